This is an optimization exercise on Yosys and OpenROAD, whose aim is small area and few clock cycles, not a production implementation.
Only simulation tests tie the RTL to the original design; equivalence was not proved.
The runs stand in the order in which they began. Some may have run side by side, so a run need not build on the results above it, and the first need not be the original design.
Not every run is shown, and edits may drop behaviour that the tests do not exercise.
In runs 15 to 17 the design's own scripts or RTL, not TritonCTS, make the clock network.
The clock input has no modelled driver; a real chip could not lean on it and would need a root buffer or a full tree.

## constraint.sdc

```tcl
create_clock -name core_clock -period 5.0 [get_ports {clk}]
set_input_delay 1.0000 -clock core_clock [delete_from_list [all_inputs] [get_ports {clk}]]
set_output_delay 1.0000 -clock core_clock [all_outputs]
set_load 0.01 [all_outputs]
```

## design.v

```verilog
`timescale 1ns / 1ps
module fifo
   #(
      parameter DATA_WIDTH = 8,
      parameter LOG2_DEPTH = 3 
   )   
   (
      input clk,
      input rst_n,
      input [DATA_WIDTH-1:0]  din,
      input wr_en,
      input rd_en,
      output reg [DATA_WIDTH-1:0] dout,
      output full,
      output empty,
      output reg valid
   );
    parameter MAX_COUNT = 2**LOG2_DEPTH;
    reg   [LOG2_DEPTH-1 : 0]   rd_ptr;
    reg   [LOG2_DEPTH-1 : 0]   wr_ptr;
    reg   [DATA_WIDTH-1 : 0]   mem[MAX_COUNT-1 : 0];    
    reg   [LOG2_DEPTH : 0]     depth_cnt;
    always @(posedge clk) begin
        if(~rst_n) begin
            wr_ptr <= 'h0;
            rd_ptr <= 'h0;
        end  
        else begin
            if(wr_en)
                wr_ptr <= wr_ptr+1;            
            if(rd_en)
                rd_ptr <= rd_ptr+1;
        end  
    end 
    assign empty= (depth_cnt=='h0);
    assign full = (depth_cnt==MAX_COUNT);
    always @(posedge clk) begin
        if (wr_en)
            mem[wr_ptr] <= din;
    end  
    always @(posedge clk) begin
        if (~rst_n) begin
            dout <= 'h0;
            valid <= 1'b0;
        end else begin
            if (rd_en)
                valid <= 1'b1;
            else
                valid <= 1'b0;
            dout <= mem[rd_ptr];            
        end
    end
    always @(posedge clk) begin
        if (~rst_n)
            depth_cnt <= 'h0;
        else begin
            case({rd_en,wr_en})
                2'b10    :  depth_cnt <= depth_cnt-1;
                2'b01    :  depth_cnt <= depth_cnt+1;
            endcase
        end  
    end  
endmodule
`timescale 1ns / 1ps
module bus_bridge
    #(
         parameter DATA_WIDTH = 32,
         parameter ADDR_WIDTH = 32
    )
    (
        input clk,
        input rst_n,
        output rsp_empty_n,    
        output rsp_full_n,
        input req_write,
        input req_din,
        input rsp_read,
        input [ADDR_WIDTH-1:0] address,
        input [31:0] size,
        input [DATA_WIDTH-1:0] dataout,
        output reg [DATA_WIDTH-1:0] datain,
        output writeReq,
        output [DATA_WIDTH-1:0] writeReq_data,
        output [ADDR_WIDTH-1:0] writeReq_addr,
        input writeAck,
        output readReq,
        output [ADDR_WIDTH-1:0] readReq_addr,
        input readAck,
        input [DATA_WIDTH-1:0] readReq_data
    );
    reg [1:0] state;
    parameter free=0, mem_request=1, bus_write=2, bus_read=3;    
    parameter FIFO_WIDTH = DATA_WIDTH + ADDR_WIDTH + 1;
    wire [FIFO_WIDTH-1:0] request_fifo_din;
    wire [FIFO_WIDTH-1:0] request_fifo_dout;
    wire request_fifo_rd_en;
    wire request_fifo_full;
    wire request_fifo_emp;    
    wire request_fifo_valid;
    wire write_request;
    wire read_request;
    wire [ADDR_WIDTH-1:0] req_address;
    wire [DATA_WIDTH-1:0] req_data; 
    wire bus_write_done;
    wire bus_read_done;       
    always @(posedge clk) begin
         if ( ~rst_n ) begin
             state <= free;
         end else begin
             case (state)
                 free: 
                     if ( req_write )                    
                         state <= mem_request;
                 mem_request: 
                     if ( write_request )
                         state <= bus_write;
                     else if ( read_request )
                         state <= bus_read;
                 bus_write: 
                     if ( bus_write_done ) begin
                         if ( ~request_fifo_emp )
                             state <= mem_request;
                         else
                             state <= free;
                     end
                 bus_read: 
                     if ( bus_read_done ) begin
                         if ( ~request_fifo_emp )
                             state <= mem_request;
                         else
                             state <= free;
                     end                
                 default : state <= free;  
             endcase        
         end
     end  
    assign request_fifo_rd_en = ( state == mem_request && request_fifo_valid == 1'b0 ) ? 1'b1 : 1'b0;
    assign request_fifo_din = {req_din, dataout, address};    
    fifo #(
        .DATA_WIDTH( FIFO_WIDTH ),
        .LOG2_DEPTH( 3 )
    )
    fifo_U(
        .clk( clk ),
        .rst_n( rst_n ),        
        .din ( request_fifo_din ),
        .wr_en ( req_write ),
        .rd_en ( request_fifo_rd_en ),
        .dout ( request_fifo_dout ),
        .full ( request_fifo_full ),
        .empty ( request_fifo_emp ),
        .valid ( request_fifo_valid )               
    );    
    assign write_request = request_fifo_dout[DATA_WIDTH+ADDR_WIDTH] & request_fifo_valid;
    assign read_request = ~request_fifo_dout[DATA_WIDTH+ADDR_WIDTH] & request_fifo_valid;    
    assign req_address = request_fifo_dout[ADDR_WIDTH-1:0];
    assign req_data = request_fifo_dout[DATA_WIDTH+ADDR_WIDTH-1:ADDR_WIDTH];
    assign bus_write_done = ( state == bus_write && writeAck == 1'b1 ) ? 1'b1 : 1'b0;
    assign bus_read_done = ( state == bus_read && readAck == 1'b1 ) ? 1'b1 : 1'b0;
    always @(posedge clk) begin
        if ( bus_read_done )
            datain <= readReq_data;
    end  
    assign rsp_empty_n = (state == free ) ? 1'b1 : 1'b0;
    assign rsp_full_n = (state == free) ? 1'b1 : 1'b0;
    assign writeReq =  write_request;
    assign writeReq_addr = req_address;
    assign writeReq_data = req_data;
    assign readReq = read_request;
    assign readReq_addr = req_address;
endmodule
`timescale 1ns / 1ps
module bus_bridge_512 (
    input clk,
    input rst_n,
    output rsp_empty_n,
    output rsp_full_n,
    input req_write,
    input req_din,
    input rsp_read,
    input [31:0] address,
    input [31:0] size,
    input [511:0] dataout,
    output [511:0] datain,
    output writeReq,
    output [511:0] writeReq_data,
    output [31:0] writeReq_addr,
    input writeAck,
    output readReq,
    output [31:0] readReq_addr,
    input readAck,
    input [511:0] readReq_data
);
    bus_bridge #(
         .DATA_WIDTH ( 512 ),
         .ADDR_WIDTH ( 32 )
    )
    bus_bridge_U (
        .clk (clk),
        .rst_n (rst_n),
        .rsp_empty_n (rsp_empty_n),
        .rsp_full_n (rsp_full_n),
        .req_write (req_write),
        .req_din (req_din),
        .rsp_read (rsp_read),
        .address (address),
        .size (size),
        .dataout (dataout),
        .datain (datain),
        .writeReq (writeReq),
        .writeReq_data (writeReq_data),
        .writeReq_addr (writeReq_addr),
        .writeAck (writeAck),
        .readReq (readReq),
        .readReq_addr (readReq_addr),
        .readAck (readAck),
        .readReq_data (readReq_data)
    );
endmodule
```

## config.mk

```make
export PLATFORM = sky130hd
export DESIGN_NAME = bus_bridge_512
export DESIGN_NICKNAME = bus_bridge_512
export VERILOG_FILES = /design/flow/design.v
export SDC_FILE = /design/flow/constraint.sdc
export NUM_CORES = 4
export LEC_CHECK = 0
export CAP_MARGIN = 20
export CORE_AREA = 10 10 790 790
export DIE_AREA = 0 0 800 800
export SLEW_MARGIN = 20
export SYNTH_MEMORY_MAX_BITS = 8192
```

## run.sh

```bash
#!/bin/bash
# synth_recipe.tcl (not shown) runs the flow's synth.tcl, then flattens the netlist and writes it again
# the make line also repeats each setting of config.mk as NAME=value (left out here)
make -C /OpenROAD-flow-scripts/flow DESIGN_CONFIG=/design/flow/config.mk WORK_HOME=/design/flow/orfs CLKGATE_MAP_FILE= SYNTH_SCRIPT=/design/flow/synth_recipe.tcl finish
```

==> results of run 1 <==
-- cell usage in the layout, fill, tap and decap left out, types with 34 or more instances in the layout --
cell	count
sky130_fd_sc_hd__mux4_2	1090
sky130_fd_sc_hd__buf_4	125
sky130_fd_sc_hd__clkinv_1	72
sky130_fd_sc_hd__clkdlybuf4s50_1	2148
sky130_fd_sc_hd__nor2b_1	554
sky130_fd_sc_hd__edfxtp_1	4872
sky130_fd_sc_hd__clkinv_16	34
sky130_fd_sc_hd__clkbuf_16	583
sky130_fd_sc_hd__mux2i_1	549
sky130_fd_sc_hd__diode_2	262
sky130_fd_sc_hd__clkinv_2	72
sky130_fd_sc_hd__clkbuf_8	57
sky130_fd_sc_hd__clkbuf_1	178
sky130_fd_sc_hd__dfxtp_1	555
sky130_fd_sc_hd__buf_12	121
-- logic make-up after synthesis --
family | synth area share
xor gates and xnor gates | 0.000266
muxes | 0.152
and+or+nand+nor | 0.0184
AOI/OAI and AO/OA | 0.000196
buffers and inverters | 0.0316
DFF | 0.797
adders and majority gates | 0.000671
-- metal layers --
metal  global-route usage  part of all wire
met5                    0            0.0011
met2                0.356              0.52
met4                0.120             0.062
met3               0.0467             0.068
met1                0.228              0.35
-- metrics by stage --
step	util	hold WS [ns]	std cells
floorplan	-	0.441	8629
global placement	0.373	0.478	18145
detailed placement	0.373	0.470	18145
CTS	0.405	0.307	19213
global route	0.406	0.337	19418
finish	0.406	0.433	19475
-- cell type report --
type / count / area, um^2
flip-flops and latches: 5430 / 157000
fillers: 53238 / 360000
diodes: 262 / 656
clock buffers: 818 / 16000
clock inverters: 250 / 3110
repair buffers: 2396 / 24900
well taps: 8064 / 10100
inverters: 5 / 18.8
multi-input cells: 2250 / 34000
-- worst reg2reg max path: stages, from the launching register on --
cell and delay (ns):
sky130_fd_sc_hd__dfxtp_4 0.98, sky130_fd_sc_hd__buf_4 0.64, sky130_fd_sc_hd__mux4_2 0.60, sky130_fd_sc_hd__mux2i_1 0.70, sky130_fd_sc_hd__nor2b_1 0.14
-- synth_stat cells --
master,n,share of area
sky130_fd_sc_hd__nor3_1,2,0.000051
sky130_fd_sc_hd__fa_1,1,0.00010
sky130_fd_sc_hd__nor4_1,1,0.000032
sky130_fd_sc_hd__xnor2_1,4,0.00018
sky130_fd_sc_hd__clkbuf_1,98,0.0019
sky130_fd_sc_hd__nor2b_1,554,0.018
sky130_fd_sc_hd__nand2b_1,4,0.00013
sky130_fd_sc_hd__mux4_2,1090,0.12
sky130_fd_sc_hd__nor2_1,8,0.00015
sky130_fd_sc_hd__o21ai_0,3,0.000076
sky130_fd_sc_hd__dfxtp_1,558,0.057
sky130_fd_sc_hd__buf_1,49,0.00093
sky130_fd_sc_hd__inv_1,5,0.000095
sky130_fd_sc_hd__buf_2,120,0.0030
sky130_fd_sc_hd__edfxtp_1,4872,0.74
sky130_fd_sc_hd__a21oi_1,2,0.000051
sky130_fd_sc_hd__nand3_1,1,0.000025
sky130_fd_sc_hd__a211oi_1,1,0.000038
sky130_fd_sc_hd__buf_4,677,0.026
sky130_fd_sc_hd__nand2_1,7,0.00013
sky130_fd_sc_hd__a31oi_1,1,0.000032
sky130_fd_sc_hd__and3_1,1,0.000032
sky130_fd_sc_hd__ha_1,9,0.00057
sky130_fd_sc_hd__xor2_1,2,0.000089
sky130_fd_sc_hd__and2_1,8,0.00025
sky130_fd_sc_hd__or4_1,1,0.000038
sky130_fd_sc_hd__mux2i_1,550,0.028
-- worst min path at each step --
stage                                                       start                                             to  depth (start not counted)
global route                                                rst_n       bus_bridge_U.fifo_U.dout[523]$_SDFF_PN0_                          2
CTS                                             readReq_data[325]             bus_bridge_U.datain[325]$_DFFE_PP_                          1
global placement    bus_bridge_U.fifo_U.depth_cnt[3]$_SDFFE_PN0P_  bus_bridge_U.fifo_U.depth_cnt[3]$_SDFFE_PN0P_                          2
floorplan           bus_bridge_U.fifo_U.depth_cnt[3]$_SDFFE_PN0P_  bus_bridge_U.fifo_U.depth_cnt[3]$_SDFFE_PN0P_                          2
detailed placement  bus_bridge_U.fifo_U.depth_cnt[3]$_SDFFE_PN0P_  bus_bridge_U.fifo_U.depth_cnt[3]$_SDFFE_PN0P_                          2
finish                                            readReq_data[3]               bus_bridge_U.datain[3]$_DFFE_PP_                          1
-- registers in the layout (all words and copies together) (netlist names) --
name,count
bus_bridge_U.fifo_U.dout,545
bus_bridge_U.fifo_U.depth_cnt,4
bus_bridge_U.fifo_U.wr_ptr,3
bus_bridge_U.datain,512
bus_bridge_U.fifo_U.valid,1
bus_bridge_U.fifo_U.rd_ptr,3
bus_bridge_U.state,2
bus_bridge_U.fifo_U.mem,4360
==> metrics.cfg, run 1 <==
[global_route]
first_global_vias=94710
globalRouteTotalUtil=0.204
globalRouteOverflowTotal=0
grt_first_pass_wirelength_um=887000
grt_start_max_net_pins=115
grt_antenna_before_repair=531

[logic_synthesis]
synth-seq-cells=5430
yosysWarnings=2
synthesis.nets=9734
seq_area_frac_synth=0.797
synth_cells=8629
syn_area_per_cell_um2=22.9
synthesis.area_um2=198000
synth.lib_cells_used.distinct=27

[route]
drc=0
antenna_nets_post_route=0
routed_wire_length_per_instance_um=34.9
num_vias=94950
detail_route.iter0.violations=9774
detail_route.wirelength_um=680000
vias_per_cell=4.88
router_iterations_before_antenna_repair=6

[worst_setup_path]
max_stage_delay_ns=0.88
r2r_start=bus_bridge_U.fifo_U.rd_ptr[0]$_SDFFE_PN0P_
critPathRequiredTime_ns=4.00
worst_ep_arrival_time_ns=2.66
r2r_cells=4
critical_path.top_delay_family=flip-flops
timing.reg2reg.setup_slack_ns=1.79
critical_path_buf_inv_count=1
crit_path_end_kind=primary output
timing.critical_path.depth=1
crit_end=writeReq_data[85]
critPathLaunchType=flop
cpMaxStageDelayCell=sky130_fd_sc_hd__dfxtp_1
timing.critical_path.from=bus_bridge_U.fifo_U.dout[117]$_SDFF_PN0_
timing.critical_path.cells=clkdlybuf4s50_1
r2r_end=bus_bridge_U.fifo_U.dout[130]$_SDFF_PN0_
max_fo_critical_path=1
type_of_the_worst_setup_path=flop to primary output

[finish]
finalInstanceArea_um2=246000
areaGrowthSynthToFinish_pct=24.6
drive_above_1_share=0.195
nNetsFinal=11767

[clocking]
cts-htree-levels=6
ctsResizeCount=0
hold_buffers=0
buffer_depth_of_the_longest_clock_path=4
clk_latency_ns=1.10
post-cts-setup-buffer-count=0
ctsRootBufferMaster=sky130_fd_sc_hd__clkbuf_16
clock-sinks=5430
tritoncts.num_buffers=579
tritoncts=built
clkSlewWorstSetupHoldPaths_ns=0.06

[timing]
final_worst_slack_ns=1.34
timing.max_slew.rel_slack=0.119
fmax_mhz=273
clock_skew_after_layout_ns=0.0782
hold_viol=0
timing_max_transition_violations_final=0
tightest_slew_ns=1.32
fin_setup_tns_ns=0
timing.final.crit_share=0.732
unrepaired_setup_endpoints_after_global_routing=no
setup-violations-final=0
min_period_ns=3.66

[job]
cap_violations=0

[die]
die_width_um=800
rows=286
die-area_um2=640000
initial_utilization=0.326
floorplan_die_height_um=800
core-area_um2=607000
io-pin-count=2187

[place]
place_congestion=0.987
setup_slack_at_placement_ns=0.930
dp_hpwl_um=488000
dpl-instance-area_um2=226000
port_buffers=2153

[run_status]
run_status=timing/DRC/antenna clean

[min_path]
min-delay-path-class=input port to flop

Testbench counts, summed over its fixed seeds: cycles 24,469.
Power of run 1 is not shown: the default activity estimate is doubtful for this run.
==> run 2: changes to the inputs <==
==> design.v (replaced) <==
`timescale 1ns / 1ps
`timescale 1ns / 1ps
module bus_bridge
    #(
         parameter DATA_WIDTH = 32,
         parameter ADDR_WIDTH = 32
    )
    (
        input clk,
        input rst_n,
        output rsp_empty_n,
        output rsp_full_n,
        input req_write,
        input req_din,
        input rsp_read,
        input [ADDR_WIDTH-1:0] address,
        input [31:0] size,
        input [DATA_WIDTH-1:0] dataout,
        output reg [DATA_WIDTH-1:0] datain,
        output writeReq,
        output [DATA_WIDTH-1:0] writeReq_data,
        output [ADDR_WIDTH-1:0] writeReq_addr,
        input writeAck,
        output readReq,
        output [ADDR_WIDTH-1:0] readReq_addr,
        input readAck,
        input [DATA_WIDTH-1:0] readReq_data
    );
    reg busy;
    always @(posedge clk) begin
        if ( ~rst_n )
            busy <= 1'b0;
        else if ( req_write )
            busy <= 1'b1;
        else if ( writeAck | readAck )
            busy <= 1'b0;
    end
    always @(posedge clk) begin
        if ( readAck )
            datain <= readReq_data;
    end
    assign rsp_full_n  = ~busy;
    assign rsp_empty_n = ~busy;
    assign writeReq      = req_write & req_din;
    assign readReq       = req_write & ~req_din;
    assign writeReq_addr = address;
    assign readReq_addr  = address;
    assign writeReq_data = dataout;
endmodule
`timescale 1ns / 1ps
module bus_bridge_512 (
    input clk,
    input rst_n,
    output rsp_empty_n,
    output rsp_full_n,
    input req_write,
    input req_din,
    input rsp_read,
    input [31:0] address,
    input [31:0] size,
    input [511:0] dataout,
    output [511:0] datain,
    output writeReq,
    output [511:0] writeReq_data,
    output [31:0] writeReq_addr,
    input writeAck,
    output readReq,
    output [31:0] readReq_addr,
    input readAck,
    input [511:0] readReq_data
);
    bus_bridge #(
         .DATA_WIDTH ( 512 ),
         .ADDR_WIDTH ( 32 )
    )
    bus_bridge_U (
        .clk (clk),
        .rst_n (rst_n),
        .rsp_empty_n (rsp_empty_n),
        .rsp_full_n (rsp_full_n),
        .req_write (req_write),
        .req_din (req_din),
        .rsp_read (rsp_read),
        .address (address),
        .size (size),
        .dataout (dataout),
        .datain (datain),
        .writeReq (writeReq),
        .writeReq_data (writeReq_data),
        .writeReq_addr (writeReq_addr),
        .writeAck (writeAck),
        .readReq (readReq),
        .readReq_addr (readReq_addr),
        .readAck (readAck),
        .readReq_data (readReq_data)
    );
endmodule
==> run 2 against run 1 <==
Compared with the run above:
- die area unchanged
- critical path depth increased by 3
- first-iteration DRC count shrank 84%
- area after synthesis is 90% lower
- worst hold slack better by 0.049 ns
- setup slack worse by 0.25 ns
- count of clock-buffer cells in the layout down 731
- via count fell by 84%
- critical path type is now input port to primary output
- critical endpoint is now readReq
- largest cell class unchanged
==> metrics.cfg, run 2 <==
[logic_synthesis]
yosysWarnings=1
synth.lib_cells_used.distinct=8
syn_area_per_cell_um2=18.0
post_synth_most_frequent_cells=sky130_fd_sc_hd__buf_4, sky130_fd_sc_hd__edfxtp_1, sky130_fd_sc_hd__nand2_1
synthesis.area_um2=19800
synth_top_cell_by_area=sky130_fd_sc_hd__edfxtp_1
synth_top_area_frac=0.778
synth_cells=1096
seq_area_frac_synth=0.779
synth-seq-cells=513
synth_top_flop_cell=sky130_fd_sc_hd__edfxtp_1
synth-edff-count=512
netlist_top_cells_area=sky130_fd_sc_hd__edfxtp_1, sky130_fd_sc_hd__buf_4, sky130_fd_sc_hd__dfxtp_1
synthMostInstantiatedCell=sky130_fd_sc_hd__buf_4
synthesis.nets=2191
postSynth.asyncResetShare=0

[finish]
number_of_flip_flops_in_the_largest_register=512
layout.filler_cells=70524
regMostFlops=bus_bridge_U.datain
areaGrowthSynthToFinish_pct=96.3
drive_above_1_share=0.0778
biggest_regs=bus_bridge_U.datain (512), bus_bridge_U.busy (1)
nNetsFinal=2739
layout.cells.most_common=sky130_fd_sc_hd__clkdlybuf4s50_1
layout_common_cells=sky130_fd_sc_hd__clkdlybuf4s50_1, sky130_fd_sc_hd__edfxtp_1, sky130_fd_sc_hd__clkbuf_16

[route]
drc=0
router_iterations_before_antenna_repair=5
num_vias=14847
detail_route.iter0.violations=1545
routed_wire_length_per_instance_um=46.8
antenna_nets_post_route=0
detail_route.wirelength_um=460000
vias_per_cell=1.51

[global_route]
globalRouteOverflowTotal=0
grt_first_pass_wirelength_um=489000
grt_antenna_before_repair=352
first_global_vias=13377
globalRouteTotalUtil=0.137
grt_start_max_net_pins=98

[timing]
hold_viol=0
fin_setup_tns_ns=0
fmax_mhz=255
min_period_ns=3.91
timing.max_slew.rel_slack=0.345
timing.final.crit_share=0.783
unrepaired_setup_endpoints_after_global_routing=no
setup-violations-final=0
tightest_slew_ns=0.982
clock_skew_after_layout_ns=0
timing_max_transition_violations_final=0

[run_status]
run_status=timing/DRC/antenna clean

[worst_setup_path]
r2r_cells=2
critPathRequiredTime_ns=4.00
max_stage_delay_ns=0.59
type_of_the_worst_setup_path=input port to primary output
critical_path_buf_inv_count=3
critical_path.top_delay_family=buffers and inverters
worst_ep_arrival_time_ns=2.91
critPathLaunchType=input port
timing.critical_path.cells=clkdlybuf4s50_1, nor2b_1, buf_4, clkdlybuf4s50_1
r2r_start=bus_bridge_U.busy$_SDFFE_PN0P_
timing.critical_path.mode_cell=sky130_fd_sc_hd__clkdlybuf4s50_1
max_fo_critical_path=3
cpMaxStageDelayCell=sky130_fd_sc_hd__clkdlybuf4s50_1
r2r_end=bus_bridge_U.busy$_SDFFE_PN0P_
timing.reg2reg.setup_slack_ns=4.35
crit_path_end_kind=primary output

[place]
port_buffers=1033
dp_hpwl_um=437000
place_congestion=0.936

[clocking]
tritoncts=built
clock-sinks=513
post-cts-setup-buffer-count=0
buffer_depth_of_the_longest_clock_path=4
clk_latency_ns=0.76
hold_buffers=0
cts-htree-levels=3
ctsResizeCount=0
tritoncts.num_buffers=78
clkSlewWorstSetupHoldPaths_ns=0.06
ctsRootBufferMaster=sky130_fd_sc_hd__clkbuf_16

[die]
io-pin-count=2187
core-area_um2=607000
die-area_um2=640000
initial_utilization=0.0326
die_width_um=800
rows=286
floorplan_die_height_um=800

[job]
cap_violations=0

[min_path]
hold_path_startpoint=bus_bridge_U.busy$_SDFFE_PN0P_
holdPathEnd=bus_bridge_U.busy$_SDFFE_PN0P_
min-delay-path-class=flop to flop
whs_path_depth=2

## run 2: cell type report
class	instances	area (um^2)	area share
repair buffers	1045	10500	0.270
clock buffers	87	2030	0.0523
inverters	1	3.75	0.0000968
flip-flops and latches	513	15400	0.397
diodes	76	190	0.00490
multi-input cells	5	32.5	0.000839
clock inverters	45	563	0.0145
well taps	8064	10100	0.260
## run 2: worst max-delay path by stage
stage               cells past startpoint       from       to
global route                            4  req_write  readReq
finish                                  4  req_write  readReq
CTS                                     4  req_write  readReq
detailed placement                      4  req_write  readReq
global placement                        4  req_write  readReq
floorplan                               1  req_write  readReq
## run 2: stage by stage
stage	setup slack, ns	std cells	util	hold slack [ns]	instance area (um^2)
2_1_floorplan	2.80	1096	-	0.446	19800
3_3_place_gp	0.941	9628	0.0594	0.473	36000
3_5_place_dp	0.972	9628	0.0594	0.470	36000
4_1_cts	0.971	9760	0.0636	0.482	38600
5_1_grt	0.992	9814	0.0639	0.520	38700
6_report	1.09	9836	0.0639	0.482	38800
## run 2: cells by family after synthesis
logic type	after synthesis	share of synthesized area
buffers and inverters	578	0.219
flip-flops	513	0.779
AND/OR/NAND/NOR	4	0.00101
AO/OA/AOI/OAI	1	0.000633
## run 2: per-layer routing
layer  wire (um)  track usage
met1       85000       0.0733
met2      203000        0.215
met3      154000        0.216
met4       17400       0.0374
met5        1270       0.0133
## run 2: worst reg2reg max path: cells and delay by family, from the launching register on
family	cells	cell delay (ns)
AO/OA/AOI/OAI	1	0.17
AND/OR/NAND/NOR	1	0.07
flip-flops	1	0.34
Testbench counts for the RTL of run 2, summed over its fixed seeds: cycles 17,662.
Power of run 2 is not shown: the default activity estimate is doubtful for this run.
==> run 3: changes to the inputs <==
==> flow/run.sh (new file) <==
#!/bin/bash
# Standard layout, unchanged (baseline for a custom flow).
bash standard.sh > standard.log 2>&1
==> standard.sh (new file) <==
#!/bin/bash
# synth_recipe.tcl (not shown) runs the flow's synth.tcl, then flattens the netlist and writes it again
# the make line also repeats each setting of config.mk as NAME=value (left out here)
make -C /OpenROAD-flow-scripts/flow DESIGN_CONFIG=/design/flow/config.mk WORK_HOME=/design/flow/orfs CLKGATE_MAP_FILE= SYNTH_SCRIPT=/design/flow/synth_recipe.tcl "${@:-finish}"
--- a/config.mk
+++ b/config.mk
@@ -8,4 +8,4 @@
 export CAP_MARGIN = 20
-export CORE_AREA = 10 10 790 790
-export DIE_AREA = 0 0 800 800
+export CORE_AREA = 5 5 395 395
+export DIE_AREA = 0 0 400 400
 export SLEW_MARGIN = 20
removed: run.sh
==> run 3 against run 2 <==
Compared with the run above:
- the run now fails in I/O pin placement (3_2_place_iop)
- area after synthesis did not move
- synthesized cell count unchanged
==> metrics.cfg, run 3 <==
[logic_synthesis]
synth-seq-cells=513
synthesis.area_um2=19800
synth_cells=1096
seq_area_frac_synth=0.779
synth-edff-count=512
synthesis.nets=2191
postSynth.asyncResetShare=0
synth.lib_cells_used.distinct=8
synth_top_area_frac=0.778
synth_top_cell_by_area=sky130_fd_sc_hd__edfxtp_1
synthMostInstantiatedCell=sky130_fd_sc_hd__buf_4
netlist_top_cells_area=sky130_fd_sc_hd__edfxtp_1, sky130_fd_sc_hd__buf_4, sky130_fd_sc_hd__dfxtp_1
yosysWarnings=1
syn_area_per_cell_um2=18.0
synth_top_flop_cell=sky130_fd_sc_hd__edfxtp_1
post_synth_most_frequent_cells=sky130_fd_sc_hd__buf_4, sky130_fd_sc_hd__edfxtp_1, sky130_fd_sc_hd__nand2_1

[die]
die_width_um=400
initial_utilization=0.130
rows=143
floorplan_die_height_um=400

[run_status]
run_status=aborted with a tool error
tool.error=[ERROR PPL-0024] Number of IO pins (2187) exceeds maximum number of available positions (1446). Increase the die perimeter from 1600.00um to 2974.32um.
failed_stage=I/O pin placement (3_2_place_iop)

-- run 3: cell counts after synthesis --
No cell type changed its count.
-- run 3: logic make-up after synthesis --
group | after synthesis | synth area share
buffers and inverters | 578 | 0.219
DFF | 513 | 0.779
and+or+nand+nor | 4 | 0.00101
AOI/OAI and AO/OA | 1 | 0.000633
==> run 4: changes to the inputs <==
==> run.sh (new file) <==
#!/bin/bash
# synth_recipe.tcl (not shown) runs the flow's synth.tcl, then flattens the netlist and writes it again
# the make line also repeats each setting of config.mk as NAME=value (left out here)
make -C /OpenROAD-flow-scripts/flow DESIGN_CONFIG=/design/flow/config.mk WORK_HOME=/design/flow/orfs CLKGATE_MAP_FILE= SYNTH_SCRIPT=/design/flow/synth_recipe.tcl finish
removed: flow/run.sh
removed: standard.sh
==> run 4 against run 3 <==
Compared with the run above:
- the flow again stops in I/O pin placement (3_2_place_iop)
- area after synthesis did not move
- synthesized cell count did not move
==> metrics.cfg, run 4 <==
[logic_synthesis]
synth.lib_cells_used.distinct=8
post_synth_most_frequent_cells=sky130_fd_sc_hd__buf_4, sky130_fd_sc_hd__edfxtp_1, sky130_fd_sc_hd__nand2_1
synth-edff-count=512
postSynth.asyncResetShare=0
netlist_top_cells_area=sky130_fd_sc_hd__edfxtp_1, sky130_fd_sc_hd__buf_4, sky130_fd_sc_hd__dfxtp_1
synth_top_area_frac=0.778
synth_cells=1096
syn_area_per_cell_um2=18.0
yosysWarnings=1
synth_top_cell_by_area=sky130_fd_sc_hd__edfxtp_1
synth_top_flop_cell=sky130_fd_sc_hd__edfxtp_1
synthMostInstantiatedCell=sky130_fd_sc_hd__buf_4
synthesis.nets=2191
synthesis.area_um2=19800
synth-seq-cells=513
seq_area_frac_synth=0.779

[die]
floorplan_die_height_um=400
die_width_um=400
initial_utilization=0.130
rows=143

[run_status]
tool.error=[ERROR PPL-0024] Number of IO pins (2187) exceeds maximum number of available positions (1446). Increase the die perimeter from 1600.00um to 2974.32um.
run_status=aborted with a tool error
failed_stage=I/O pin placement (3_2_place_iop)

-- run 4: cell counts after synthesis --
Identical to the previous run, type by type.
-- run 4: logic make-up after synthesis --
family | share of synthesized area
buffers and inverters | 0.219
AO/OA/AOI/OAI | 0.000633
flip-flops | 0.779
AND/OR/NAND/NOR | 0.00101
==> run 5: changes to the inputs <==
--- a/config.mk
+++ b/config.mk
@@ -8,4 +8,5 @@
 export CAP_MARGIN = 20
-export CORE_AREA = 5 5 395 395
-export DIE_AREA = 0 0 400 400
+export CORE_AREA = 2 2 1498 60
+export CTS_BUF_LIST = sky130_fd_sc_hd__clkbuf_2 sky130_fd_sc_hd__clkbuf_4 sky130_fd_sc_hd__clkbuf_8
+export DIE_AREA = 0 0 1500 62
 export SLEW_MARGIN = 20
==> run 5 against run 4 <==
Compared with the run above:
- the flow stops in global routing (5_1_grt)
- synthesized cell count stayed put
- area after synthesis unchanged
==> metrics.cfg, run 5 <==
[global_route]
grt_start_max_net_pins=118
first_global_vias=13881
grt_first_pass_wirelength_um=196000
globalRouteOverflowTotal=2004
globalRouteTotalUtil=0.347

[logic_synthesis]
post_synth_xor_area_fraction=0
seq_area_frac_synth=0.779
synth.lib_cells_used.distinct=8
synth_fa_ha_area_frac=0
synthesis.nets=2191
synth-edff-count=512
synth_top_cell_by_area=sky130_fd_sc_hd__edfxtp_1
fraction_of_the_mapped_netlist_area_in_compound_gates=0.000633
synth_top_area_frac=0.778
yosysWarnings=1
synth-seq-cells=513
synth_simple_gate_area_frac=0.00101
netlist_top_cells_area=sky130_fd_sc_hd__edfxtp_1, sky130_fd_sc_hd__buf_4, sky130_fd_sc_hd__dfxtp_1
syn_area_per_cell_um2=18.0
synthMostInstantiatedCell=sky130_fd_sc_hd__buf_4
post_synthesis_mux_area_share=0
synthesis.area_um2=19800
synth_top_family_by_area=buffers and inverters
synth_top_flop_cell=sky130_fd_sc_hd__edfxtp_1
synth_cells=1096
post_synth_most_frequent_cells=sky130_fd_sc_hd__buf_4, sky130_fd_sc_hd__edfxtp_1, sky130_fd_sc_hd__nand2_1
postSynth.asyncResetShare=0

[die]
io-pin-count=2187
initial_utilization=0.231
die_width_um=1500
floorplan_die_height_um=62
rows=21

[clocking]
ctsResizeCount=0
tritoncts.num_buffers=48
hold_buffers=0
post-cts-setup-buffer-count=0
ctsRootBufferMaster=sky130_fd_sc_hd__clkbuf_8
cts-htree-levels=2
buffer_depth_of_the_longest_clock_path=3
clock-sinks=513

[run_status]
tool.error=[ERROR GRT-0116] Global routing finished with congestion. Check the congestion regions in the DRC Viewer.
run_status=aborted with a tool error
failed_stage=global routing (5_1_grt)

[place]
dpl-instance-area_um2=27500
place_congestion=1.71
port_buffers=1033
dp_hpwl_um=134000

run 5: cell counts after synthesis:
No cell type changed its count.
run 5: worst max-delay path by stage:
stage,startpoint,endpoint,cells after the start
global placement,req_din,writeReq,3
detailed placement,req_din,writeReq,3
floorplan,req_write,readReq,1
CTS,req_din,writeReq,3
run 5: kinds of logic after synthesis:
| kind of cell | count (synthesis) |
|---|---|
| buffers and inverters | 578 |
| AOI/OAI and AO/OA | 1 |
| and+or+nand+nor | 4 |
| DFF | 513 |
run 5: layer usage:
layer	GRT overflow	track usage
met5	135	0.427
met4	0	0.0490
met3	1865	0.578
met2	0	0.332
met1	4	0.292
run 5: metrics by stage:
step | setup slack, ns | util | hold WS (ns) | instances
2_1_floorplan | 2.80 | - | 0.446 | 1096
3_3_place_gp | 1.74 | 0.322 | 0.463 | 2806
3_5_place_dp | 1.74 | 0.322 | 0.474 | 2806
4_1_cts | 1.74 | 0.332 | 0.488 | 2887
==> run 6: changes to the inputs <==
==> flow/run.sh (new file) <==
#!/bin/bash
# Standard ORFS layout with two changes after the (unchanged) standard
# synthesis: ports are buffered with the smallest buffer, and CTS inserts no
# dummy loads and uses small clock buffers.
set -uo pipefail
bash standard.sh synth > synth.log 2>&1 || exit 1
export BUFFER_PORTS_ARGS="-buffer_cell sky130_fd_sc_hd__buf_1"
export CTS_ARGS="-sink_clustering_enable -repair_clock_nets -dont_use_dummy_load -buf_list {sky130_fd_sc_hd__clkbuf_2 sky130_fd_sc_hd__clkbuf_4 sky130_fd_sc_hd__clkbuf_8}"
bash standard.sh finish > layout.log 2>&1 || exit 1
==> standard.sh (new file) <==
#!/bin/bash
# synth_recipe.tcl (not shown) runs the flow's synth.tcl, then flattens the netlist and writes it again
# the make line also repeats each setting of config.mk as NAME=value (left out here)
make -C /OpenROAD-flow-scripts/flow DESIGN_CONFIG=/design/flow/config.mk WORK_HOME=/design/flow/orfs CLKGATE_MAP_FILE= SYNTH_SCRIPT=/design/flow/synth_recipe.tcl "${@:-finish}"
--- a/config.mk
+++ b/config.mk
@@ -8,5 +8,5 @@
 export CAP_MARGIN = 20
-export CORE_AREA = 2 2 1498 60
+export CORE_AREA = 10 10 790 790
 export CTS_BUF_LIST = sky130_fd_sc_hd__clkbuf_2 sky130_fd_sc_hd__clkbuf_4 sky130_fd_sc_hd__clkbuf_8
-export DIE_AREA = 0 0 1500 62
+export DIE_AREA = 0 0 800 800
 export SLEW_MARGIN = 20
removed: run.sh
==> run 6 against run 5 <==
Compared with the run above:
- the run now finishes clean
- area after synthesis did not move
- synthesized cell count did not move
==> metrics.cfg, run 6 <==
[timing]
fin_setup_tns_ns=0
timing_max_transition_violations_final=0
setup-violations-final=0
final_worst_slack_ns=1.80
tightest_slew_ns=1.13
timing.final.crit_share=0.641
min_period_ns=3.20
hold_viol=0
fmax_mhz=312
unrepaired_setup_endpoints_after_global_routing=no
timing.max_slew.rel_slack=0.248
clock_skew_after_layout_ns=0

[global_route]
grt_first_pass_wirelength_um=490000
first_global_vias=14046
globalRouteTotalUtil=0.137
grt_start_max_net_pins=120
globalRouteOverflowTotal=0
grt_antenna_before_repair=371

[place]
port_buffers=1033
place_congestion=0.983
dpl-instance-area_um2=29600
dp_hpwl_um=438000
setup_slack_at_placement_ns=1.59

[clocking]
ctsRootBufferMaster=sky130_fd_sc_hd__clkbuf_8
tritoncts=built
clk_latency_ns=0.90
ctsResizeCount=0
cts-htree-levels=3
clkSlewWorstSetupHoldPaths_ns=0.05
buffer_depth_of_the_longest_clock_path=4
tritoncts.num_buffers=111
clock-sinks=513

[finish]
finalInstanceArea_um2=32100
nNetsFinal=2859
areaGrowthSynthToFinish_pct=62.6
multi_input_area_um2=32.5
regMostFlops=bus_bridge_U.datain
final-seq-area_um2=15400
layout.filler_cells=71378
biggest_regs=bus_bridge_U.datain (512), bus_bridge_U.busy (1)
number_of_flip_flops_in_the_largest_register=512
layout.cells.most_common=sky130_fd_sc_hd__buf_1
drive_above_1_share=0.0749
layout_common_cells=sky130_fd_sc_hd__buf_1, sky130_fd_sc_hd__edfxtp_1, sky130_fd_sc_hd__clkbuf_8

[worst_setup_path]
critPathRequiredTime_ns=4.00
r2r_end=bus_bridge_U.busy$_SDFFE_PN0P_
timing.critical_path.mode_cell=sky130_fd_sc_hd__buf_1
crit_path_end_kind=primary output
r2r_start=bus_bridge_U.busy$_SDFFE_PN0P_
cpMaxStageDelayCell=sky130_fd_sc_hd__nor2b_1
timing.critical_path.cells=buf_1, nor2b_1, buf_1
max_fo_critical_path=3
critPathLaunchType=input port
type_of_the_worst_setup_path=input port to primary output
timing.reg2reg.setup_slack_ns=4.36
max_stage_delay_ns=0.55
worst_ep_arrival_time_ns=2.20
r2r_cells=2

[die]
die_width_um=800
die-area_um2=640000
io-pin-count=2187
floorplan_die_height_um=800
initial_utilization=0.0326
core-area_um2=607000
rows=286

[route]
routed_wire_length_per_instance_um=46.6
detail_route.iter0.violations=1535
antenna_nets_post_route=0
router_iterations_before_antenna_repair=6
num_vias=15363
drc=0
vias_per_cell=1.55
detail_route.wirelength_um=461000

[logic_synthesis]
synth_cells=1096
post_synth_most_frequent_cells=sky130_fd_sc_hd__buf_4, sky130_fd_sc_hd__edfxtp_1, sky130_fd_sc_hd__nand2_1
synth-edff-count=512
netlist_top_cells_area=sky130_fd_sc_hd__edfxtp_1, sky130_fd_sc_hd__buf_4, sky130_fd_sc_hd__dfxtp_1
synthesis.area_um2=19800
synth_top_flop_cell=sky130_fd_sc_hd__edfxtp_1
seq_area_frac_synth=0.779
yosysWarnings=1
syn_area_per_cell_um2=18.0
synthMostInstantiatedCell=sky130_fd_sc_hd__buf_4
synth.lib_cells_used.distinct=8
synthesis.nets=2191
synth_top_area_frac=0.778
synth_top_cell_by_area=sky130_fd_sc_hd__edfxtp_1
postSynth.asyncResetShare=0
synth-seq-cells=513

[min_path]
whs_path_depth=1
hold_path_startpoint=readReq_data[362]
holdPathEnd=bus_bridge_U.datain[362]$_DFFE_PP_
min-delay-path-class=input port to flop

[run_status]
run_status=timing/DRC/antenna clean

[job]
cap_violations=0

run 6: through the flow:
step | util | hold slack [ns] | std cells
global placement | 0.0488 | 0.478 | 9633
global route | 0.0528 | 0.0402 | 9871
detailed placement | 0.0488 | 0.478 | 9633
finish | 0.0530 | 0.182 | 9899
floorplan | - | 0.446 | 1096
CTS | 0.0527 | 0.000260 | 9826
run 6: worst max path at each step:
stage	startpoint	to	slack, ns	cells past startpoint
5_1_grt	req_write	readReq	1.63	3
2_1_floorplan	req_write	readReq	2.80	1
6_report	req_write	readReq	1.80	3
4_1_cts	req_write	readReq	1.59	3
3_5_place_dp	req_write	readReq	1.59	3
3_3_place_gp	req_write	readReq	1.58	3
run 6: cell families (layout without fill, tap and decap cells):
logic type,after synthesis,after routing,synth area share
AND/OR/NAND/NOR,4,4,0.00101
other,0,73,0
AO/OA/AOI/OAI,1,1,0.000633
buffers and inverters,578,1244,0.219
flip-flops,513,513,0.779
run 6: final cells by class:
type,count,area share
clock buffer,111,0.0476
timing repair buffer,1132,0.152
antenna,73,0.00569
inverter,1,0.000117
tap,8064,0.314
multi-input combinational,5,0.00101
sequential,513,0.479
run 6: per-layer routing:
layer / vias up / share of wire / global-route usage
met4: 82 / 0.039 / 0.0420
li1: 4651 / - / -
met5: - / 0.0029 / 0.0106
met2: 3158 / 0.44 / 0.214
met1: 6566 / 0.17 / 0.0678
met3: 906 / 0.35 / 0.226
run 6: repair_timing:
action                                 CTS  global route
endpoints found under the hold margin   82             0
hold buffers                            82             0
buffers inserted                         0             0
run 6: critical path, delay by kind of cell:
family | cells | cell delay, ns
buffers and inverters | 2 | 0.64
and+or+nand+nor | 1 | 0.55
Power of run 6 is not shown: the default activity estimate is doubtful for this run.
==> run 7: changes to the inputs <==
==> flow/run.sh (replaced) <==
#!/bin/bash
# Standard ORFS layout with these changes after the (unchanged) standard
# synthesis: read-data pins go on the left edge and write-data pins on the
# right edge of a tall, narrow die; ports are buffered with the smallest
# buffer; CTS inserts no dummy loads and uses small clock buffers.
set -uo pipefail
bash standard.sh synth > synth.log 2>&1 || exit 1
export PRE_IO_PLACEMENT_TCL="$PWD/flow/pins.tcl"
export BUFFER_PORTS_ARGS="-buffer_cell sky130_fd_sc_hd__buf_1"
export CTS_ARGS="-sink_clustering_enable -repair_clock_nets -dont_use_dummy_load -buf_list {sky130_fd_sc_hd__clkbuf_2 sky130_fd_sc_hd__clkbuf_4 sky130_fd_sc_hd__clkbuf_8}"
bash standard.sh finish > layout.log 2>&1 || exit 1
==> flow/pins.tcl (new file) <==
# Read-data pins (in and out) on the left edge, write-data pass-through pins
# on the right edge; place_pins orders them within each edge.
set left_pins {}
set right_pins {}
for {set i 0} {$i < 512} {incr i} {
  lappend left_pins "readReq_data\[$i\]" "datain\[$i\]"
  lappend right_pins "dataout\[$i\]" "writeReq_data\[$i\]"
}
set_io_pin_constraint -pin_names $left_pins -region left:*
set_io_pin_constraint -pin_names $right_pins -region right:*
--- a/config.mk
+++ b/config.mk
@@ -8,5 +8,5 @@
 export CAP_MARGIN = 20
-export CORE_AREA = 10 10 790 790
+export CORE_AREA = 2 2 78 1458
 export CTS_BUF_LIST = sky130_fd_sc_hd__clkbuf_2 sky130_fd_sc_hd__clkbuf_4 sky130_fd_sc_hd__clkbuf_8
-export DIE_AREA = 0 0 800 800
+export DIE_AREA = 0 0 80 1460
 export SLEW_MARGIN = 20
==> run 7 against run 6 <==
Compared with the run above:
- the flow now stops in global routing (5_1_grt)
- synthesized cell count unchanged
- area after synthesis unchanged
==> metrics.cfg, run 7 <==
[logic_synthesis]
post_synth_most_frequent_cells=sky130_fd_sc_hd__buf_4, sky130_fd_sc_hd__edfxtp_1, sky130_fd_sc_hd__nand2_1
synth_top_flop_cell=sky130_fd_sc_hd__edfxtp_1
synthesis.nets=2191
synth_top_area_frac=0.778
seq_area_frac_synth=0.779
synthesis.area_um2=19800
synth-edff-count=512
postSynth.asyncResetShare=0
synth.lib_cells_used.distinct=8
synth-seq-cells=513
yosysWarnings=1
synthMostInstantiatedCell=sky130_fd_sc_hd__buf_4
netlist_top_cells_area=sky130_fd_sc_hd__edfxtp_1, sky130_fd_sc_hd__buf_4, sky130_fd_sc_hd__dfxtp_1
syn_area_per_cell_um2=18.0
synth_top_cell_by_area=sky130_fd_sc_hd__edfxtp_1
synth_cells=1096

[die]
rows=535
die_width_um=80
io-pin-count=2187
floorplan_die_height_um=1460
initial_utilization=0.180

[global_route]
globalRouteTotalUtil=1.24
grt_start_max_net_pins=100
globalRouteOverflowTotal=53661
grt_first_pass_wirelength_um=922000
first_global_vias=42356

[clocking]
buffer_depth_of_the_longest_clock_path=4
cts-htree-levels=2
post-cts-setup-buffer-count=0
clock-sinks=513
ctsResizeCount=0
ctsRootBufferMaster=sky130_fd_sc_hd__clkbuf_8
tritoncts.num_buffers=50
hold_buffers=0

[run_status]
failed_stage=global routing (5_1_grt)
run_status=aborted with a tool error
tool.error=[ERROR GRT-0116] Global routing finished with congestion. Check the congestion regions in the DRC Viewer.

[place]
port_buffers=1033
dp_hpwl_um=540000
setup_slack_at_placement_ns=2.25
place_congestion=1.70

[run 7: worst min path at each step]
stage	from	to	slack, ns	cells past startpoint
after floorplan	bus_bridge_U.busy$_SDFFE_PN0P_	bus_bridge_U.busy$_SDFFE_PN0P_	0.45	2
after global placement	bus_bridge_U.busy$_SDFFE_PN0P_	bus_bridge_U.busy$_SDFFE_PN0P_	0.46	2
after detailed placement	bus_bridge_U.busy$_SDFFE_PN0P_	bus_bridge_U.busy$_SDFFE_PN0P_	0.47	2
after CTS	readReq_data[459]	bus_bridge_U.datain[459]$_DFFE_PP_	0.009	1
[run 7: stage by stage]
| stage | hold slack, ns | cells | utilization | instance area, um^2 |
|---|---|---|---|---|
| 2_1_floorplan | 0.446 | 1096 | - | 19800 |
| 3_3_place_gp | 0.461 | 2915 | 0.193 | 21200 |
| 3_5_place_dp | 0.470 | 2915 | 0.193 | 21200 |
| 4_1_cts | 0.00923 | 2965 | 0.200 | 21900 |
[run 7: logic make-up after synthesis]
| group | share of synthesized area |
|---|---|
| buf+inv | 0.219 |
| simple gates | 0.00101 |
| compound gates | 0.000633 |
| flops | 0.779 |
[run 7: metal layers]
| layer | global-route usage | overflow |
|---|---|---|
| met5 | 0.421 | 98 |
| met4 | 4.06 | 39151 |
| met3 | 0.859 | 2792 |
| met2 | 0.977 | 11616 |
| met1 | 0.432 | 4 |
==> run 8: changes to the inputs <==
--- a/flow/pins.tcl
+++ b/flow/pins.tcl
@@ -10 +10,9 @@
 set_io_pin_constraint -pin_names $right_pins -region right:*
+# Pins joined only by a pass-through wire have no cell to pull them together,
+# so keep each such set next to each other.
+for {set i 0} {$i < 512} {incr i} {
+  set_io_pin_constraint -group -order -pin_names [list "dataout\[$i\]" "writeReq_data\[$i\]"]
+}
+for {set i 0} {$i < 32} {incr i} {
+  set_io_pin_constraint -group -order -pin_names [list "writeReq_addr\[$i\]" "address\[$i\]" "readReq_addr\[$i\]"]
+}
==> run 8 against run 7 <==
Compared with the run above:
- the flow again stops in global routing (5_1_grt)
- area after synthesis is the same
- synthesized cell count is the same
==> metrics.cfg, run 8 <==
[logic_synthesis]
synth_top_cell_by_area=sky130_fd_sc_hd__edfxtp_1
yosysWarnings=1
synth-seq-cells=513
synthesis.area_um2=19800
synth_top_area_frac=0.778
synth_top_flop_cell=sky130_fd_sc_hd__edfxtp_1
synthMostInstantiatedCell=sky130_fd_sc_hd__buf_4
synth.lib_cells_used.distinct=8
postSynth.asyncResetShare=0
syn_area_per_cell_um2=18.0
netlist_top_cells_area=sky130_fd_sc_hd__edfxtp_1, sky130_fd_sc_hd__buf_4, sky130_fd_sc_hd__dfxtp_1
seq_area_frac_synth=0.779
synthesis.nets=2191
post_synth_most_frequent_cells=sky130_fd_sc_hd__buf_4, sky130_fd_sc_hd__edfxtp_1, sky130_fd_sc_hd__nand2_1
synth-edff-count=512
synth_cells=1096

[place]
placedCellCount=2916
dpl-instance-area_um2=21200
dp_hpwl_um=234000
port_buffers=1033
place_congestion=1.61

[clocking]
clock-sinks=513
tritoncts.num_buffers=50
ctsResizeCount=0
buffer_depth_of_the_longest_clock_path=3
post-cts-setup-buffer-count=0
cts-htree-levels=2
hold_buffers=0
ctsRootBufferMaster=sky130_fd_sc_hd__clkbuf_8

[global_route]
grt_first_pass_wirelength_um=462000
first_global_vias=27945
globalRouteTotalUtil=0.597
globalRouteOverflowTotal=2018
grt_start_max_net_pins=106

[die]
rows=535
initial_utilization=0.180
floorplan_die_height_um=1460
io-pin-count=2187
die_width_um=80

[run_status]
run_status=aborted with a tool error
failed_stage=global routing (5_1_grt)
tool.error=[ERROR GRT-0116] Global routing finished with congestion. Check the congestion regions in the DRC Viewer.

==> run 8: cell counts after synthesis <==
No cell type changed its count.
==> run 8: through the flow <==
step                worst slack, ns  hold WS, ns
global placement               2.12        0.463
detailed placement             2.13        0.459
floorplan                      2.80        0.446
CTS                            1.55        0.114
==> run 8: kinds of logic after synthesis <==
logic type / Yosys count / synth area share
buffers and inverters: 578 / 0.219
DFF: 513 / 0.779
and+or+nand+nor: 4 / 0.00101
AOI/OAI and AO/OA: 1 / 0.000633
==> run 8: worst max path at each step <==
| stage | from | cells past startpoint | endpoint |
|---|---|---|---|
| floorplan | req_write | 1 | readReq |
| global placement | readAck | 2 | bus_bridge_U.datain[432]$_DFFE_PP_ |
| detailed placement | readAck | 2 | bus_bridge_U.datain[436]$_DFFE_PP_ |
| CTS | bus_bridge_U.datain[461]$_DFFE_PP_ | 1 | datain[461] |
==> run 8: layer usage <==
layer	track usage	overflow
met5	0.0758	0
met4	0.724	389
met3	0.429	0
met2	0.876	1629
met1	0.408	0
==> run 9: changes to the inputs <==
--- a/flow/pins.tcl
+++ b/flow/pins.tcl
@@ -1,3 +1,3 @@
-# Read-data pins (in and out) on the left edge, write-data pass-through pins
-# on the right edge; place_pins orders them within each edge.
+# Read-data pins (in and out) on the left edge of a tall, narrow die; the
+# write-data pass-through pins go wherever place_pins puts them.
 set left_pins {}
@@ -9,3 +9,3 @@
 set_io_pin_constraint -pin_names $left_pins -region left:*
-set_io_pin_constraint -pin_names $right_pins -region right:*
+
 # Pins joined only by a pass-through wire have no cell to pull them together,
--- a/config.mk
+++ b/config.mk
@@ -8,5 +8,5 @@
 export CAP_MARGIN = 20
-export CORE_AREA = 2 2 78 1458
+export CORE_AREA = 2 2 78 1698
 export CTS_BUF_LIST = sky130_fd_sc_hd__clkbuf_2 sky130_fd_sc_hd__clkbuf_4 sky130_fd_sc_hd__clkbuf_8
-export DIE_AREA = 0 0 80 1460
+export DIE_AREA = 0 0 80 1700
 export SLEW_MARGIN = 20
==> run 9 against run 8 <==
Compared with the run above:
- the run fails in I/O pin placement (3_2_place_iop)
- area after synthesis unchanged
- synthesized cell count unchanged
==> metrics.cfg, run 9 <==
[run_status]
run_status=aborted with a tool error
failed_stage=I/O pin placement (3_2_place_iop)
tool.error=[ERROR PPL-0086] Pin group of size 2 was not assigned.

[logic_synthesis]
postSynth.asyncResetShare=0
synth_cells=1096
synth.lib_cells_used.distinct=8
seq_area_frac_synth=0.779
synth-seq-cells=513
synthesis.area_um2=19800
synthMostInstantiatedCell=sky130_fd_sc_hd__buf_4
synth-edff-count=512
syn_area_per_cell_um2=18.0
synthesis.nets=2191
synth_top_flop_cell=sky130_fd_sc_hd__edfxtp_1
synth_top_cell_by_area=sky130_fd_sc_hd__edfxtp_1
yosysWarnings=1
synth_top_area_frac=0.778
post_synth_most_frequent_cells=sky130_fd_sc_hd__buf_4, sky130_fd_sc_hd__edfxtp_1, sky130_fd_sc_hd__nand2_1
netlist_top_cells_area=sky130_fd_sc_hd__edfxtp_1, sky130_fd_sc_hd__buf_4, sky130_fd_sc_hd__dfxtp_1

[die]
floorplan_die_height_um=1700
die_width_um=80
initial_utilization=0.155
rows=623

-- run 9: cell counts after synthesis --
Identical to the previous run, type by type.
-- run 9: cell families after synthesis --
family / share of synthesized area
compound gates: 0.000633
flops: 0.779
simple gates: 0.00101
buf+inv: 0.219
==> run 10: changes to the inputs <==
==> flow/run.sh (replaced) <==
#!/bin/bash
# Standard ORFS layout with two changes after the (unchanged) standard
# synthesis: ports are buffered with the smallest buffer, and CTS inserts no
# dummy loads and uses small clock buffers.
set -uo pipefail
bash standard.sh synth > synth.log 2>&1 || exit 1
export BUFFER_PORTS_ARGS="-buffer_cell sky130_fd_sc_hd__buf_1"
export CTS_ARGS="-sink_clustering_enable -repair_clock_nets -dont_use_dummy_load -buf_list {sky130_fd_sc_hd__clkbuf_2 sky130_fd_sc_hd__clkbuf_4 sky130_fd_sc_hd__clkbuf_8}"
bash standard.sh finish > layout.log 2>&1 || exit 1
--- a/config.mk
+++ b/config.mk
@@ -8,5 +8,5 @@
 export CAP_MARGIN = 20
-export CORE_AREA = 2 2 78 1698
+export CORE_AREA = 2 2 1148 398
 export CTS_BUF_LIST = sky130_fd_sc_hd__clkbuf_2 sky130_fd_sc_hd__clkbuf_4 sky130_fd_sc_hd__clkbuf_8
-export DIE_AREA = 0 0 80 1700
+export DIE_AREA = 0 0 1150 400
 export SLEW_MARGIN = 20
removed: flow/pins.tcl
==> run 10 against run 9 <==
Compared with the run above:
- the run now finishes clean
- synthesized cell count is the same
- area after synthesis is the same
==> metrics.cfg, run 10 <==
[run_status]
run_status=timing/DRC/antenna clean

[global_route]
globalRouteOverflowTotal=0
grt_antenna_before_repair=263
globalRouteTotalUtil=0.175
grt_first_pass_wirelength_um=449000
first_global_vias=12957
grt_start_max_net_pins=92

[place]
place_congestion=1.08
placedCellCount=7594
port_buffers=1033
dp_hpwl_um=362000

[timing]
setup-violations-final=0
fmax_mhz=336
hold_viol=0
tightest_slew_ns=1.20
clock_skew_after_layout_ns=0
fin_setup_tns_ns=0
timing.final.crit_share=0.596
unrepaired_setup_endpoints_after_global_routing=no
timing_max_transition_violations_final=0
timing.max_slew.rel_slack=0.198
min_period_ns=2.98

[clocking]
post-cts-setup-buffer-count=0
cts-htree-levels=3
clkSlewWorstSetupHoldPaths_ns=0.07
tritoncts=built
clk_latency_ns=0.86
clock-sinks=513
hold_buffers=0
buffer_depth_of_the_longest_clock_path=3
ctsRootBufferMaster=sky130_fd_sc_hd__clkbuf_8
tritoncts.num_buffers=96
ctsResizeCount=0

[die]
initial_utilization=0.0437
floorplan_die_height_um=400
die-area_um2=460000
die_width_um=1150
core-area_um2=452000
rows=145
io-pin-count=2187

[logic_synthesis]
synth.lib_cells_used.distinct=8
synth_fa_ha_area_frac=0
synth_top_family_by_area=buffers and inverters
synth_simple_gate_area_frac=0.00101
synth_top_area_frac=0.778
synth_top_flop_cell=sky130_fd_sc_hd__edfxtp_1
yosysWarnings=1
post_synth_most_frequent_cells=sky130_fd_sc_hd__buf_4, sky130_fd_sc_hd__edfxtp_1, sky130_fd_sc_hd__nand2_1
fraction_of_the_mapped_netlist_area_in_compound_gates=0.000633
synthMostInstantiatedCell=sky130_fd_sc_hd__buf_4
synthesis.nets=2191
post_synthesis_mux_area_share=0
netlist_top_cells_area=sky130_fd_sc_hd__edfxtp_1, sky130_fd_sc_hd__buf_4, sky130_fd_sc_hd__dfxtp_1
synth-edff-count=512
post_synth_xor_area_fraction=0
postSynth.asyncResetShare=0
syn_area_per_cell_um2=18.0
seq_area_frac_synth=0.779
synth_top_cell_by_area=sky130_fd_sc_hd__edfxtp_1
synthesis.area_um2=19800
synth-seq-cells=513
synth_cells=1096

[finish]
layout.cells.most_common=sky130_fd_sc_hd__buf_1
instances_no_fill=7732
regMostFlops=bus_bridge_U.datain
biggest_regs=bus_bridge_U.datain (512), bus_bridge_U.busy (1)
areaGrowthSynthToFinish_pct=44.0
layout_common_cells=sky130_fd_sc_hd__buf_1, sky130_fd_sc_hd__edfxtp_1, sky130_fd_sc_hd__clkbuf_8
layout.filler_cells=52917
number_of_flip_flops_in_the_largest_register=512
drive_above_1_share=0.0686
nNetsFinal=2760

[worst_setup_path]
critPathLaunchType=flop
critical_path_buf_inv_count=1
cpMaxStageDelayCell=sky130_fd_sc_hd__edfxtp_1
r2r_cells=2
timing.reg2reg.setup_slack_ns=4.37
worst_ep_arrival_time_ns=1.98
max_stage_delay_ns=0.91
critical_path.top_delay_family=flip-flops
critPathRequiredTime_ns=4.00
type_of_the_worst_setup_path=flop to primary output
r2r_start=bus_bridge_U.busy$_SDFFE_PN0P_
max_fo_critical_path=1
r2r_end=bus_bridge_U.busy$_SDFFE_PN0P_
timing.critical_path.cells=buf_1
crit_path_end_kind=primary output

[min_path]
hold_path_startpoint=readReq_data[173]
min-delay-path-class=input port to flop
holdPathEnd=bus_bridge_U.datain[173]$_DFFE_PP_
whs_path_depth=1

[route]
num_vias=18785
detail_route.iter0.violations=4335
routed_wire_length_per_instance_um=55.1
detail_route.wirelength_um=426000
drc=0
vias_per_cell=2.43
router_iterations_before_antenna_repair=7
antenna_nets_post_route=0

[job]
cap_violations=0

==> run 10: cell counts after synthesis <==
Identical to the previous run, type by type.
==> run 10: through the flow <==
step	setup slack, ns	hold WS [ns]	cell area [um^2]	utilization
after floorplan	2.80	0.446	19800	-
after global placement	2.11	0.458	27000	0.0598
after detailed placement	2.15	0.462	27000	0.0598
after CTS	1.74	0.158	28400	0.0628
after global routing	1.81	0.203	28400	0.0629
final	2.02	0.265	28500	0.0630
==> run 10: cells by family (layout without fill, tap and decap cells) <==
family,count (synthesis),count (layout)
flip-flops,513,513
AO/OA/AOI/OAI,1,1
buffers and inverters,578,1145
AND/OR/NAND/NOR,4,4
other,0,42
==> run 10: cell type report <==
type                    count  area [um^2]  share of cell area
flip-flops and latches    513        15400               0.541
well taps                6027         7540               0.265
repair buffers           1048         4060               0.143
clock buffers              96         1320              0.0464
diodes                     42          105             0.00369
multi-input cells           5         32.5             0.00114
inverters                   1         3.75            0.000132
==> run 10: how the worst max path moves through the flow <==
stage,from,cells past startpoint,end,slack [ns]
after floorplan,req_write,1,readReq,2.80
after global placement,readAck,2,bus_bridge_U.datain[384]$_DFFE_PP_,2.11
after detailed placement,readAck,2,bus_bridge_U.datain[384]$_DFFE_PP_,2.15
after CTS,bus_bridge_U.busy$_SDFFE_PN0P_,2,rsp_full_n,1.74
after global routing,bus_bridge_U.busy$_SDFFE_PN0P_,2,rsp_full_n,1.81
final,bus_bridge_U.datain[158]$_DFFE_PP_,1,datain[158],2.02
==> run 10: per-layer routing <==
metal	share of wire	routed length, um	global-route usage
met3	0.26	109000	0.217
met2	0.30	128000	0.173
met5	0.030	12800	0.204
met4	0.020	8730	0.0242
met1	0.39	168000	0.203
Power of run 10 is not shown: the default activity estimate is doubtful for this run.
==> run 11: changes to the inputs <==
==> flow/run.sh (replaced) <==
#!/bin/bash
# Standard ORFS layout with these changes after the (unchanged) standard
# synthesis: pins placed by flow/pins.tcl on a tall, narrow die; ports are
# buffered with the smallest buffer; CTS inserts no dummy loads and uses
# small clock buffers.
set -uo pipefail
bash standard.sh synth > synth.log 2>&1 || exit 1
export PRE_IO_PLACEMENT_TCL="$PWD/flow/pins.tcl"
export BUFFER_PORTS_ARGS="-buffer_cell sky130_fd_sc_hd__buf_1"
export CTS_ARGS="-sink_clustering_enable -repair_clock_nets -dont_use_dummy_load -root_buf sky130_fd_sc_hd__clkbuf_16 -buf_list {sky130_fd_sc_hd__clkbuf_8}"
bash standard.sh finish > layout.log 2>&1 || exit 1
==> flow/pins.tcl (new file) <==
# Pin placement for a tall, narrow die (sourced just before place_pins).
# Left edge: readReq_data[i] and datain[i] next to each other, so each
# datain register sits between its two pins. Right edge: the pass-through
# pins dataout[i]/writeReq_data[i] and address[i]/writeReq_addr[i]/
# readReq_addr[i] next to each other (place_pins has no cell to pull such
# pins together), with clk and readAck in the middle of the right edge so
# the clock tree and the readAck fan-out start at the centre of the
# registers. Pins are 0.8 x 0.3 um met3 shapes on every second met3 track,
# as place_pins makes them; place_pins places the remaining pins.
set block [ord::get_db_block]
set die [$block getDieArea]
set dbu [$block getDefUnits]
set W [expr {double([$die xMax]) / $dbu}]
set pitch 0.68
set off 0.34
set first 4
proc put_pin {name x y} {
  place_pin -pin_name $name -layer met3 -location [list $x $y] -pin_size {0.8 0.3}
}
set k $first
for {set i 0} {$i < 512} {incr i} {
  put_pin "readReq_data\[$i\]" 0.4 [expr {$off + $pitch * $k}]
  incr k 2
  put_pin "datain\[$i\]" 0.4 [expr {$off + $pitch * $k}]
  incr k 2
}
set right {}
for {set i 0} {$i < 512} {incr i} {
  lappend right "dataout\[$i\]" "writeReq_data\[$i\]"
}
for {set i 0} {$i < 32} {incr i} {
  lappend right "writeReq_addr\[$i\]" "address\[$i\]" "readReq_addr\[$i\]"
}
# the middle of the left-edge data pins
set mid [expr {$first + 1024}]
set k $first
set n 0
foreach p $right {
  if {$n == 512} {
    # skip the middle slots, leaving room for clk and readAck
    put_pin clk [expr {$W - 0.4}] [expr {$off + $pitch * ($mid - 4)}]
    put_pin readAck [expr {$W - 0.4}] [expr {$off + $pitch * ($mid + 4)}]
    set k [expr {$mid + 8}]
  }
  put_pin $p [expr {$W - 0.4}] [expr {$off + $pitch * $k}]
  incr k 2
  incr n
}
--- a/config.mk
+++ b/config.mk
@@ -8,5 +8,5 @@
 export CAP_MARGIN = 20
-export CORE_AREA = 2 2 1148 398
+export CORE_AREA = 2 2 78 1538
 export CTS_BUF_LIST = sky130_fd_sc_hd__clkbuf_2 sky130_fd_sc_hd__clkbuf_4 sky130_fd_sc_hd__clkbuf_8
-export DIE_AREA = 0 0 1150 400
+export DIE_AREA = 0 0 80 1540
 export SLEW_MARGIN = 20
==> run 11 against run 10 <==
Compared with the run above:
- the run now fails in global routing (5_1_grt)
- synthesized cell count unchanged
- area after synthesis unchanged
==> metrics.cfg, run 11 <==
[logic_synthesis]
post_synth_xor_area_fraction=0
postSynth.asyncResetShare=0
synth_cells=1096
syn_area_per_cell_um2=18.0
fraction_of_the_mapped_netlist_area_in_compound_gates=0.000633
synth_top_cell_by_area=sky130_fd_sc_hd__edfxtp_1
synth_top_area_frac=0.778
netlist_top_cells_area=sky130_fd_sc_hd__edfxtp_1, sky130_fd_sc_hd__buf_4, sky130_fd_sc_hd__dfxtp_1
synthMostInstantiatedCell=sky130_fd_sc_hd__buf_4
post_synth_most_frequent_cells=sky130_fd_sc_hd__buf_4, sky130_fd_sc_hd__edfxtp_1, sky130_fd_sc_hd__nand2_1
synth_top_flop_cell=sky130_fd_sc_hd__edfxtp_1
synthesis.nets=2191
post_synthesis_mux_area_share=0
seq_area_frac_synth=0.779
synth_top_family_by_area=buffers and inverters
synth_simple_gate_area_frac=0.00101
synth_fa_ha_area_frac=0
synth.lib_cells_used.distinct=8
yosysWarnings=1
synth-edff-count=512
synthesis.area_um2=19800
synth-seq-cells=513

[clocking]
ctsResizeCount=0
ctsRootBufferMaster=sky130_fd_sc_hd__clkbuf_16
cts-htree-levels=2
buffer_depth_of_the_longest_clock_path=4
clock-sinks=513
hold_buffers=0
tritoncts.num_buffers=40
post-cts-setup-buffer-count=0

[place]
placedCellCount=3002
dp_hpwl_um=23400
dpl-instance-area_um2=21400
place_congestion=0.592
port_buffers=1033

[run_status]
tool.error=[ERROR GRT-0080] Invalid pin placement.
failed_stage=global routing (5_1_grt)
run_status=aborted with a tool error

[die]
io-pin-count=41
initial_utilization=0.171
rows=564
floorplan_die_height_um=1540
die_width_um=80

-- run 11: cell counts after synthesis --
Identical to the previous run, type by type.
-- run 11: worst max path at each step --
stage          startpoint       end  slack, ns  depth (start not counted)
3_5_place_dp    req_write  writeReq       2.24                          4
2_1_floorplan   req_write   readReq       2.80                          1
3_3_place_gp    req_write  writeReq       2.24                          4
4_1_cts         req_write  writeReq       2.23                          4
-- run 11: stage by stage --
stage                     setup WS, ns  hold slack (ns)
after floorplan                   2.80            0.446
after global placement            2.24            0.456
after detailed placement          2.24            0.471
after CTS                         2.23            0.213
-- run 11: kinds of logic after synthesis --
family          count (synthesis)
simple gates                    4
buf+inv                       578
flops                         513
compound gates                  1
==> run 12: changes to the inputs <==
--- a/flow/run.sh
+++ b/flow/run.sh
@@ -9,3 +9,3 @@
 export BUFFER_PORTS_ARGS="-buffer_cell sky130_fd_sc_hd__buf_1"
-export CTS_ARGS="-sink_clustering_enable -repair_clock_nets -dont_use_dummy_load -root_buf sky130_fd_sc_hd__clkbuf_16 -buf_list {sky130_fd_sc_hd__clkbuf_8}"
+export CTS_ARGS="-sink_clustering_enable -repair_clock_nets -dont_use_dummy_load -buf_list {sky130_fd_sc_hd__clkbuf_4 sky130_fd_sc_hd__clkbuf_8 sky130_fd_sc_hd__clkbuf_16}"
 bash standard.sh finish > layout.log 2>&1 || exit 1
==> run 12 against run 11 <==
Compared with the run above:
- the run again fails in global routing (5_1_grt)
- synthesized cell count did not move
- area after synthesis did not move
==> metrics.cfg, run 12 <==
[logic_synthesis]
netlist_top_cells_area=sky130_fd_sc_hd__edfxtp_1, sky130_fd_sc_hd__buf_4, sky130_fd_sc_hd__dfxtp_1
seq_area_frac_synth=0.779
synthMostInstantiatedCell=sky130_fd_sc_hd__buf_4
synth_top_flop_cell=sky130_fd_sc_hd__edfxtp_1
synthesis.area_um2=19800
syn_area_per_cell_um2=18.0
synth-edff-count=512
synth_top_area_frac=0.778
synth-seq-cells=513
yosysWarnings=1
postSynth.asyncResetShare=0
synth.lib_cells_used.distinct=8
post_synth_most_frequent_cells=sky130_fd_sc_hd__buf_4, sky130_fd_sc_hd__edfxtp_1, sky130_fd_sc_hd__nand2_1
synth_cells=1096
synthesis.nets=2191
synth_top_cell_by_area=sky130_fd_sc_hd__edfxtp_1

[run_status]
failed_stage=global routing (5_1_grt)
run_status=aborted with a tool error
tool.error=[ERROR GRT-0080] Invalid pin placement.

[place]
place_congestion=0.592
placedCellCount=3002
dp_hpwl_um=23400
port_buffers=1033

[die]
initial_utilization=0.171
floorplan_die_height_um=1540
io-pin-count=41
die_width_um=80
rows=564

[clocking]
ctsRootBufferMaster=sky130_fd_sc_hd__clkbuf_16
hold_buffers=0
clock-sinks=513
ctsResizeCount=0
post-cts-setup-buffer-count=0
tritoncts.num_buffers=22
cts-htree-levels=1
buffer_depth_of_the_longest_clock_path=3

run 12: cell counts after synthesis:
No cell type changed its count.
run 12: worst max-delay path by stage:
stage / endpoint / start
3_3_place_gp: writeReq / req_write
4_1_cts: writeReq / req_write
3_5_place_dp: writeReq / req_write
2_1_floorplan: readReq / req_write
run 12: logic make-up after synthesis:
logic type | count (synthesis) | synth area share
flip-flops | 513 | 0.779
AND/OR/NAND/NOR | 4 | 0.00101
AO/OA/AOI/OAI | 1 | 0.000633
buffers and inverters | 578 | 0.219
run 12: metrics by stage:
stage / setup slack [ns] / area (um^2)
CTS: 2.23 / 21900
detailed placement: 2.24 / 21400
global placement: 2.24 / 21400
floorplan: 2.80 / 19800
==> run 13: changes to the inputs <==
--- a/flow/run.sh
+++ b/flow/run.sh
@@ -8,4 +8,5 @@
 export PRE_IO_PLACEMENT_TCL="$PWD/flow/pins.tcl"
+export PRE_CTS_TCL="$PWD/flow/cts_pre.tcl"
 export BUFFER_PORTS_ARGS="-buffer_cell sky130_fd_sc_hd__buf_1"
-export CTS_ARGS="-sink_clustering_enable -repair_clock_nets -dont_use_dummy_load -buf_list {sky130_fd_sc_hd__clkbuf_4 sky130_fd_sc_hd__clkbuf_8 sky130_fd_sc_hd__clkbuf_16}"
+export CTS_ARGS="-sink_clustering_enable -repair_clock_nets -dont_use_dummy_load -sink_clustering_size 12 -sink_clustering_max_diameter 40 -buf_list {sky130_fd_sc_hd__clkbuf_4 sky130_fd_sc_hd__clkbuf_8 sky130_fd_sc_hd__clkbuf_16}"
 bash standard.sh finish > layout.log 2>&1 || exit 1
==> flow/cts_pre.tcl (new file) <==
set_max_transition 0.100 -clock_path [all_clocks]
--- a/flow/pins.tcl
+++ b/flow/pins.tcl
@@ -33,4 +33,2 @@
 }
-# the middle of the left-edge data pins
-set mid [expr {$first + 1024}]
 set k $first
@@ -40,5 +38,5 @@
     # skip the middle slots, leaving room for clk and readAck
-    put_pin clk [expr {$W - 0.4}] [expr {$off + $pitch * ($mid - 4)}]
-    put_pin readAck [expr {$W - 0.4}] [expr {$off + $pitch * ($mid + 4)}]
-    set k [expr {$mid + 8}]
+    put_pin clk [expr {$W - 0.4}] [expr {$off + $pitch * ($k + 2)}]
+    put_pin readAck [expr {$W - 0.4}] [expr {$off + $pitch * ($k + 6)}]
+    incr k 10
   }
==> run 13 against run 12 <==
Compared with the run above:
- the run now finishes clean
- area after synthesis is the same
- synthesized cell count unchanged
==> metrics.cfg, run 13 <==
[clocking]
ctsResizeCount=0
tritoncts.num_buffers=48
clock-sinks=513
post-cts-setup-buffer-count=0
clk_latency_ns=0.69
tritoncts=built
clkSlewWorstSetupHoldPaths_ns=0.10
hold_buffers=0

[route]
drc=0
routed_wire_length_per_instance_um=12.4
router_iterations_before_antenna_repair=4
antenna_nets_post_route=0
vias_per_cell=3.02
num_vias=9201
detail_route.wirelength_um=37700
detail_route.iter0.violations=191

[logic_synthesis]
synth_top_cell_by_area=sky130_fd_sc_hd__edfxtp_1
synthMostInstantiatedCell=sky130_fd_sc_hd__buf_4
netlist_top_cells_area=sky130_fd_sc_hd__edfxtp_1, sky130_fd_sc_hd__buf_4, sky130_fd_sc_hd__dfxtp_1
synth_top_flop_cell=sky130_fd_sc_hd__edfxtp_1
post_synth_most_frequent_cells=sky130_fd_sc_hd__buf_4, sky130_fd_sc_hd__edfxtp_1, sky130_fd_sc_hd__nand2_1
synth-seq-cells=513
synth-edff-count=512
synth_top_area_frac=0.778
synth_cells=1096
yosysWarnings=1
postSynth.asyncResetShare=0
syn_area_per_cell_um2=18.0
synthesis.area_um2=19800
synthesis.nets=2191
synth.lib_cells_used.distinct=8
seq_area_frac_synth=0.779

[finish]
regMostFlops=bus_bridge_U.datain
multi_input_area_um2=32.5
number_of_flip_flops_in_the_largest_register=512
drive_above_1_share=0.0520
biggest_regs=bus_bridge_U.datain (512), bus_bridge_U.busy (1)
areaGrowthSynthToFinish_pct=14.3
layout.filler_cells=12712
instances_no_fill=3049
antenna_cells=0
nNetsFinal=2731
final-seq-area_um2=15400
layout.cells.most_common=sky130_fd_sc_hd__buf_1
layout_common_cells=sky130_fd_sc_hd__buf_1, sky130_fd_sc_hd__edfxtp_1, sky130_fd_sc_hd__clkbuf_16

[global_route]
first_global_vias=10774
grt_antenna_before_repair=0
grt_start_max_net_pins=119
grt_first_pass_wirelength_um=54300
globalRouteTotalUtil=0.0594
globalRouteOverflowTotal=0

[place]
dp_hpwl_um=23700
port_buffers=1033
place_congestion=0.596
placedCellCount=3001

[die]
rows=564
initial_utilization=0.171
floorplan_die_height_um=1540
core-area_um2=116000
io-pin-count=41
die-area_um2=123000
die_width_um=80

[timing]
setup-violations-final=0
timing_max_transition_violations_final=0
fin_setup_tns_ns=0
unrepaired_setup_endpoints_after_global_routing=no
timing.max_slew.rel_slack=0.568
timing.final.crit_share=0.530
hold_viol=0
tightest_slew_ns=0.649
finalHoldWorstSlack_ns=0.456
clock_skew_after_layout_ns=0
fmax_mhz=377
min_period_ns=2.65

[job]
cap_violations=0

[worst_setup_path]
r2r_start=bus_bridge_U.busy$_SDFFE_PN0P_
crit_path_end_kind=primary output
timing.critical_path.from=req_write
worst_ep_arrival_time_ns=1.65
critPathRequiredTime_ns=4.00
max_fo_critical_path=3
type_of_the_worst_setup_path=input port to primary output
critPathLaunchType=input port

[min_path]
min-delay-path-class=input port to flop
hold_path_startpoint=readReq_data[278]

[run_status]
run_status=timing/DRC/antenna clean

-- run 13: cell counts after synthesis --
Identical to the previous run, type by type.
-- run 13: final cells by class --
type	count	area share
clock buffers	48	0.0532
repair buffers	1067	0.185
inverters	1	0.000166
well taps	1415	0.0784
multi-input cells	5	0.00144
flip-flops and latches	513	0.682
-- run 13: logic make-up (layout without fill, tap and decap cells) --
family,count (synthesis),in the layout,synth area share
AOI/OAI and AO/OA,1,1,0.000633
and+or+nand+nor,4,4,0.00101
DFF,513,513,0.779
buffers and inverters,578,1116,0.219
-- run 13: path summary, 6_finish.rpt --
kind | endpoint | slack [ns] | depth (start not counted)
hold reg to reg | bus_bridge_U.busy$_SDFFE_PN0P_ | 0.48 | 2
hold / removal | bus_bridge_U.datain[278]$_DFFE_PP_ | 0.46 | 1
setup / recovery | writeReq | 2.35 | 4
setup reg to reg | bus_bridge_U.busy$_SDFFE_PN0P_ | 4.36 | 2
-- run 13: worst max-delay path: stages --
cell and delay, ns:
sky130_fd_sc_hd__buf_1 0.07, sky130_fd_sc_hd__buf_4 0.23, sky130_fd_sc_hd__and2_1 0.17, sky130_fd_sc_hd__buf_4 0.13
-- run 13: layer usage --
| layer | track usage | up-vias | part of all wire | wire [um] |
|---|---|---|---|---|
| met4 | 0.0522 | 0 | 0.066 | 2470 |
| met2 | 0.0882 | 1091 | 0.41 | 15500 |
| met1 | 0.0514 | 3747 | 0.29 | 10800 |
| met5 | 0 | - | 0 | 0 |
| li1 | - | 4305 | - | - |
| met3 | 0.0404 | 58 | 0.24 | 8970 |
-- run 13: per-stage QoR --
step	utilization	instance area, um^2	setup WS [ns]
floorplan	-	19800	2.80
global placement	0.185	21400	2.22
detailed placement	0.185	21400	2.23
CTS	0.195	22600	2.22
global route	0.195	22600	2.25
finish	0.195	22600	2.35
Power of run 13 is not shown: the default activity estimate is doubtful for this run.
==> run 14: changes to the inputs <==
==> flow/run.sh (replaced) <==
#!/bin/bash
# Standard ORFS layout with these changes after the (unchanged) standard
# synthesis: pins placed by flow/pins.tcl on a tall, narrow die; ports are
# buffered with the smallest buffer; the clock tree is built by
# flow/my_cts.tcl (a balanced three-level buffer tree) instead of TritonCTS.
set -uo pipefail
bash standard.sh synth > synth.log 2>&1 || exit 1
export PRE_IO_PLACEMENT_TCL="$PWD/flow/pins.tcl"
export PRE_CTS_TCL="$PWD/flow/my_cts.tcl"
export BUFFER_PORTS_ARGS="-buffer_cell sky130_fd_sc_hd__buf_1"
bash standard.sh finish > layout.log 2>&1 || exit 1
==> flow/my_cts.tcl (new file) <==
# A simple clock tree: split the clock sinks in two along the longer side of
# their bounding box, recursively, down to groups of at most LEAF_SIZE sinks;
# each group gets a buffer at the centre of what it drives, so the tree is a
# balanced binary tree with every sink at the same depth.
proc mycts_centroid {pts} {
  set sx 0; set sy 0
  foreach p $pts { set sx [expr {$sx + [lindex $p 0]}]; set sy [expr {$sy + [lindex $p 1]}] }
  set n [llength $pts]
  return [list [expr {$sx / $n}] [expr {$sy / $n}]]
}
# sinks: list of {x y iterm}; fanouts: how many parts each level splits into,
# from the top; masters: the buffer cell of each level, from the top, one
# more than fanouts (the last is the leaf buffer). Returns {x y input-iterm}
# of the subtree's buffer.
proc mycts_build {sinks fanouts masters level} {
  global mycts
  set block [ord::get_db_block]
  set master [lindex $masters 0]
  if {[llength $fanouts] == 0} {
    set children $sinks
  } else {
    set k [lindex $fanouts 0]
    set xs [lmap s $sinks {lindex $s 0}]
    set ys [lmap s $sinks {lindex $s 1}]
    set dx [expr {[tcl::mathfunc::max {*}$xs] - [tcl::mathfunc::min {*}$xs]}]
    set dy [expr {[tcl::mathfunc::max {*}$ys] - [tcl::mathfunc::min {*}$ys]}]
    set idx [expr {$dx > $dy ? 0 : 1}]
    set sorted [lsort -real -index $idx $sinks]
    set n [llength $sorted]
    set children {}
    for {set j 0} {$j < $k} {incr j} {
      set lo [expr {($n * $j) / $k}]
      set hi [expr {($n * ($j + 1)) / $k - 1}]
      if {$hi < $lo} { continue }
      lappend children [mycts_build [lrange $sorted $lo $hi] [lrange $fanouts 1 end] [lrange $masters 1 end] [expr {$level + 1}]]
    }
  }
  set c [mycts_centroid $children]
  set i [incr mycts(count)]
  set inst [odb::dbInst_create $block [$mycts(db) findMaster $master] "clkbuf_my_${level}_$i"]
  set net [odb::dbNet_create $block "clknet_my_${level}_$i"]
  $net setSigType CLOCK
  foreach ch $children { [lindex $ch 2] connect $net }
  set dbu [$block getDefUnits]
  $inst setLocation [expr {int([lindex $c 0] * $dbu)}] [expr {int([lindex $c 1] * $dbu)}]
  $inst setPlacementStatus PLACED
  [$inst findITerm X] connect $net
  return [list [lindex $c 0] [lindex $c 1] [$inst findITerm A]]
}
proc my_clock_tree {args} {
  global mycts
  set mycts(db) [ord::get_db]
  set block [ord::get_db_block]
  set dbu [$block getDefUnits]
  set clk_net [$block findNet $mycts(clk_net)]
  set sinks {}
  foreach it [$clk_net getITerms] {
    if {[$it isInputSignal] || [[$it getMTerm] getSigType] eq "CLOCK" || [$it isClocked]} {
      set xy [$it getAvgXY]
      if {[lindex $xy 0] == 0} { set loc [[$it getInst] getLocation]; set xy [list 1 [lindex $loc 0] [lindex $loc 1]] }
      lappend sinks [list [expr {double([lindex $xy 1]) / $dbu}] [expr {double([lindex $xy 2]) / $dbu}] $it]
    }
  }
  puts "my_clock_tree: [llength $sinks] sinks on $mycts(clk_net)"
  foreach s $sinks { [lindex $s 2] disconnect }
  set mycts(count) 0
  set root [mycts_build $sinks $mycts(fanouts) $mycts(masters) 0]
  [lindex $root 2] connect $clk_net
  puts "my_clock_tree: $mycts(count) buffers"
  set_propagated_clock [all_clocks]
}

# Used in place of TritonCTS: flow/run.sh sources this file before CTS, and
# the CTS step's call to clock_tree_synthesis then builds this tree instead.
# Four branches from the root, each splitting into eight leaf buffers of 16
# registers each: every register sits three buffers below the clock port.
set mycts(clk_net) clk
set mycts(fanouts) {4 8}
set mycts(masters) {sky130_fd_sc_hd__clkbuf_16 sky130_fd_sc_hd__clkbuf_16 sky130_fd_sc_hd__clkbuf_8}
rename clock_tree_synthesis orfs_clock_tree_synthesis
proc clock_tree_synthesis {args} { my_clock_tree }
removed: flow/cts_pre.tcl
==> run 14 against run 13 <==
Compared with the run above:
- area after synthesis did not move
- synthesized cell count unchanged
- the run now fails in clock tree synthesis (4_1_cts)
==> metrics.cfg, run 14 <==
[logic_synthesis]
synth-seq-cells=513
postSynth.asyncResetShare=0
post_synthesis_mux_area_share=0
netlist_top_cells_area=sky130_fd_sc_hd__edfxtp_1, sky130_fd_sc_hd__buf_4, sky130_fd_sc_hd__dfxtp_1
synth_top_flop_cell=sky130_fd_sc_hd__edfxtp_1
synthMostInstantiatedCell=sky130_fd_sc_hd__buf_4
synth_cells=1096
post_synth_most_frequent_cells=sky130_fd_sc_hd__buf_4, sky130_fd_sc_hd__edfxtp_1, sky130_fd_sc_hd__nand2_1
synth_fa_ha_area_frac=0
syn_area_per_cell_um2=18.0
yosysWarnings=1
synthesis.area_um2=19800
synth_top_area_frac=0.778
post_synth_xor_area_fraction=0
seq_area_frac_synth=0.779
synth_top_family_by_area=buffers and inverters
synth_top_cell_by_area=sky130_fd_sc_hd__edfxtp_1
synth_simple_gate_area_frac=0.00101
synth-edff-count=512
synth.lib_cells_used.distinct=8
synthesis.nets=2191
fraction_of_the_mapped_netlist_area_in_compound_gates=0.000633

[die]
die_width_um=80
floorplan_die_height_um=1540
rows=564
initial_utilization=0.171
io-pin-count=41

[place]
placedCellCount=3001
dp_hpwl_um=23700
port_buffers=1033
place_congestion=0.596

[run_status]
failed_stage=clock tree synthesis (4_1_cts)
run_status=aborted with a tool error
tool.error=Error: cts.tcl, 36 can't read "mycts(clk_net)": no such element in array

run 14: cells by family after synthesis:
kind of cell           count (synthesis)
AO/OA/AOI/OAI                          1
buffers and inverters                578
AND/OR/NAND/NOR                        4
flip-flops                           513
run 14: worst max-delay path by stage:
stage | slack, ns | end | cells after the start
3_3_place_gp | 2.22 | writeReq | 4
2_1_floorplan | 2.80 | readReq | 1
3_5_place_dp | 2.23 | writeReq | 4
run 14: stage by stage:
step                      instance area [um^2]  setup slack, ns
after floorplan                          19800             2.80
after global placement                   21400             2.22
after detailed placement                 21400             2.23
==> run 15: changes to the inputs <==
--- a/flow/my_cts.tcl
+++ b/flow/my_cts.tcl
@@ -76,5 +76,5 @@
 # registers each: every register sits three buffers below the clock port.
-set mycts(clk_net) clk
-set mycts(fanouts) {4 8}
-set mycts(masters) {sky130_fd_sc_hd__clkbuf_16 sky130_fd_sc_hd__clkbuf_16 sky130_fd_sc_hd__clkbuf_8}
+set ::mycts(clk_net) clk
+set ::mycts(fanouts) {4 8}
+set ::mycts(masters) {sky130_fd_sc_hd__clkbuf_16 sky130_fd_sc_hd__clkbuf_16 sky130_fd_sc_hd__clkbuf_8}
 rename clock_tree_synthesis orfs_clock_tree_synthesis
==> run 15 against run 14 <==
Compared with the run above:
- now clean on timing, DRC and antenna
- synthesized cell count is the same
- area after synthesis is the same
==> metrics.cfg, run 15 <==
[worst_setup_path]
crit_path_end_kind=primary output
worst_ep_arrival_time_ns=1.65
critical_path_buf_inv_count=3
timing.critical_path.cells=buf_1, buf_4, and2_1, buf_4
cpMaxStageDelayCell=sky130_fd_sc_hd__buf_4
critical_path.top_delay_family=buffers and inverters
critPathLaunchType=input port
max_stage_delay_ns=0.23
max_fo_critical_path=3
critPathRequiredTime_ns=4.00
type_of_the_worst_setup_path=input port to primary output
timing.critical_path.mode_cell=sky130_fd_sc_hd__buf_4

[timing]
unrepaired_setup_endpoints_after_global_routing=no
hold_viol=0
fin_setup_tns_ns=0
timing.max_slew.rel_slack=0.564
timing_max_transition_violations_final=0
timing.final.crit_share=0.530
min_period_ns=2.65
final_worst_slack_ns=2.35
setup-violations-final=0
fmax_mhz=377
clock_skew_after_layout_ns=0
tightest_slew_ns=0.654

[finish]
multi_input_area_um2=32.5
antenna_cells=0
areaGrowthSynthToFinish_pct=11.0
final-seq-area_um2=15400
biggest_regs=bus_bridge_U.datain (512), bus_bridge_U.busy (1)
finalInstanceArea_um2=21900
number_of_flip_flops_in_the_largest_register=512
layout.filler_cells=12801
postLayoutCoreUtil=0.190
layout.cells.most_common=sky130_fd_sc_hd__buf_1
nNetsFinal=2720
layout_common_cells=sky130_fd_sc_hd__buf_1, sky130_fd_sc_hd__edfxtp_1, sky130_fd_sc_hd__clkbuf_8, sky130_fd_sc_hd__buf_4, sky130_fd_sc_hd__clkbuf_16
drive_above_1_share=0.0456
regMostFlops=bus_bridge_U.datain

[place]
place_congestion=0.596
dp_hpwl_um=23700
dpl-instance-area_um2=21400
port_buffers=1033
setup_slack_at_placement_ns=2.23

[die]
die_width_um=80
floorplan_die_height_um=1540
die-area_um2=123000
rows=564
io-pin-count=41
initial_utilization=0.171
core-area_um2=116000

[global_route]
met2_routing_resource_usage_after_global_routing=0.0557
grt_start_max_net_pins=119
grt_antenna_before_repair=0
busiest_layer=met2
globalRouteOverflowTotal=0
grt_util_met3=0.0406
first_global_vias=10152
use_met1=0.0508
grt_first_pass_wirelength_um=46400
globalRouteTotalUtil=0.0464

[clocking]
ctsResizeCount=0
hold_buffers=0
clkSlewWorstSetupHoldPaths_ns=0.10
clk_latency_ns=0.65
post-cts-setup-buffer-count=0

[logic_synthesis]
synthesis.nets=2191
postSynth.asyncResetShare=0
syn_area_per_cell_um2=18.0
synth.lib_cells_used.distinct=8
synthesis.area_um2=19800
synth_cells=1096
yosysWarnings=1
synth-edff-count=512
seq_area_frac_synth=0.779
netlist_top_cells_area=sky130_fd_sc_hd__edfxtp_1, sky130_fd_sc_hd__buf_4, sky130_fd_sc_hd__dfxtp_1
synth-seq-cells=513
synthMostInstantiatedCell=sky130_fd_sc_hd__buf_4
synth_top_flop_cell=sky130_fd_sc_hd__edfxtp_1
synth_top_cell_by_area=sky130_fd_sc_hd__edfxtp_1
synth_top_area_frac=0.778
post_synth_most_frequent_cells=sky130_fd_sc_hd__buf_4, sky130_fd_sc_hd__edfxtp_1, sky130_fd_sc_hd__nand2_1

[route]
router_iterations_before_antenna_repair=4
num_vias=9102
antenna_nets_post_route=0
detail_route.iter0.violations=160
routed_wire_length_per_instance_um=10.5
vias_per_cell=3.00
drc=0
detail_route.wirelength_um=31800

[job]
cap_violations=0

[min_path]
min-delay-path-class=flop to flop

[run_status]
run_status=timing/DRC/antenna clean

## run 15: cells by family (layout without fill, tap and decap cells)
group / count (synthesis) / count (layout) / synth area share
compound gates: 1 / 1 / 0.000633
simple gates: 4 / 4 / 0.00101
buf+inv: 578 / 1105 / 0.219
flops: 513 / 513 / 0.779
## run 15: final timing paths
path / endpoint / depth (start not counted) / from / slack (ns)
worst max-delay path: writeReq / 4 / req_write / 2.35
worst min-delay path: bus_bridge_U.busy$_SDFFE_PN0P_ / 2 / bus_bridge_U.busy$_SDFFE_PN0P_ / 0.48
worst max register to register: bus_bridge_U.busy$_SDFFE_PN0P_ / 2 / bus_bridge_U.busy$_SDFFE_PN0P_ / 4.36
worst min register to register: bus_bridge_U.busy$_SDFFE_PN0P_ / 2 / bus_bridge_U.busy$_SDFFE_PN0P_ / 0.48
## run 15: layout make-up
cell class / count / share of cell area
sequential: 513 / 0.702
timing repair buffer: 1067 / 0.190
tap: 1415 / 0.0807
buffer: 37 / 0.0258
multi-input combinational: 5 / 0.00148
inverter: 1 / 0.000171
## run 15: through the flow
step                hold WS [ns]  std cells
finish                     0.481       3038
global route               0.495       3038
CTS                        0.411       3038
detailed placement         0.469       3001
global placement           0.458       3001
floorplan                  0.446       1096
## run 15: routing by layer
layer	wire length, um	vias up
met5	0	-
met4	2220	0
met3	9330	54
met2	9720	1085
met1	10500	3679
li1	-	4284
## run 15: worst register-to-register path, stage by stage, from the launching register on
cell	delay [ns]
sky130_fd_sc_hd__dfxtp_1	0.35
sky130_fd_sc_hd__nand2_1	0.06
sky130_fd_sc_hd__o31ai_2	0.16
Power of run 15 is not shown: the default activity estimate is doubtful for this run.
==> run 16: changes to the inputs <==
==> flow/run.sh (replaced) <==
#!/bin/bash
# Standard ORFS layout with these changes after the (unchanged) standard
# synthesis: pins placed by flow/pins.tcl on a tall, narrow die; ports are
# buffered with the smallest buffer; readAck's fan-out gets the buffer tree
# of flow/resize_hook.tcl; the clock tree is built by flow/cts_hook.tcl
# instead of TritonCTS.
set -uo pipefail
bash standard.sh synth > synth.log 2>&1 || exit 1
export PRE_IO_PLACEMENT_TCL="$PWD/flow/pins.tcl"
export PRE_RESIZE_TCL="$PWD/flow/resize_hook.tcl"
export PRE_CTS_TCL="$PWD/flow/cts_hook.tcl"
export BUFFER_PORTS_ARGS="-buffer_cell sky130_fd_sc_hd__buf_1"
bash standard.sh finish > layout.log 2>&1 || exit 1
==> flow/cts_hook.tcl (new file) <==
# Sourced before CTS (PRE_CTS_TCL): the CTS step's call to
# clock_tree_synthesis builds the tree of tree.tcl instead of running
# TritonCTS. The root buffer, at the centre of the registers, drives 32 leaf
# buffers of about 16 registers each.
source [file join [file dirname [info script]] tree.tcl]
set ::mycts(clk_net) clk
set ::mycts(fanouts) {32}
set ::mycts(masters) {sky130_fd_sc_hd__clkbuf_16 sky130_fd_sc_hd__clkbuf_8}
rename clock_tree_synthesis orfs_clock_tree_synthesis
proc clock_tree_synthesis {args} { my_clock_tree }
==> flow/resize_hook.tcl (new file) <==
# Sourced before the post-placement repair (PRE_RESIZE_TCL): replace the
# buffers the timing-driven placer put on readAck's fan-out (512 enable pins
# and the state logic) with a small three-level tree; repair_design then
# fixes anything left over.
source [file join [file dirname [info script]] tree.tcl]
set block [ord::get_db_block]
set ack_buf ""
foreach it [[[$block findBTerm readAck] getNet] getITerms] {
  if {[$it isInputSignal]} { set ack_buf [[$it getInst] getName] }
}
my_unbuffer $ack_buf
my_fanout_tree $ack_buf {4 4} {sky130_fd_sc_hd__buf_4 sky130_fd_sc_hd__buf_2 sky130_fd_sc_hd__buf_2} ack
==> flow/tree.tcl (new file) <==
# Buffer trees for the clock and for the readAck fan-out. The loads are split
# into equal parts along the longer side of their bounding box, level by
# level (mycts_build); each part gets a buffer at the centre of what it
# drives, so every load sits at the same depth below the root.
proc mycts_centroid {pts} {
  set sx 0; set sy 0
  foreach p $pts { set sx [expr {$sx + [lindex $p 0]}]; set sy [expr {$sy + [lindex $p 1]}] }
  set n [llength $pts]
  return [list [expr {$sx / $n}] [expr {$sy / $n}]]
}
# sinks: list of {x y iterm}; fanouts: how many parts each level splits into,
# from the top; masters: the buffer cell of each level, from the top, one
# more than fanouts (the last is the leaf buffer). Returns {x y input-iterm}
# of the subtree's buffer.
proc mycts_build {sinks fanouts masters level} {
  global mycts
  set block [ord::get_db_block]
  set master [lindex $masters 0]
  if {[llength $fanouts] == 0} {
    set children $sinks
  } else {
    set k [lindex $fanouts 0]
    set xs [lmap s $sinks {lindex $s 0}]
    set ys [lmap s $sinks {lindex $s 1}]
    set dx [expr {[tcl::mathfunc::max {*}$xs] - [tcl::mathfunc::min {*}$xs]}]
    set dy [expr {[tcl::mathfunc::max {*}$ys] - [tcl::mathfunc::min {*}$ys]}]
    set idx [expr {$dx > $dy ? 0 : 1}]
    set sorted [lsort -real -index $idx $sinks]
    set n [llength $sorted]
    set children {}
    for {set j 0} {$j < $k} {incr j} {
      set lo [expr {($n * $j) / $k}]
      set hi [expr {($n * ($j + 1)) / $k - 1}]
      if {$hi < $lo} { continue }
      lappend children [mycts_build [lrange $sorted $lo $hi] [lrange $fanouts 1 end] [lrange $masters 1 end] [expr {$level + 1}]]
    }
  }
  set c [mycts_centroid $children]
  set i [incr mycts(count)]
  set inst [odb::dbInst_create $block [$mycts(db) findMaster $master] "$mycts(prefix)buf_${level}_$i"]
  set net [odb::dbNet_create $block "$mycts(prefix)net_${level}_$i"]
  $net setSigType $mycts(sigtype)
  foreach ch $children { [lindex $ch 2] connect $net }
  set dbu [$block getDefUnits]
  $inst setLocation [expr {int([lindex $c 0] * $dbu)}] [expr {int([lindex $c 1] * $dbu)}]
  $inst setPlacementStatus PLACED
  [$inst findITerm X] connect $net
  return [list [lindex $c 0] [lindex $c 1] [$inst findITerm A]]
}
proc my_clock_tree {args} {
  global mycts
  set mycts(db) [ord::get_db]
  set block [ord::get_db_block]
  set dbu [$block getDefUnits]
  set clk_net [$block findNet $mycts(clk_net)]
  set sinks {}
  foreach it [$clk_net getITerms] {
    if {[$it isInputSignal] || [[$it getMTerm] getSigType] eq "CLOCK" || [$it isClocked]} {
      set xy [$it getAvgXY]
      if {[lindex $xy 0] == 0} { set loc [[$it getInst] getLocation]; set xy [list 1 [lindex $loc 0] [lindex $loc 1]] }
      lappend sinks [list [expr {double([lindex $xy 1]) / $dbu}] [expr {double([lindex $xy 2]) / $dbu}] $it]
    }
  }
  puts "my_clock_tree: [llength $sinks] sinks on $mycts(clk_net)"
  foreach s $sinks { [lindex $s 2] disconnect }
  set mycts(count) 0
  set mycts(prefix) clk
  set mycts(sigtype) CLOCK
  set root [mycts_build $sinks $mycts(fanouts) $mycts(masters) 0]
  [lindex $root 2] connect $clk_net
  puts "my_clock_tree: $mycts(count) buffers"
  set_propagated_clock [all_clocks]
}

# The same tree for the fan-out of a signal net: every load of the net
# driven by the output of the instance drv_inst moves below the tree.
proc my_fanout_tree {drv_inst fanouts masters prefix} {
  global mycts
  set mycts(db) [ord::get_db]
  set block [ord::get_db_block]
  set dbu [$block getDefUnits]
  set drv [$block findInst $drv_inst]
  set net [[$drv findITerm X] getNet]
  set sinks {}
  foreach it [$net getITerms] {
    if {[$it isOutputSignal]} { continue }
    set xy [$it getAvgXY]
    lappend sinks [list [expr {double([lindex $xy 1]) / $dbu}] [expr {double([lindex $xy 2]) / $dbu}] $it]
  }
  puts "my_fanout_tree: [llength $sinks] loads on [$net getName]"
  foreach s $sinks { [lindex $s 2] disconnect }
  set mycts(count) 0
  set mycts(prefix) $prefix
  set mycts(sigtype) SIGNAL
  set root [mycts_build $sinks $fanouts $masters 0]
  [lindex $root 2] connect $net
  puts "my_fanout_tree: $mycts(count) buffers"
}


# Remove the buffers hanging below the output net of instance drv_inst (the
# placer's timing repair adds them), so that every load is on that net again.
proc my_unbuffer {drv_inst} {
  set block [ord::get_db_block]
  set top [[[$block findInst $drv_inst] findITerm X] getNet]
  set removed 0
  set again 1
  while {$again} {
    set again 0
    foreach it [$top getITerms] {
      if {[$it isOutputSignal]} { continue }
      set inst [$it getInst]
      if {![regexp {^sky130_fd_sc_hd__(buf|clkbuf)_[0-9]+$} [[$inst getMaster] getName]]} { continue }
      set out [[$inst findITerm X] getNet]
      if {[$out getBTerms] ne ""} { continue }
      set loads {}
      foreach it2 [$out getITerms] { if {![$it2 isOutputSignal]} { lappend loads $it2 } }
      foreach it2 $loads { $it2 disconnect; $it2 connect $top }
      $it disconnect
      odb::dbInst_destroy $inst
      odb::dbNet_destroy $out
      incr removed
      set again 1
      break
    }
  }
  puts "my_unbuffer: removed $removed buffers below [$top getName]"
}
removed: flow/my_cts.tcl
==> run 16 against run 15 <==
Compared with the run above:
- first-iteration DRC count up 10%
- sequential share of layout area increased by 0.87 points
- utilization shrank 0.23 points
- synthesized cell count did not move
- critical path type unchanged
- global-route usage about the same
- still clean on timing, DRC and antenna
- critical endpoint unchanged
- maximum frequency up 0.84%
- critical path depth unchanged
==> metrics.cfg, run 16 <==
[run_status]
run_status=timing/DRC/antenna clean

[finish]
number_of_flip_flops_in_the_largest_register=512
instances_no_fill=3023
multi_input_area_um2=32.5
biggest_regs=bus_bridge_U.datain (512), bus_bridge_U.busy (1)
layout.filler_cells=12794
layout_common_cells=sky130_fd_sc_hd__buf_1, sky130_fd_sc_hd__edfxtp_1, sky130_fd_sc_hd__clkbuf_8
final-seq-area_um2=15400
layout.cells.most_common=sky130_fd_sc_hd__buf_1
finalInstanceArea_um2=21700
drive_above_1_share=0.0367
areaGrowthSynthToFinish_pct=9.67
nNetsFinal=2705
regMostFlops=bus_bridge_U.datain
antenna_cells=0

[logic_synthesis]
post_synth_most_frequent_cells=sky130_fd_sc_hd__buf_4, sky130_fd_sc_hd__edfxtp_1, sky130_fd_sc_hd__nand2_1
postSynth.asyncResetShare=0
synth_top_area_frac=0.778
synth_top_flop_cell=sky130_fd_sc_hd__edfxtp_1
synthesis.nets=2191
yosysWarnings=1
syn_area_per_cell_um2=18.0
synth-seq-cells=513
synthesis.area_um2=19800
synthMostInstantiatedCell=sky130_fd_sc_hd__buf_4
synth.lib_cells_used.distinct=8
seq_area_frac_synth=0.779
synth_top_cell_by_area=sky130_fd_sc_hd__edfxtp_1
synth_cells=1096
synth-edff-count=512
netlist_top_cells_area=sky130_fd_sc_hd__edfxtp_1, sky130_fd_sc_hd__buf_4, sky130_fd_sc_hd__dfxtp_1

[worst_setup_path]
timing.reg2reg.setup_slack_ns=4.35
critPathLaunchType=input port
r2r_end=bus_bridge_U.busy$_SDFFE_PN0P_
type_of_the_worst_setup_path=input port to primary output
crit_path_end_kind=primary output
r2r_cells=2
max_stage_delay_ns=0.23
timing.critical_path.mode_cell=sky130_fd_sc_hd__buf_4
max_fo_critical_path=3
critical_path_buf_inv_count=3
worst_ep_arrival_time_ns=1.63
timing.critical_path.cells=buf_1, buf_4, and2_1, buf_4
r2r_start=bus_bridge_U.busy$_SDFFE_PN0P_
critical_path.top_delay_family=buffers and inverters
cpMaxStageDelayCell=sky130_fd_sc_hd__buf_4
timing.critical_path.from=req_write
critPathRequiredTime_ns=4.00

[job]
cap_violations=0

[timing]
setup-violations-final=0
min_period_ns=2.63
clock_skew_after_layout_ns=0
hold_viol=0
tightest_slew_ns=0.690
timing_max_transition_violations_final=0
fin_setup_tns_ns=0
timing.final.crit_share=0.526
unrepaired_setup_endpoints_after_global_routing=no
timing.max_slew.rel_slack=0.540
fmax_mhz=380

[clocking]
clk_latency_ns=0.59
post-cts-setup-buffer-count=0
clkSlewWorstSetupHoldPaths_ns=0.10
ctsResizeCount=0
hold_buffers=0

[global_route]
globalRouteOverflowTotal=0
grt_start_max_net_pins=34
grt_first_pass_wirelength_um=46200
grt_antenna_before_repair=0
globalRouteTotalUtil=0.0465
first_global_vias=9928

[min_path]
holdPathEnd=bus_bridge_U.busy$_SDFFE_PN0P_
min-delay-path-class=flop to flop
hold_path_startpoint=bus_bridge_U.busy$_SDFFE_PN0P_
whs_path_depth=2

[route]
vias_per_cell=2.97
routed_wire_length_per_instance_um=10.6
detail_route.wirelength_um=31900
num_vias=8975
detail_route.iter0.violations=176
router_iterations_before_antenna_repair=4
antenna_nets_post_route=0
drc=0

[place]
placedCellCount=2990
dp_hpwl_um=24600
dpl-instance-area_um2=21200
place_congestion=0.596
port_buffers=1033

[die]
core-area_um2=116000
die-area_um2=123000
die_width_um=80
io-pin-count=41
initial_utilization=0.171
rows=564
floorplan_die_height_um=1540

==> run 16: cell count changes in the layout (fill, tap and decap cells not counted), sizes merged <==
cell	previous run	this run
buf	1066	1055
clkbuf	38	34
==> run 16: kinds of logic (layout without fill, tap and decap cells) <==
group / after synthesis / count (layout) / synth area share
simple gates: 4 / 4 / 0.00101
flops: 513 / 513 / 0.779
buf+inv: 578 / 1090 / 0.219
compound gates: 1 / 1 / 0.000633
==> run 16: layout make-up <==
class                           instances  share of cell area
Sequential cell                       513               0.710
Multi-Input combinational cell          5             0.00150
Timing Repair Buffer                 1035               0.180
Buffer                                 54              0.0264
Inverter                                1            0.000173
Tap cell                             1415              0.0817
==> run 16: worst max-delay path by stage <==
stage / endpoint / slack, ns / cells after the start
after global routing: writeReq / 2.27 / 4
final: writeReq / 2.37 / 4
after global placement: writeReq / 2.22 / 4
after floorplan: readReq / 2.80 / 1
after CTS: writeReq / 2.22 / 4
after detailed placement: bus_bridge_U.datain[511]$_DFFE_PP_ / 2.05 / 4
==> run 16: tightest hold or removal path, stage by stage, from the launching register on <==
cell and delay (ns):
sky130_fd_sc_hd__dfxtp_1 0.33, sky130_fd_sc_hd__nand2_1 0.07, sky130_fd_sc_hd__o31ai_2 0.05
==> run 16: per-stage QoR <==
stage / setup slack, ns / hold WS (ns) / utilization
floorplan: 2.80 / 0.446 / -
global placement: 2.22 / 0.458 / 0.185
detailed placement: 2.05 / 0.472 / 0.183
CTS: 2.22 / 0.465 / 0.187
global route: 2.27 / 0.514 / 0.187
finish: 2.37 / 0.483 / 0.187
==> run 16: routing by layer <==
metal | vias up | track usage | routed length (um)
met1 | 3604 | 0.0512 | 10700
met2 | 1075 | 0.0615 | 10800
met4 | 0 | 0.0238 | 1360
met5 | - | 0 | 0
met3 | 39 | 0.0393 | 9110
li1 | 4257 | - | -
Power of run 16 is not shown: the default activity estimate is doubtful for this run.
==> run 17: changes to the inputs <==
==> flow/cts_hook.tcl (replaced) <==
# Sourced before CTS (PRE_CTS_TCL): the CTS step's call to
# clock_tree_synthesis builds the tree of tree.tcl instead of running
# TritonCTS. The root buffer, at the centre of the registers, drives 48 leaf
# buffers of about 11 registers each.
source [file join [file dirname [info script]] tree.tcl]
set ::mycts(clk_net) clk
set ::mycts(fanouts) {48}
set ::mycts(masters) {sky130_fd_sc_hd__clkbuf_16 sky130_fd_sc_hd__clkbuf_4}
rename clock_tree_synthesis orfs_clock_tree_synthesis
proc clock_tree_synthesis {args} { my_clock_tree }
==> run 17 against run 16 <==
Compared with the run above:
- worst hold slack barely moved
- cell count rose by 0.53%
- maximum frequency did not move
- critical path type unchanged
- sequential share of layout area rose by 0.26 points
- area after synthesis did not move
- via count rose by 1.4%
- design area fell by 0.37%
- first-iteration DRC count rose by 4.5%
- highest routed layer unchanged
==> metrics.cfg, run 17 <==
[worst_setup_path]
r2r_end=bus_bridge_U.busy$_SDFFE_PN0P_
cpMaxStageDelayCell=sky130_fd_sc_hd__buf_4
type_of_the_worst_setup_path=input port to primary output
timing.reg2reg.setup_slack_ns=4.35
max_fo_critical_path=3
r2r_start=bus_bridge_U.busy$_SDFFE_PN0P_
max_stage_delay_ns=0.23
critPathRequiredTime_ns=4.00
r2r_cells=2
timing.critical_path.cells=buf_1, buf_4, and2_1, buf_4
timing.critical_path.mode_cell=sky130_fd_sc_hd__buf_4
crit_path_end_kind=primary output
critPathLaunchType=input port
worst_ep_arrival_time_ns=1.63

[logic_synthesis]
post_synth_most_frequent_cells=sky130_fd_sc_hd__buf_4, sky130_fd_sc_hd__edfxtp_1, sky130_fd_sc_hd__nand2_1
synthMostInstantiatedCell=sky130_fd_sc_hd__buf_4
seq_area_frac_synth=0.779
synth_cells=1096
synth_top_area_frac=0.778
synth.lib_cells_used.distinct=8
synthesis.nets=2191
synth_top_flop_cell=sky130_fd_sc_hd__edfxtp_1
yosysWarnings=1
synth_top_cell_by_area=sky130_fd_sc_hd__edfxtp_1
postSynth.asyncResetShare=0
syn_area_per_cell_um2=18.0
netlist_top_cells_area=sky130_fd_sc_hd__edfxtp_1, sky130_fd_sc_hd__buf_4, sky130_fd_sc_hd__dfxtp_1
synth-seq-cells=513
synthesis.area_um2=19800
synth-edff-count=512

[route]
detail_route.iter0.violations=184
router_iterations_before_antenna_repair=4
detail_route.wirelength_um=31800
wirelength_met1_um=10700
antenna_nets_post_route=0
vias_per_cell=2.99
num_vias=9099
drc=0
wl_met3_um=9080
dr_wl_met2_um=10700
top_layer_used=met4
routed_wire_length_per_instance_um=10.5

[die]
floorplan_die_height_um=1540
rows=564
io-pin-count=41
initial_utilization=0.171
die-area_um2=123000
core-area_um2=116000
die_width_um=80

[run_status]
run_status=timing/DRC/antenna clean

[finish]
regMostFlops=bus_bridge_U.datain
areaGrowthSynthToFinish_pct=9.27
drive_above_1_share=0.0462
antenna_cells=0
biggest_regs=bus_bridge_U.datain (512), bus_bridge_U.busy (1)
layout_common_cells=sky130_fd_sc_hd__buf_1, sky130_fd_sc_hd__edfxtp_1, sky130_fd_sc_hd__clkbuf_4
layout.cells.most_common=sky130_fd_sc_hd__buf_1
nNetsFinal=2721
number_of_flip_flops_in_the_largest_register=512

[min_path]
hold_path_startpoint=bus_bridge_U.busy$_SDFFE_PN0P_
holdPathEnd=bus_bridge_U.busy$_SDFFE_PN0P_
min-delay-path-class=flop to flop
whs_path_depth=2

[timing]
setup-violations-final=0
tightest_slew_ns=0.689
timing_max_transition_violations_final=0
timing.max_slew.rel_slack=0.541
timing.final.crit_share=0.526
min_period_ns=2.63
hold_viol=0
clock_skew_after_layout_ns=0
fin_setup_tns_ns=0
fmax_mhz=380
unrepaired_setup_endpoints_after_global_routing=no

[global_route]
globalRouteTotalUtil=0.0464
grt_first_pass_wirelength_um=46200
first_global_vias=10016
globalRouteOverflowTotal=0
grt_start_max_net_pins=49
grt_antenna_before_repair=0

[clocking]
clk_latency_ns=0.59
hold_buffers=0
clkSlewWorstSetupHoldPaths_ns=0.10
ctsResizeCount=0
post-cts-setup-buffer-count=0

[place]
dp_hpwl_um=24600
place_congestion=0.596
port_buffers=1033

[job]
cap_violations=0

## run 17: cell counts after synthesis
No cell type changed its count.
## run 17: how the worst max path moves through the flow
| stage | start | to | slack (ns) | depth (start not counted) |
|---|---|---|---|---|
| after floorplan | req_write | readReq | 2.80 | 1 |
| after global placement | req_write | writeReq | 2.22 | 4 |
| after detailed placement | readAck | bus_bridge_U.datain[511]$_DFFE_PP_ | 2.05 | 4 |
| after CTS | req_write | writeReq | 2.22 | 4 |
| after global routing | req_write | writeReq | 2.27 | 4 |
| final | req_write | writeReq | 2.37 | 4 |
## run 17: critical path: cells and delay by family
family                 cells  cell delay, ns
buffers and inverters      3            0.43
AND/OR/NAND/NOR            1            0.16
## run 17: through the flow
step / setup WS (ns) / std cells / instance area (um^2) / utilization / hold slack, ns
final: 2.37 / 3039 / 21600 / 0.187 / 0.484
after global routing: 2.27 / 3039 / 21600 / 0.187 / 0.515
after CTS: 2.22 / 3039 / 21600 / 0.187 / 0.467
after detailed placement: 2.05 / 2990 / 21200 / 0.183 / 0.472
after global placement: 2.22 / 3001 / 21400 / 0.185 / 0.458
after floorplan: 2.80 / 1096 / 19800 / - / 0.446
## run 17: layout make-up
| cell class | instances | area [um^2] |
|---|---|---|
| Sequential cell | 513 | 15400 |
| Fill cell | 12817 | 94100 |
| Buffer | 70 | 493 |
| Timing Repair Buffer | 1035 | 3900 |
| Multi-Input combinational cell | 5 | 32.5 |
| Inverter | 1 | 3.75 |
| Tap cell | 1415 | 1770 |
## run 17: logic make-up (layout without fill, tap and decap cells)
kind of cell           after synthesis  after routing  synth area share
AO/OA/AOI/OAI                        1              1          0.000633
buffers and inverters              578           1106             0.219
flip-flops                         513            513             0.779
AND/OR/NAND/NOR                      4              4           0.00101
## run 17: layer usage
| metal | global-route usage | vias up |
|---|---|---|
| li1 | - | 4306 |
| met1 | 0.0520 | 3648 |
| met2 | 0.0605 | 1090 |
| met3 | 0.0392 | 55 |
| met4 | 0.0240 | 0 |
| met5 | 0 | - |
Power of run 17 is not shown: the default activity estimate is doubtful for this run.

-- re-timing with driven ports --
The results above use ideal ports. As a check the final layouts listed here were re-extracted and re-timed, cells and wires unchanged.
Step 1, drivers: a clkbuf_16 drives clk and a buf_2 each remaining input, both assumed.
Step 2, shift: input delay + t, output delay - t, t = (earliest + latest rising clock arrival at the registers) / 2. This alone moves slack from input paths to output paths.
Slacks: ideal / step 1 / step 2; pairs: ideal / step 1.
run	t (ns)	setup WS [ns]	hold WS [ns]	worst slew at a driven data input, ns
run 1	1.204	1.338 / 1.198 / 0.982	0.433 / 0.337 / 0.480	0.71
run 2	0.879	1.086 / 1.055 / 1.055	0.482 / 0.482 / 0.482	0.87
run 6	1.043	1.797 / 1.764 / 1.764	0.182 / 0.130 / 0.481	0.73
run 10	0.913	2.021 / 1.958 / 2.098	0.265 / 0.239 / 0.470	0.89
run 13	0.699	2.349 / 2.323 / 2.294	0.456 / 0.456 / 0.478	0.11
run 15	0.678	2.349 / 2.323 / 2.323	0.481 / 0.481 / 0.481	0.11
run 16	0.617	2.371 / 2.347 / 2.217	0.483 / 0.483 / 0.483	0.11
run 17	0.621	2.371 / 2.347 / 2.218	0.484 / 0.484 / 0.484	0.11
After both steps every run listed still meets setup and hold. For run 1, which loses most, drivers alone change the setup slack by -0.140 ns; drivers and shift together by -0.356 ns.
